From an optimization exercise on the open Yosys and OpenROAD flow, aimed at a short achievable clock period and few clock cycles; shortcuts taken in it are not production practice. The RTL was checked by simulation tests, not by an equivalence proof against the original design. The runs stand in the order in which they began. Some may have run side by side, so a run need not build on the results above it, and the first need not be the original design. Some runs may be left out. An edit can pass the tests and still lose a function that they never use.

--- design.v ---
module Adder_32bit (sum, overflow, data1, data2);
	output [31:0]sum;
	output overflow;
	input [31:0]data1,data2;
	wire  carry_out;
	wire [31:0] carry;
	genvar i;
   	generate 
		for(i=0; i<32; i=i+1)
			begin: Adder_32bit
				if(i==0) 
					half_adder f(sum[0], carry[0], data1[0], data2[0]);
				else
					full_adder f(sum[i], carry[i], data1[i], data2[i], carry[i-1]);
			end
   	endgenerate
	assign carry_out = carry[31];
	assign overflow=(data1[31]==1'b0 & data2[31]==1'b0 & sum[31]==1'b1)|(data1[31]==1'b1 & data2[31]==1'b1 & sum[31]==1'b0);
endmodule 
module half_adder(out, carry, in1, in2);
   output out, carry;
	input in1, in2;
   assign out = in1^in2;
   assign carry = in1&in2;
endmodule  
module full_adder(out, carry_out, in1, in2, carry_in);
   output out, carry_out;
	input in1, in2, carry_in;
	assign out = (in1^in2) ^ carry_in;
	assign carry_out = (in1&carry_in) | (in1&in2) | (in2&carry_in);
endmodule  
module Two_Complement(out, data);
	output [31:0]out;
	input [31:0]data;
	wire [31:0]one_complement;
	assign one_complement = ~data;
	Adder_32bit adder(out, overflow, one_complement, 32'd1);
endmodule 
module Multiply(
data1,data2,out,overflow
);
input [31:0]	data1,data2;
output [31:0]	out;
output 		overflow;
wire [63:0]	product;
wire [31:0]data1_m,data2_m;
wire [31:0]multiplier,multiplicant;
wire [31:0]product_m;
Two_Complement m1(data1_m,data1);
Two_Complement m2(data2_m,data2);
Two_Complement m3(product_m,product[31:0]);
assign multiplicant	=	(data1[31]==0) ? data1 : data1_m;
assign multiplier	=	(data2[31]==0) ? data2 : data2_m;
assign product = multiplicant * multiplier;
assign out = (data1[31]^data2[31]==0) ? product[31:0] : product_m;
assign overflow = (product[63:32]!=32'b0) ? 1'b1 : 1'b0;
endmodule
module ALU_Cal(ALU_out, Zero, overflow, ALUControl, read_data1, data2,data2_c);
	output [31:0] ALU_out;
	output Zero,overflow;
	input [31:0]read_data1;
	input [31:0]data2;
	input [3:0]ALUControl;
	output [31:0]data2_c;
	wire [31:0]sum,diff,product;
	wire overflow1,overflow2,overflow3;
	Two_Complement m1(data2_c,data2);
	Adder_32bit 	m2(sum,overflow1,read_data1,data2);
	Adder_32bit 	m3(diff,overflow2,read_data1,data2_c);
	Multiply 		m4(read_data1,data2,product,overflow3);
	assign ALU_out = 	(ALUControl == 4'b0010) ? sum :  
				(ALUControl == 4'b0110) ? diff :  
				(ALUControl == 4'b1000) ? product :  
				(ALUControl == 4'b0000) ? (read_data1 & data2) :  
				(ALUControl == 4'b0001) ? (read_data1 | data2) :  
				(read_data1 < data2);  
	assign Zero = (ALU_out == 0) ? 1 : 0;
	assign overflow = 	(ALUControl == 4'b0010) ? overflow1:
				(ALUControl == 4'b0110) ? overflow2:
				(ALUControl == 4'b1000) ? overflow3:
				1'b0;
endmodule	
module ALU_Control (ALUControl , function_code , ALUOp);
	output [3:0]ALUControl;
	input [5:0]function_code;
	input [1:0]ALUOp;
	assign ALUControl = 	(ALUOp == 2'b01) ? (4'b0110) :  
				(ALUOp == 2'b00) ? (4'b0010) :  
				(ALUOp	== 2'b11) ? (4'b0010) :  
			     	(function_code == 6'b100000) ? (4'b0010) :  
				(function_code == 6'b100010) ? (4'b0110) :  
				(function_code == 6'b011010) ? (4'b1111) :  
				(function_code == 6'b010010) ? (4'b1000) :  
				(function_code == 6'b100100) ? (4'b0000) :  
				(function_code == 6'b100101) ? (4'b0001) :  
				(function_code == 6'b101010) ? (4'b0111) :  
				4'b0010;  
endmodule						
module Add_Address_Branch(PC_in,offset,PC_out);
	output [31:0]PC_out;
	input [31:0]PC_in, offset;
	assign PC_out = PC_in + (offset << 2);
endmodule
module Add_PC(PC_in,PC_out);
	input [31:0]PC_in;
	output [31:0]PC_out;
	assign PC_out = PC_in+32'b100;
endmodule
module Exception_Handle(OPCode,ALU_out, ALUOp,rst, ALUControl,  OverFlow,read_data2, Enable);
input [3:0]ALUControl;
input [5:0]OPCode;
input [31:0]read_data2;
input [31:0]ALU_out;
input [1:0]ALUOp;
input OverFlow,rst;
output Enable;
assign Enable = (OPCode==6'b000010)? 0:
		(ALUOp==2'b00 & (ALU_out[0] | ALU_out[1])) ? 1:  
		(&ALUControl & ~|read_data2) ? 1:   
              	(OverFlow)? 1: 0;   
endmodule 
module JumpAddressing(PC_in,instruction,PC_out);
	input [3:0]PC_in;
	input [25:0]instruction;
	output [31:0]PC_out;
	wire [27:0]temp;
	assign PC_out={PC_in,instruction,2'b00};
endmodule
module Main_Control(Opcode,rst,Enable,RegDst,Branch,MemRead,MemtoReg,MemWrite,ALUSrc,RegWrite,Jump,ALUOp);
	input [5:0]Opcode;
	input rst;
	input Enable;	
	output reg RegDst,Branch,MemRead,MemtoReg,MemWrite,ALUSrc,RegWrite,Jump;
	output reg [1:0]ALUOp;
	always@(*)
	begin
		if(rst==1'b0 || Enable==1'b1)
			begin
			RegDst=1'b0;
			Branch=1'b0;
			MemRead=1'b0;
			MemtoReg=1'b0;
			MemWrite=1'b0;
			ALUSrc=1'b0;
			RegWrite=1'b0;
			ALUOp=2'b00;
			Jump=1'b0;
			end
		else begin
		case(Opcode)
		6'b000000:
					begin
					RegDst=1'b1;
					Branch=1'b0;
					MemRead=1'b0;
					MemtoReg=1'b0;
					MemWrite=1'b0;
					ALUSrc=1'b0;
					RegWrite=1'b1;
					ALUOp=2'b10;
					Jump=1'b0;
					end
		6'b100011:
					begin
					RegDst=1'b0;
					Branch=1'b0;
					MemRead=1'b1;
					MemtoReg=1'b1;
					MemWrite=1'b0;
					ALUSrc=1'b1;
					RegWrite=1'b1;
					ALUOp=2'b00;
					Jump=1'b0;
					end
		6'b101011:
					begin
					RegDst=1'bx; 
					Branch=1'b0;
					MemRead=1'b0;
					MemtoReg=1'bx; 
					MemWrite=1'b1;
					ALUSrc=1'b1;
					RegWrite=1'b0;
					ALUOp=2'b00;
					Jump=1'b0;
					end
		6'b000100:
					begin
					RegDst=1'bx; 
					Branch=1'b1;
					MemRead=1'b0;
					MemtoReg=1'bx; 
					MemWrite=1'b0;
					ALUSrc=1'b0;
					RegWrite=1'b0;
					ALUOp=2'b01;
					Jump=1'b0;
					end
		6'b001000:
					begin
					RegDst=1'b0;
					Branch=1'b0;
					MemRead=1'b0;
					MemtoReg=1'b0;
					MemWrite=1'b0;
					ALUSrc=1'b1;
					RegWrite=1'b1;
					ALUOp=2'b11;
					Jump=1'b0;
					end
		6'b000010:
					begin
					RegDst=1'b0;
					Branch=1'b0;
					MemRead=1'b0;
					MemtoReg=1'b0;
					MemWrite=1'b0;
					ALUSrc=1'b0;
					RegWrite=1'b0;
					ALUOp=2'b00;
					Jump=1'b1;
					end
		default:
					begin
					RegDst=1'b0;
					Branch=1'b0;
					MemRead=1'b0;
					MemtoReg=1'b0;
					MemWrite=1'b0;
					ALUSrc=1'b0;
					RegWrite=1'b0;
					ALUOp=2'b00;
					Jump=1'b0;
					end
		endcase
		end
	end
endmodule
module Mux_ALU(data_out, read_data2, sign_extend_data, ALUSrc);
	output [31:0]data_out;
	input [31:0]read_data2;
	input [31:0]sign_extend_data;
	input ALUSrc;
	assign data_out = (ALUSrc == 1'b0) ? read_data2 : sign_extend_data;
endmodule 
module Mux_Jump(PC_out,PC_jump,PC_other,Jump);
	output [31:0]PC_out;
	input [31:0]PC_jump,PC_other;
	input Jump;
	assign PC_out = (Jump==1'b1) ? PC_jump : PC_other;
endmodule 
module Mux_Memory(reg_write_data, read_data, ALU_out, MemtoReg);
	output [31:0]reg_write_data;
	input [31:0]read_data, ALU_out;
	input MemtoReg;
	assign reg_write_data = (MemtoReg==1'b1) ? read_data : ALU_out;
endmodule 
module Mux_PC(PC_out, PC_in_add4, PC_in_addim, Branch, Zero);
	output [31:0]PC_out;
	input [31:0]PC_in_add4,PC_in_addim;
	input Branch, Zero;
	assign PC_out = (Branch && Zero) ? PC_in_addim : PC_in_add4;
endmodule 	
module Mux_Register(RegDst,rt_register, rd_register, write_register);
	input RegDst;
	input [4:0]rt_register,rd_register;
	output [4:0] write_register;
	assign write_register = (RegDst == 1'b1) ? rd_register : rt_register;
endmodule
module PC(PC_in,PC_out,clk,Enable,rst);
	input [31:0]PC_in;
	input clk,rst,Enable;
	output reg [31:0]PC_out;
	always@(posedge clk  or negedge rst)
		begin
		if(!rst)
			PC_out<=32'b0;
		else if (!Enable)
			PC_out<=PC_in;
		end
endmodule
module Register_File(read_register1, read_register2 ,write_register, write_data, RegWrite, clk, rst, read_data1, read_data2);
	input [4:0]read_register1,read_register2,write_register;
	input [31:0]write_data;
	input RegWrite,clk,rst;
	output [31:0]read_data1,read_data2;
	wire [31:0]register[0:31];
	assign read_data1 = (!rst) ? 32'b0: register[read_register1];
	assign read_data2 = (!rst) ? 32'b0: register[read_register2];
	genvar g;
	generate
		for (g = 0; g < 32; g = g + 1) begin: regs
			reg [31:0] q;
			assign register[g] = q;
			if (g >= 16 && g <= 21) begin: with_reset
				always @(posedge clk or negedge rst)
				begin
					if(!rst)
						q <= g - 16;
					else if(RegWrite && write_register == g)
						q <= write_data;
				end
			end else begin: no_reset
				always @(posedge clk)
				begin
					if(rst && RegWrite && write_register == g)
						q <= write_data;
				end
			end
		end
	endgenerate
endmodule 
module Sign_Extend (sign_extend_in , sign_extend_out);
	input [15:0]sign_extend_in;
	output [31:0]sign_extend_out;
	wire [15:0]temp0=16'b0;
	wire [15:0]temp1=~temp0;
	assign sign_extend_out = (sign_extend_in[15]==1'b1) ? {temp1 , sign_extend_in[15:0]} : {temp0  , sign_extend_in[15:0]};
endmodule
module Interface(
clk,rst,imem_addr,imem_rdata,dmem_addr,dmem_wdata,dmem_we,dmem_rdata,halted,epc
);
	input 	clk,
	      	rst;
	input [31:0]	imem_rdata, 
			dmem_rdata; 
	output [31:0]	imem_addr, 
			dmem_wdata,
			epc; 
	output [4:0]	dmem_addr; 
	output		dmem_we,
			halted;
	wire [31:0] 	instruction,
			read_data1,
			read_data2,
			ALU_out,
			read_data_mem,
			sign_extend_out,
			PC_output,
			PC_input,
			reg_write_data,
			Add_PC_output,
			Add_Address_Branch_output,
			ALU_data2,
			PC_output_jump,
			PC_output_MUX_branch;			
	wire [4:0]	write_register;
	wire [3:0] 	ALUControl;
	wire [1:0]	ALUOp;
	wire 	Zero,
		OverFlow,
		RegDst,
		Branch,
		MemRead,
		MemtoReg,
		MemWrite,
		ALUSrc,
		RegWrite,
		Enable,
		Jump;
	reg	halted_q;
	assign instruction	= imem_rdata;
	assign read_data_mem	= MemRead ? dmem_rdata : 32'b0;
	assign imem_addr	= PC_output;
	assign dmem_addr	= ALU_out[6:2];
	assign dmem_wdata	= read_data2;
	assign dmem_we		= MemWrite & ~Enable;
	assign epc		= PC_output;
	assign halted		= halted_q;
	always @(posedge clk or negedge rst)
	begin
		if(!rst)
			halted_q <= 1'b0;
		else if(Enable)
			halted_q <= 1'b1;
	end
	Exception_Handle Exception(
			.OPCode(instruction[31:26]),
			.ALU_out(ALU_out),
			.ALUOp(ALUOp),
			.rst(rst),
			.ALUControl(ALUControl),
			.OverFlow(OverFlow),
			.read_data2(read_data2),
			.Enable(Enable)
			);
	PC module_PC(
			.Enable(Enable),
			.PC_in(PC_input),
			.clk(clk),
			.rst(rst),
			.PC_out(PC_output)
			);
	Add_PC module_Add_PC(
			.PC_in(PC_output),
			.PC_out(Add_PC_output)
			);
	Add_Address_Branch module_Add_Address_Branch(
			.PC_in(Add_PC_output),
			.offset(sign_extend_out),
			.PC_out(Add_Address_Branch_output)
			);
	Mux_PC module_Mux_PC(
			.PC_in_add4(Add_PC_output),
			.PC_in_addim(Add_Address_Branch_output),
			.Branch(Branch),
			.Zero(Zero),
			.PC_out(PC_output_MUX_branch)
			);
	JumpAddressing module_JumpAddressing(
			.PC_in(Add_PC_output[31:28]),
			.instruction(instruction[25:0]),
			.PC_out(PC_output_jump)
			);
	Mux_Jump module_MUX_Jump(
			.PC_jump(PC_output_jump),
			.PC_other(PC_output_MUX_branch),
			.Jump(Jump),
			.PC_out(PC_input)
			);
	Main_Control module_Main_Control(
			.Opcode(instruction[31:26]),
			.rst(rst),
			.Enable(1'b0),
			.RegDst(RegDst),
			.Branch(Branch),
			.MemRead(MemRead),
			.MemtoReg(MemtoReg),
			.MemWrite(MemWrite),
			.ALUSrc(ALUSrc),
			.RegWrite(RegWrite),
			.ALUOp(ALUOp),
			.Jump(Jump)
			);
	Mux_Register module_Mux_Register(
			.RegDst(RegDst),
			.rt_register(instruction[20:16]),
			.rd_register(instruction[15:11]),
			.write_register(write_register)
			);
	Register_File module_Register_File(
			.read_register1(instruction[25:21]),
			.read_register2(instruction[20:16]),
			.write_register(write_register),
			.write_data(reg_write_data),
			.RegWrite(RegWrite & ~Enable),
			.clk(clk),
			.rst(rst),
			.read_data1(read_data1),
			.read_data2(read_data2)
			);
	Sign_Extend module_Sign_Extend(
			.sign_extend_in(instruction[15:0]),
			.sign_extend_out(sign_extend_out)
			);
	Mux_ALU module_Mux_ALU(
			.read_data2(read_data2),
			.sign_extend_data(sign_extend_out),
			.ALUSrc(ALUSrc),
			.data_out(ALU_data2)
			);
	ALU_Control module_ALU_Control(
			.function_code(instruction[5:0]),  
			.ALUOp(ALUOp),
			.ALUControl(ALUControl)
			);
	ALU_Cal module_ALU_Cal(
			.read_data1(read_data1),
			.data2(ALU_data2),
			.ALUControl(ALUControl),
			.ALU_out(ALU_out),
			.Zero(Zero),
			.overflow(OverFlow)
			);
	Mux_Memory module_Mux_Memory(
			.read_data(read_data_mem),
			.ALU_out(ALU_out),
			.MemtoReg(MemtoReg),
			.reg_write_data(reg_write_data)
			);
endmodule
--- run.sh ---
#!/bin/bash
# synth_recipe.tcl (not shown) runs the flow's synth.tcl, then flattens the netlist and writes it again
# the make line also repeats each setting of config.mk as NAME=value (left out here)
make -C /OpenROAD-flow-scripts/flow DESIGN_CONFIG=/design/flow/config.mk WORK_HOME=/design/flow/orfs CLKGATE_MAP_FILE= SYNTH_SCRIPT=/design/flow/synth_recipe.tcl finish
--- constraint.sdc ---
create_clock -name core_clock -period 28.0 [get_ports {clk}]
set_input_delay 5.6000 -clock core_clock [delete_from_list [all_inputs] [get_ports {clk}]]
set_output_delay 5.6000 -clock core_clock [all_outputs]
set_load 0.01 [all_outputs]
--- config.mk ---
export PLATFORM = sky130hd
export DESIGN_NAME = Interface
export DESIGN_NICKNAME = Interface
export VERILOG_FILES = /design/flow/design.v
export SDC_FILE = /design/flow/constraint.sdc
export NUM_CORES = 4
export LEC_CHECK = 0
export CAP_MARGIN = 20
export CORE_MARGIN = 2
export CORE_UTILIZATION = 40
export SETUP_SLACK_MARGIN = 5
export SLEW_MARGIN = 20
==> impl_metrics.yaml, run 1 <==
placement:
  place_area_sq_um: 102000
  place.gp.congestion: 1.06
  place_ws_ns: -1.13
  portBuffers: 164
  dp_hpwl_um: 337000
synthesis:
  synth-edff-count: 832
  ys_types: 105
  synth-seq-area-share_pct: 34.0
  async_flop_share_pct: 21.1
  ys_warn_count: 5
  synthXorXnorAreaFrac_pct: 0.924
  netlist_area_sq_um: 90000
  synth_seq_cells: 1055
  avgSynthCellArea_sq_um: 10.4
  synth_top_area_share_pct: 27.8
  synth-compound-area-share_pct: 13.6
  syn_inst: 8679
  synth.area.top_cells: "edfxtp_1 (28%), fa_1 (21%), ha_1 (6.7%)"
  yosysTopAreaCell: "edfxtp_1"
  muxShareOfSynthArea_pct: 3.66
  synth_fa_ha_area_share_pct: 28.0
  synth_top_family_by_area: "adder cells"
  synth-simple-area-share_pct: 12.5
  synth_ff_type: "edfxtp_1"
sta:
  slew_headroom_pct: 14.5
  skew_ns: 0.0497
  worst_pin_slew_ns: 1.28
  hold_violations: 0
  tns_ns: 0
  period_needed_ns: 26.73
  rsz0062_at_grt: "yes"
  setup_slack_ns: 1.27
  fmax_ghz: 0.0374
  hold_ws_ns: 0.482
  slew_violations: 0
  finalCritPeriodShare_pct: 95.5
  setup_viol: 0
clock_network:
  path_clk_slew_ns: 0.10
  cts_sinks: 1055
  h-tree-depth: 3
  numCtsBuffers: 108
  cts_tree: "built"
  clockBufferDepth: 3
  cts_root_buf: "clkbuf_16"
  clk-insertion-delay-late_ns: 0.79
setup_path:
  crit_slowest_cell: "o21ai_0"
  crit_path_frequent_cell: "fa_2"
  cp.arrival_ns: 21.13
  cp.depth: 53
  worstSetupEndpointType: "output port"
  critPathMaxStageDelay_ns: 0.77
  critical_path.top_delay_family: "adder cells"
  criticalPathCategory: "input pin to output port"
  start_kind: "input pin"
  worst-path-buf-inv: 9
  worstReg2RegEnd: "module_Register_File.regs[30].q[15]$_DFFE_PP_"
  startpoint: "imem_rdata[17]"
  critPathMaxFanout: 15
  reg2reg_from: "module_Register_File.regs[11].q[0]$_DFFE_PP_"
  r2r_slack_ns: 9.94
  crit_path_end: "dmem_we"
  rr_worst_depth: 57
  worstPathRequired_ns: 22.40
global_routing:
  track_usage_pct: 40.3
  overflow: 0
  antenna_found_initial: 29
  grt_pass1_vias: 81149
  grt_pass1_wl_um: 646000
  grt_max_degree: 95
die:
  rows: 174
  pin_count: 169
  initial_core_util_pct: 40.1
  die_y_um: 478
  dieArea_sq_um: 229000
  die_x_um: 478
  core_area_sq_um: 224000
cells_and_area:
  final_area_sq_um: 108000
  synthToLayoutAreaGrowth_pct: 20.0
  drive_gt1_share_pct: 18.5
  finalNetCount: 10941
detailed_routing:
  first_iter_violations: 11634
  drtAntennaViolNets: 0
  drt-vias-per-instance: 6.46
  dr.pass1.iters: 10
  drc_errors: 0
  wl_um: 467000
  vias: 80991
  avgRoutedWirePerCell_um: 37.3
min_path:
  min_path_type: "register to register"
outcome:
  outcome: "timing/DRC/antenna clean"
run:
  maxCapViolCount: 0
-- area by class of cell --
type	count	area (sq um)
Fill cell	20842	116000
Clock buffer	143	3030
Antenna cell	15	37.5
Timing Repair Buffer	1195	10500
Sequential cell	1055	30600
Multi-Input combinational cell	5971	55200
Inverter	1105	4160
Clock inverter	63	779
Tap cell	2992	3740
-- cells in the final DEF, fill, tap and decap left out, types with 63 or more instances in the layout --
master | Yosys | routed
inv_1 | 1102 | 1087
buf_4 | 49 | 910
fa_1 | 957 | 886
edfxtp_1 | 832 | 832
nand2_1 | 805 | 792
nor2_1 | 785 | 721
a22oi_1 | 457 | 436
ha_1 | 482 | 435
a21oi_1 | 266 | 231
a22o_1 | 217 | 216
dfrtp_1 | 216 | 216
a221oi_1 | 213 | 205
nand3_1 | 194 | 189
nand4_1 | 171 | 171
mux2_1 | 160 | 160
clkdlybuf4s50_1 | 0 | 152
o21ai_0 | 160 | 137
clkbuf_16 | 0 | 115
nor3_1 | 121 | 88
fa_2 | 0 | 71
buf_12 | 0 | 70
xnor2_1 | 70 | 69
and3_1 | 70 | 68
nor2_4 | 0 | 66
mux2i_1 | 78 | 63
-- metrics by stage --
step                util [%]  std cells
detailed placement      45.3      12162
CTS                     47.8      12482
finish                  48.2      12539
global route            48.2      12527
global placement        45.3      12162
floorplan                  -       8682
-- flip-flops by register name (all words and copies together), names as in the netlist --
name and flops:
module_PC.PC_out 30, halted_q 1, module_Register_File.regs.q 1024
-- cells by family after synthesis --
family / after synthesis
xor gates and xnor gates: 95
DFF: 1055
other: 1
muxes: 301
and+or+nand+nor: 2439
buffers and inverters: 1656
adders and majority gates: 1439
AOI/OAI and AO/OA: 1693
-- cell usage after synthesis, types with 23 or more instances --
cell type / instances
a22oi_1: 457
and3_1: 70
nand2b_1: 28
mux2_2: 63
mux2i_1: 78
a221oi_1: 213
and4_1: 25
xnor2_1: 70
nand3_1: 194
ha_1: 482
mux2_1: 160
o211ai_1: 23
buf_2: 84
nand4_1: 171
and2_1: 41
a22o_1: 217
clkbuf_1: 378
nor3_1: 121
o21ai_1: 42
nor2_1: 785
nand2_1: 805
dfrtp_1: 216
a21oi_1: 266
a21o_1: 41
buf_4: 49
nor4_1: 42
or3_1: 23
o21ai_0: 160
xor2_1: 25
inv_1: 1102
o22ai_1: 25
edfxtp_1: 832
fa_1: 957
a31oi_1: 38
-- metal layers --
metal  share of wire, %  vias to the layer above  GRT usage (%)
li1                   -                    31901              -
met1                 36                    41038           48.8
met2                 44                     6106           61.7
met3                 12                     1928           12.4
met4                8.7                       18           26.8
met5              0.082                        -          0.609
-- worst reg2reg max path: cells and delay by family (launching register included) --
kind,cells,cell delay (ns)
adders and majority gates,31,11.28
buffers and inverters,11,2.36
AOI/OAI and AO/OA,6,1.58
and+or+nand+nor,6,1.20
muxes,2,0.53
DFF,1,0.49
xor gates and xnor gates,1,0.17
-- worst min-delay path by stage --
stage,cells after the start,start,endpoint,slack (ns)
3_3_place_gp,1,halted_q$_DFFE_PN0N_,halted_q$_DFFE_PN0N_,0.45
5_1_grt,1,halted_q$_DFFE_PN0N_,halted_q$_DFFE_PN0N_,0.53
2_1_floorplan,1,module_Register_File.regs[16].q[7]$_DFFE_PN0P_,module_Register_File.regs[16].q[7]$_DFFE_PN0P_,0.48
4_1_cts,1,halted_q$_DFFE_PN0N_,halted_q$_DFFE_PN0N_,0.48
6_report,1,halted_q$_DFFE_PN0N_,halted_q$_DFFE_PN0N_,0.48
3_5_place_dp,1,halted_q$_DFFE_PN0N_,halted_q$_DFFE_PN0N_,0.45
-- repair_timing --
action / in CTS / in global routing
buffers inserted: 111 / 39
gates resized for setup: 213 / 98
endpoints found under the setup margin: 1051 / 633
pin swaps: 146 / 123
hold buffers: 0 / 0
gates cloned: 3 / 2
Testbench counts, summed over its fixed seeds: cycles 27,468.
Power of run 1 is not shown: the default activity estimate is doubtful for this run.
==> run 2: changes to the inputs <==
==> design.v (replaced) <==
module Interface(
clk,rst,imem_addr,imem_rdata,dmem_addr,dmem_wdata,dmem_we,dmem_rdata,halted,epc
);
	input		clk, rst;
	input  [31:0]	imem_rdata, dmem_rdata;
	output [31:0]	imem_addr, dmem_wdata, epc;
	output [4:0]	dmem_addr;
	output		dmem_we, halted;
	parameter PRED_BEQ = 0;	 
	reg [31:0]	pc_f;		 
	reg [31:0]	ir;		 
	reg [31:0]	pc_d;		 
	reg		v_d;		 
	reg		halt_q;
	reg [31:0]	epc_q;
	reg		m_ld, m_mul;	 
	reg [4:0]	m_rd;
	reg		m_we;		 
	reg [4:0]	m_addr;
	reg [31:0]	m_wdata;
	reg [31:0]	m_a, m_b;	 
	reg [1:0]	x_st;		 
	reg [31:0]	x_a, x_b;	 
	reg [31:0]	x_ll, x_lh, x_hl, x_hh;
	assign imem_addr  = pc_f;
	assign dmem_addr  = m_addr;
	assign dmem_wdata = m_wdata;
	assign dmem_we    = m_we;
	assign halted     = halt_q;
	assign epc        = epc_q;
	wire [31:0]	rf [0:31];
	wire		wr_e;		 
	wire [4:0]	wa_e;
	wire [31:0]	wd_e;
	wire		wr_l = m_ld | m_mul;	 
	wire [31:0]	wd_l;
	genvar g;
	generate
		for (g = 0; g < 32; g = g + 1) begin: regs
			reg [31:0] q;
			assign rf[g] = q;
			if (g >= 16 && g <= 21) begin: with_reset
				always @(posedge clk or negedge rst)
					if (!rst)
						q <= g - 16;
					else if (wr_e && wa_e == g)
						q <= wd_e;
					else if (wr_l && m_rd == g)
						q <= wd_l;
			end else begin: no_reset
				always @(posedge clk)
					if (wr_e && wa_e == g)
						q <= wd_e;
					else if (wr_l && m_rd == g)
						q <= wd_l;
			end
		end
	endgenerate
	wire [5:0]	op = ir[31:26];
	wire [5:0]	fn = ir[5:0];
	wire [4:0]	rs = ir[25:21];
	wire [4:0]	rt = ir[20:16];
	wire [4:0]	rd = ir[15:11];
	wire [31:0]	simm = {{16{ir[15]}}, ir[15:0]};
	wire is_r    = op == 6'b000000;
	wire is_lw   = op == 6'b100011;
	wire is_sw   = op == 6'b101011;
	wire is_addi = op == 6'b001000;
	wire is_beq  = op == 6'b000100;
	wire is_j    = op == 6'b000010;
	wire is_oth  = !(is_r | is_lw | is_sw | is_addi | is_beq | is_j);
	wire f_sub = is_r & (fn == 6'b100010);
	wire f_and = is_r & (fn == 6'b100100);
	wire f_or  = is_r & (fn == 6'b100101);
	wire f_slt = is_r & (fn == 6'b101010);
	wire f_div = is_r & (fn == 6'b011010);
	wire f_mul = is_r & (fn == 6'b010010);
	wire f_add = is_r & !(f_sub | f_and | f_or | f_slt | f_div | f_mul);
	wire use_rs = !is_j;
	wire use_rt = is_r | is_beq | is_sw | is_oth;
	wire [31:0]	a = rf[rs];
	wire [31:0]	b = rf[rt];
	wire [31:0]	y   = (is_lw | is_sw | is_addi) ? simm : b;
	wire [31:0]	sum = a + y;
	wire		ovf_add = (a[31] == y[31]) & (sum[31] != a[31]);
	wire [31:0]	dif = a + ~b + 32'd1;
	wire		bc31 = (b[30:0] == 31'd0) ? b[31] : ~b[31];
	wire		ovf_sub = (a[31] == bc31) & (dif[31] != a[31]);
	wire		ltu = a < b;
	wire		eq  = a == b;
	wire [31:0]	an = a ^ {32{a[31]}};
	wire [31:0]	bn = b ^ {32{b[31]}};
	wire [31:0]	ta, tb;		 
	genvar k;
	generate
		for (k = 0; k < 32; k = k + 1) begin: smear
			assign ta[k] = |an[31:k];
			assign tb[k] = |bn[31:k];
		end
	endgenerate
	wire [30:0]	t32, t33;
	generate
		for (k = 0; k < 31; k = k + 1) begin: pairs
			assign t32[k] = ta[k] & tb[30-k];
			assign t33[k] = ta[k] & tb[31-k];
		end
	endgenerate
	wire		ge32 = |t32;
	wire		ge33 = |t33;
	wire		mul_sure = !ge32 | (!ge33 & !(a[31] & b[31]));
	wire [33:0]	x_mid = {2'b00, x_lh} + {2'b00, x_hl} + {18'd0, x_ll[31:16]};
	wire		x_ovf = (x_hh != 32'd0) | (x_mid[33:16] != 18'd0);
	wire		haz_m = (m_ld | m_mul) & ((use_rs & (m_rd == rs)) | (use_rt & (m_rd == rt)));
	wire		mul_wait = f_mul & !mul_sure & (x_st != 2'd2);
	wire		stall = v_d & (haz_m | mul_wait);
	wire		fault =
		((f_add | is_addi | is_lw | is_sw | is_oth) & ovf_add) |
		((is_lw | is_sw | is_oth) & (sum[1:0] != 2'b00)) |
		((f_sub | is_beq) & ovf_sub) |
		(f_div & (b == 32'd0)) |
		(f_mul & !mul_sure & x_ovf);
	wire		go = v_d & !stall;		 
	wire		commit = go & !fault;
	wire		flt = go & fault;
	wire [31:0]	res =
		f_sub ? dif :
		f_and ? (a & b) :
		f_or  ? (a | b) :
		(f_slt | f_div) ? {31'd0, ltu} :
		sum;
	assign wr_e = commit & ((is_r & !f_mul) | is_addi);
	assign wa_e = is_r ? rd : rt;
	assign wd_e = res;
	wire [31:0]	mul_lo = m_a * m_b;
	assign wd_l = m_ld ? dmem_rdata : mul_lo;
	always @(posedge clk or negedge rst)
		if (!rst) begin
			m_ld  <= 1'b0;
			m_mul <= 1'b0;
			m_we  <= 1'b0;
		end else begin
			m_ld  <= commit & is_lw;
			m_mul <= commit & f_mul;
			m_we  <= commit & is_sw;
		end
	always @(posedge clk) begin
		m_rd    <= is_lw ? rt : rd;
		m_addr  <= sum[6:2];
		m_wdata <= b;
		m_a     <= a;
		m_b     <= b;
	end
	always @(posedge clk or negedge rst)
		if (!rst)
			x_st <= 2'd0;
		else if (go)
			x_st <= 2'd0;
		else if (v_d & f_mul & !haz_m & !mul_sure & x_st != 2'd2)
			x_st <= x_st + 2'd1;
	always @(posedge clk) begin
		if (x_st == 2'd0) begin
			x_a <= a[31] ? -a : a;
			x_b <= b[31] ? -b : b;
		end
		x_ll <= x_a[15:0]  * x_b[15:0];
		x_lh <= x_a[15:0]  * x_b[31:16];
		x_hl <= x_a[31:16] * x_b[15:0];
		x_hh <= x_a[31:16] * x_b[31:16];
	end
	wire [31:0]	pc4_f = pc_f + 32'd4;
	wire		fj = imem_rdata[31:26] == 6'b000010;
	wire		fb = PRED_BEQ && (imem_rdata[31:26] == 6'b000100) &&
			     (imem_rdata[25:21] == imem_rdata[20:16]);
	wire [31:0]	fj_tgt = {pc4_f[31:28], imem_rdata[25:0], 2'b00};
	wire [31:0]	fb_tgt = pc4_f + {{14{imem_rdata[15]}}, imem_rdata[15:0], 2'b00};
	wire [31:0]	br_tgt = pc_d + 32'd4 + {simm[29:0], 2'b00};
	wire		redirect = go & is_beq & eq & !(PRED_BEQ && rs == rt);
	always @(posedge clk or negedge rst)
		if (!rst) begin
			pc_f   <= 32'd0;
			v_d    <= 1'b0;
			halt_q <= 1'b0;
		end else begin
			if (flt)
				halt_q <= 1'b1;
			if (redirect)
				pc_f <= br_tgt;
			else if (!stall)
				pc_f <= fj ? fj_tgt : fb ? fb_tgt : pc4_f;
			if (!stall)
				v_d <= !halt_q & !flt & !redirect;
		end
	always @(posedge clk) begin
		if (!stall) begin
			ir   <= imem_rdata;
			pc_d <= pc_f;
		end
		if (flt)
			epc_q <= pc_d;
	end
endmodule
==> run 2 against run 1 <==
- final cell count is 51% higher
- critical endpoint is now regs[9].q[3]$_DFFE_PP_
- utilization is 4.2 points lower
- die area is 46% higher
- worst setup slack better by 15 ns
- fmax is 130% higher
- critical path depth is 25 lower
- worst hold slack worse by 0.031 ns
- routed wire length is 49% higher
- design area is 34% higher
- area after synthesis is 47% higher
==> impl_metrics.yaml, run 2 <==
detailed_routing:
  drt-vias-per-instance: 6.55
  drtAntennaViolNets: 0
  first_iter_violations: 19559
  drc_errors: 0
  dr.pass1.iters: 10
  wl_um: 698000
  vias: 124023
  avgRoutedWirePerCell_um: 36.9
cells_and_area:
  multi_input_area_sq_um: 83600
  fill_cells: 32120
  synthToLayoutAreaGrowth_pct: 9.74
  finalNetCount: 16364
  drive_gt1_share_pct: 7.38
  final_cell_mix: "inv_1 (1414), nand2_1 (1315), fa_1 (1201)"
  largest_reg_flops: 1024
  layout_commonest_cell: "inv_1"
  stdcell_count: 18927
  largest-register: "regs.q"
  seq_area_sq_um: 39300
clock_network:
  clk-insertion-delay-late_ns: 0.97
  ctsHoldBuffers: 0
  cts_sinks: 1409
  numCtsBuffers: 176
  cts_root_buf: "clkbuf_16"
  clockBufferDepth: 4
  cts_tree: "built"
  cts-resized-gates: 0
  cts_setup_buffers: 0
  path_clk_slew_ns: 0.06
  h-tree-depth: 4
synthesis:
  synth-seq-area-share_pct: 29.7
  syn_inst: 14689
  yosysTopAreaCell: "edfxtp_1"
  avgSynthCellArea_sq_um: 9.00
  yosysMostFrequentCell: "inv_1"
  synthTopCellsByCount: "inv_1 (1416), nand2_1 (1320), fa_1 (1201)"
  synth_ff_type: "edfxtp_1"
  synth_top_area_share_pct: 22.5
  async_flop_share_pct: 16.4
  netlist_area_sq_um: 132000
  synth.area.top_cells: "edfxtp_1 (23%), fa_1 (18%), ha_1 (7.3%)"
  synth_seq_cells: 1409
  ys_types: 110
  synth-edff-count: 992
  ys_warn_count: 1
setup_path:
  reg2reg_from: "ir[19]$_DFFE_PN_"
  worstReg2RegEnd: "regs[9].q[3]$_DFFE_PP_"
  crit_path_frequent_cell: "buf_4"
  critPathMaxFanout: 34
  worstPathRequired_ns: 28.49
  worstSetupEndpointType: "register"
  rr_worst_depth: 28
  cp.arrival_ns: 12.20
  critPathMaxStageDelay_ns: 0.89
  crit_slowest_cell: "or3_1"
  r2r_slack_ns: 16.29
  criticalPathCategory: "register to register"
  critical_path.top_delay_family: "simple AND/OR/NAND/NOR gates"
  worst-path-buf-inv: 8
  start_kind: "register"
global_routing:
  track_usage_pct: 40.9
  grt_pass1_wl_um: 955000
  antenna_found_initial: 109
  grt_pass1_vias: 116912
  overflow: 0
  grt_max_degree: 101
die:
  die_x_um: 579
  die_y_um: 579
  pin_count: 169
  core_area_sq_um: 330000
  dieArea_sq_um: 335000
  rows: 211
  initial_core_util_pct: 40.1
min_path:
  min_path_type: "register to register"
  hold_start: "pc_d[1]$_DFFE_PN_"
  holdPathEnd: "epc_q[1]$_DFFE_PP_"
  whs_path_depth: 0
placement:
  dp_cells: 18507
  place.gp.congestion: 1.07
  portBuffers: 168
  dp_hpwl_um: 479000
outcome:
  outcome: "timing/DRC/antenna clean"
sta:
  setup_viol: 0
  hold_violations: 0
  skew_ns: 0.113
  finalCritPeriodShare_pct: 41.8
  tns_ns: 0
  worst_pin_slew_ns: 1.31
  rsz0062_at_grt: "no"
  slew_violations: 0
  fmax_ghz: 0.0854
  slew_headroom_pct: 12.2
  period_needed_ns: 11.71
run:
  maxCapViolCount: 0
-- run 2: changes by cell type in the layout (fill, tap and decap cells not counted), sizes merged, moves of 454 or more --
cell | previous run | this run
nand2 | 807 | 1320
buf | 1039 | 479
a21oi | 267 | 1083
nand3 | 200 | 902
and2 | 43 | 695
and3 | 70 | 524
-- run 2: worst max-delay path by stage --
stage	startpoint	end	slack, ns	depth (start not counted)
global placement	ir[19]$_DFFE_PN_	regs[9].q[4]$_DFFE_PP_	17.32	30
detailed placement	ir[19]$_DFFE_PN_	regs[9].q[4]$_DFFE_PP_	17.29	28
CTS	ir[19]$_DFFE_PN_	regs[25].q[21]$_DFFE_PP_	17.20	28
floorplan	m_b[4]$_DFF_P_	regs[10].q[31]$_DFFE_PP_	20.02	30
finish	ir[19]$_DFFE_PN_	regs[9].q[3]$_DFFE_PP_	16.29	28
global route	ir[19]$_DFFE_PN_	regs[9].q[3]$_DFFE_PP_	16.50	29
-- run 2: kinds of logic after synthesis --
| logic type | Yosys count | synth area share (%) |
|---|---|---|
| muxes | 117 | 0.925 |
| AOI/OAI and AO/OA | 2610 | 12.4 |
| adders and majority gates | 1974 | 25.5 |
| xor gates and xnor gates | 361 | 2.39 |
| DFF | 1409 | 29.7 |
| buffers and inverters | 2615 | 7.86 |
| and+or+nand+nor | 5603 | 21.2 |
-- run 2: metrics by stage --
stage | setup slack, ns | area [sq um] | hold slack [ns] | util, %
2_1_floorplan | 20.02 | 132000 | 0.426 | -
3_3_place_gp | 17.32 | 139000 | 0.435 | 42.1
3_5_place_dp | 17.29 | 139000 | 0.440 | 42.2
4_1_cts | 17.20 | 145000 | 0.450 | 43.9
5_1_grt | 16.50 | 145000 | 0.458 | 43.9
6_report | 16.29 | 145000 | 0.452 | 44.0
-- run 2: layer usage --
metal  GRT usage (%)  part of all wire [%]  routed length, um  up-vias
met1            50.8                    37             258000    61524
li1                -                     -                  -    49712
met3            15.7                    14              94400     2817
met4            30.7                   9.0              63100       60
met2            57.3                    40             282000     9910
met5           0.383                 0.082                572        -
-- run 2: layout make-up --
class | count | area share, %
diodes | 90 | 0.155
inverters | 1426 | 3.69
clock buffers | 235 | 3.28
flip-flops and latches | 1409 | 27.1
well taps | 4366 | 3.77
multi-input cells | 10665 | 57.6
clock inverters | 90 | 0.624
repair buffers | 646 | 3.74
Testbench counts for the RTL of run 2, summed over its fixed seeds: cycles 28,740.
Power of run 2 is not shown: default switching activity piles up to over one toggle a cycle in this logic, so the estimate is an artifact.
## Run 3: large edit since run 2, in outline
design.v: 201 -> 2897 lines; modules unchanged: 0
  mul32lo_p: new, 1999 lines, shown in part
  mul16x16: new, 683 lines, not shown
  Interface: edited, 201 -> 215 lines
==> module mul32lo_p as of run 3, first 70 of 1999 lines <==
module mul32lo_p(clk, a, b, p);
	input         clk;
	input  [31:0] a, b;
	output [31:0] p;
	wire t1 = a[0] & b[0];
	wire t2 = a[1] & b[0];
	wire t3 = a[2] & b[0];
	wire t4 = a[3] & b[0];
	wire t5 = a[4] & b[0];
	wire t6 = a[5] & b[0];
	wire t7 = a[6] & b[0];
	wire t8 = a[7] & b[0];
	wire t9 = a[8] & b[0];
	wire t10 = a[9] & b[0];
	wire t11 = a[10] & b[0];
	wire t12 = a[11] & b[0];
	wire t13 = a[12] & b[0];
	wire t14 = a[13] & b[0];
	wire t15 = a[14] & b[0];
	wire t16 = a[15] & b[0];
	wire t17 = a[16] & b[0];
	wire t18 = a[17] & b[0];
	wire t19 = a[18] & b[0];
	wire t20 = a[19] & b[0];
	wire t21 = a[20] & b[0];
	wire t22 = a[21] & b[0];
	wire t23 = a[22] & b[0];
	wire t24 = a[23] & b[0];
	wire t25 = a[24] & b[0];
	wire t26 = a[25] & b[0];
	wire t27 = a[26] & b[0];
	wire t28 = a[27] & b[0];
	wire t29 = a[28] & b[0];
	wire t30 = a[29] & b[0];
	wire t31 = a[30] & b[0];
	wire t32 = a[31] & b[0];
	wire t33 = a[0] & b[1];
	wire t34 = a[1] & b[1];
	wire t35 = a[2] & b[1];
	wire t36 = a[3] & b[1];
	wire t37 = a[4] & b[1];
	wire t38 = a[5] & b[1];
	wire t39 = a[6] & b[1];
	wire t40 = a[7] & b[1];
	wire t41 = a[8] & b[1];
	wire t42 = a[9] & b[1];
	wire t43 = a[10] & b[1];
	wire t44 = a[11] & b[1];
	wire t45 = a[12] & b[1];
	wire t46 = a[13] & b[1];
	wire t47 = a[14] & b[1];
	wire t48 = a[15] & b[1];
	wire t49 = a[16] & b[1];
	wire t50 = a[17] & b[1];
	wire t51 = a[18] & b[1];
	wire t52 = a[19] & b[1];
	wire t53 = a[20] & b[1];
	wire t54 = a[21] & b[1];
	wire t55 = a[22] & b[1];
	wire t56 = a[23] & b[1];
	wire t57 = a[24] & b[1];
	wire t58 = a[25] & b[1];
	wire t59 = a[26] & b[1];
	wire t60 = a[27] & b[1];
	wire t61 = a[28] & b[1];
	wire t62 = a[29] & b[1];
	wire t63 = a[30] & b[1];
	wire t64 = a[0] & b[2];
	wire t65 = a[1] & b[2];
	wire t66 = a[2] & b[2];
==> module Interface as of run 3 <==
module Interface(
clk,rst,imem_addr,imem_rdata,dmem_addr,dmem_wdata,dmem_we,dmem_rdata,halted,epc
);
	input		clk, rst;
	input  [31:0]	imem_rdata, dmem_rdata;
	output [31:0]	imem_addr, dmem_wdata, epc;
	output [4:0]	dmem_addr;
	output		dmem_we, halted;
	reg [31:0]	pc_f;		 
	reg [31:0]	ir;		 
	reg [31:0]	rs_oh, rt_oh;	 
	reg [31:0]	pc_d;		 
	reg		v_d;		 
	reg		halt_q;
	reg [31:0]	epc_q;
	reg		w_alu, w_ld, w_mul;	 
	reg [4:0]	w_rd;
	reg [31:0]	w_oh;		 
	reg [31:0]	w_res;
	reg		m_we;		 
	reg [4:0]	m_addr;
	reg [31:0]	m_wdata;
	reg [1:0]	x_st;		 
	reg [31:0]	x_a, x_b;	 
	reg [31:0]	x_ll, x_lh, x_hl, x_hh;
	assign imem_addr  = pc_f;
	assign dmem_addr  = m_addr;
	assign dmem_wdata = m_wdata;
	assign dmem_we    = m_we;
	assign halted     = halt_q;
	assign epc        = epc_q;
	wire [31:0]	rf [0:31];
	wire [31:0]	mul_lo;
	wire [31:0]	wd = w_ld ? dmem_rdata : w_mul ? mul_lo : w_res;
	genvar g;
	generate
		for (g = 0; g < 32; g = g + 1) begin: regs
			reg [31:0] q;
			assign rf[g] = q;
			if (g >= 16 && g <= 21) begin: with_reset
				always @(posedge clk or negedge rst)
					if (!rst)
						q <= g - 16;
					else if (w_oh[g])
						q <= wd;
			end else begin: no_reset
				always @(posedge clk)
					if (w_oh[g])
						q <= wd;
			end
		end
	endgenerate
	reg [31:0]	a_rf, b_rf;
	integer i;
	always @(*) begin
		a_rf = 32'd0;
		b_rf = 32'd0;
		for (i = 0; i < 32; i = i + 1) begin
			a_rf = a_rf | (rf[i] & {32{rs_oh[i]}});
			b_rf = b_rf | (rf[i] & {32{rt_oh[i]}});
		end
	end
	wire [5:0]	op = ir[31:26];
	wire [5:0]	fn = ir[5:0];
	wire [4:0]	rs = ir[25:21];
	wire [4:0]	rt = ir[20:16];
	wire [4:0]	rd = ir[15:11];
	wire [31:0]	simm = {{16{ir[15]}}, ir[15:0]};
	wire is_r    = op == 6'b000000;
	wire is_lw   = op == 6'b100011;
	wire is_sw   = op == 6'b101011;
	wire is_addi = op == 6'b001000;
	wire is_beq  = op == 6'b000100;
	wire is_j    = op == 6'b000010;
	wire is_oth  = !(is_r | is_lw | is_sw | is_addi | is_beq | is_j);
	wire f_sub = is_r & (fn == 6'b100010);
	wire f_and = is_r & (fn == 6'b100100);
	wire f_or  = is_r & (fn == 6'b100101);
	wire f_slt = is_r & (fn == 6'b101010);
	wire f_div = is_r & (fn == 6'b011010);
	wire f_mul = is_r & (fn == 6'b010010);
	wire f_add = is_r & !(f_sub | f_and | f_or | f_slt | f_div | f_mul);
	wire use_rs = !is_j;
	wire use_rt = is_r | is_beq | is_sw | is_oth;
	wire		byp_a = w_alu & (w_rd == rs);
	wire		byp_b = w_alu & (w_rd == rt);
	wire [31:0]	a = byp_a ? w_res : a_rf;
	wire [31:0]	b = byp_b ? w_res : b_rf;
	wire [31:0]	y   = (is_lw | is_sw | is_addi) ? simm : b;
	wire [31:0]	sum = a + y;
	wire		ovf_add = (a[31] == y[31]) & (sum[31] != a[31]);
	wire [31:0]	dif = a + ~b + 32'd1;
	wire		bc31 = (b[30:0] == 31'd0) ? b[31] : ~b[31];
	wire		ovf_sub = (a[31] == bc31) & (dif[31] != a[31]);
	wire		ltu = a < b;
	wire		eq  = a == b;
	wire [31:0]	an = a ^ {32{a[31]}};
	wire [31:0]	bn = b ^ {32{b[31]}};
	wire [31:0]	ta, tb;		 
	genvar k;
	generate
		for (k = 0; k < 32; k = k + 1) begin: smear
			assign ta[k] = |an[31:k];
			assign tb[k] = |bn[31:k];
		end
	endgenerate
	wire [30:0]	t32, t33;
	generate
		for (k = 0; k < 31; k = k + 1) begin: pairs
			assign t32[k] = ta[k] & tb[30-k];
			assign t33[k] = ta[k] & tb[31-k];
		end
	endgenerate
	wire		ge32 = |t32;
	wire		ge33 = |t33;
	wire		mul_sure = !ge32 | (!ge33 & !(a[31] & b[31]));
	wire [33:0]	x_mid = {2'b00, x_lh} + {2'b00, x_hl} + {18'd0, x_ll[31:16]};
	wire		x_ovf = (x_hh != 32'd0) | (x_mid[33:16] != 18'd0);
	wire		haz = (w_ld | w_mul) & ((use_rs & (w_rd == rs)) | (use_rt & (w_rd == rt)));
	wire		stall = v_d & haz;
	wire		replay = v_d & !haz & f_mul & !mul_sure & (x_st != 2'd2);
	wire		fault =
		((f_add | is_addi | is_lw | is_sw | is_oth) & ovf_add) |
		((is_lw | is_sw | is_oth) & (sum[1:0] != 2'b00)) |
		((f_sub | is_beq) & ovf_sub) |
		(f_div & (b == 32'd0)) |
		(f_mul & !mul_sure & x_ovf);
	wire		go = v_d & !stall & !replay;	 
	wire		commit = go & !fault;
	wire		flt = go & fault;
	wire [31:0]	res =
		f_sub ? dif :
		f_and ? (a & b) :
		f_or  ? (a | b) :
		(f_slt | f_div) ? {31'd0, ltu} :
		sum;
	wire		wr_alu = (is_r & !f_mul) | is_addi;
	wire		wr_any = wr_alu | is_lw | f_mul;
	wire [4:0]	dst = is_r ? rd : rt;
	mul32lo_p mul(.clk(clk), .a(a), .b(b), .p(mul_lo));
	always @(posedge clk or negedge rst)
		if (!rst) begin
			w_alu <= 1'b0;
			w_ld  <= 1'b0;
			w_mul <= 1'b0;
			w_oh  <= 32'd0;
			m_we  <= 1'b0;
		end else begin
			w_alu <= commit & wr_alu;
			w_ld  <= commit & is_lw;
			w_mul <= commit & f_mul;
			w_oh  <= (commit & wr_any) ? (32'd1 << dst) : 32'd0;
			m_we  <= commit & is_sw;
		end
	always @(posedge clk) begin
		w_rd    <= dst;
		w_res   <= res;
		m_addr  <= sum[6:2];
		m_wdata <= b;
	end
	always @(posedge clk or negedge rst)
		if (!rst)
			x_st <= 2'd0;
		else if (replay | x_st == 2'd1)
			x_st <= x_st + 2'd1;
		else if (go)
			x_st <= 2'd0;
	always @(posedge clk) begin
		if (x_st == 2'd0) begin
			x_a <= a[31] ? -a : a;
			x_b <= b[31] ? -b : b;
		end
		x_ll <= p_ll;
		x_lh <= p_lh;
		x_hl <= p_hl;
		x_hh <= p_hh;
	end
	wire [31:0]	p_ll, p_lh, p_hl, p_hh;
	mul16x16 m_ll(.a(x_a[15:0]),  .b(x_b[15:0]),  .p(p_ll));
	mul16x16 m_lh(.a(x_a[15:0]),  .b(x_b[31:16]), .p(p_lh));
	mul16x16 m_hl(.a(x_a[31:16]), .b(x_b[15:0]),  .p(p_hl));
	mul16x16 m_hh(.a(x_a[31:16]), .b(x_b[31:16]), .p(p_hh));
	wire [31:0]	pc4_f = pc_f + 32'd4;
	wire		fj = imem_rdata[31:26] == 6'b000010;
	wire [31:0]	fj_tgt = {pc4_f[31:28], imem_rdata[25:0], 2'b00};
	wire [31:0]	br_tgt = pc_d + 32'd4 + {simm[29:0], 2'b00};
	wire		redirect = go & is_beq & eq;
	always @(posedge clk or negedge rst)
		if (!rst) begin
			pc_f   <= 32'd0;
			v_d    <= 1'b0;
			halt_q <= 1'b0;
		end else begin
			if (flt)
				halt_q <= 1'b1;
			if (redirect)
				pc_f <= br_tgt;
			else if (replay)
				pc_f <= pc_d;
			else if (!stall)
				pc_f <= fj ? fj_tgt : pc4_f;
			if (!stall)
				v_d <= !halt_q & !flt & !redirect & !replay;
		end
	always @(posedge clk) begin
		if (!stall) begin
			ir    <= imem_rdata;
			rs_oh <= 32'd1 << imem_rdata[25:21];
			rt_oh <= 32'd1 << imem_rdata[20:16];
			pc_d  <= pc_f;
		end
		if (!halt_q)
			epc_q <= pc_d;
	end
endmodule
removed: run.sh
==> flow/run.sh (new file) <==
#!/bin/bash
# The standard layout, with the timing repairs aimed at a much shorter
# period than the 28 ns constraint (which the design meets many times over):
# a setup margin of MARGIN ns makes repair_timing work until every path has
# that much slack. The constraints themselves are unchanged.
set -euo pipefail
MARGIN=21.5
bash standard.sh SETUP_SLACK_MARGIN=$MARGIN finish > standard_flow.log 2>&1
==> standard.sh (new file) <==
#!/bin/bash
# synth_recipe.tcl (not shown) runs the flow's synth.tcl, then flattens the netlist and writes it again
# the make line also repeats each setting of config.mk as NAME=value (left out here)
make -C /OpenROAD-flow-scripts/flow DESIGN_CONFIG=/design/flow/config.mk WORK_HOME=/design/flow/orfs CLKGATE_MAP_FILE= SYNTH_SCRIPT=/design/flow/synth_recipe.tcl "${@:-finish}"
==> run 3 against run 2 <==
- critical endpoint is now imem_addr[25]
- non-clock buffer count increased by 163
- first-iteration DRC count shrank 22%
- worst setup slack better by 4.6 ns
- largest cell class unchanged
- global-route usage down 8.4 points
- utilization up 2.8 points
- design area shrank 2.6%
- clock-buffer cell count is 17 higher
- clock skew is 0.0062 ns higher
- final cell count fell by 16%
==> impl_metrics.yaml, run 3 <==
sta:
  finalCritPeriodShare_pct: 25.3
  tns_ns: 0
  hold_violations: 0
  rsz0062_at_grt: "yes"
  worst_pin_slew_ns: 1.27
  slew_violations: 0
  fmax_ghz: 0.141
  setup_viol: 0
  period_needed_ns: 7.07
  skew_ns: 0.119
  slew_headroom_pct: 14.9
synthesis:
  yosysMostFrequentCell: "inv_1"
  avgSynthCellArea_sq_um: 10.6
  synth_top_area_share_pct: 26.1
  synth.area.top_cells: "edfxtp_1 (26%), fa_1 (20%), a22oi_1 (6.4%)"
  synth-edff-count: 1056
  ys_types: 109
  synth_ff_type: "edfxtp_1"
  synthTopCellsByCount: "inv_1 (1684), fa_1 (1208), edfxtp_1 (1056)"
  yosysTopAreaCell: "edfxtp_1"
  synth_seq_cells: 1683
  async_flop_share_pct: 15.7
  ys_warn_count: 2
  netlist_area_sq_um: 121000
  synth-seq-area-share_pct: 37.6
  syn_inst: 11438
die:
  pin_count: 169
  core_area_sq_um: 302000
  dieArea_sq_um: 308000
  rows: 202
  die_y_um: 555
  die_x_um: 555
  initial_core_util_pct: 40.1
global_routing:
  grt_pass1_wl_um: 720000
  antenna_found_initial: 38
  grt_max_degree: 89
  overflow: 0
  grt_pass1_vias: 98983
  track_usage_pct: 32.6
cells_and_area:
  largest_reg_flops: 1024
  layout_commonest_cell: "inv_1"
  final_cell_mix: "inv_1 (1630), fa_1 (1191), edfxtp_1 (1056)"
  drive_gt1_share_pct: 15.2
  fill_cells: 27595
  finalNetCount: 13559
  synthToLayoutAreaGrowth_pct: 16.5
  largest-register: "regs.q"
setup_path:
  start_kind: "register"
  critical_path.top_delay_family: "flip-flops"
  criticalPathCategory: "register to output port"
  critPathMaxFanout: 2
  reg2reg_from: "x_a[12]$_DFFE_PN_"
  crit_chain: "buf_6"
  rr_worst_depth: 27
  cp.arrival_ns: 1.47
  worst-path-buf-inv: 1
  worstSetupEndpointType: "output port"
  worstReg2RegEnd: "x_lh[31]$_DFF_P_"
  r2r_slack_ns: 21.33
  crit_slowest_cell: "dfrtp_2"
  worstPathRequired_ns: 22.40
  critPathMaxStageDelay_ns: 0.44
placement:
  portBuffers: 168
  place.gp.congestion: 1.03
  dp_hpwl_um: 334000
min_path:
  whs_path_depth: 0
  hold_start: "pc_d[0]$_DFFE_PN_"
  holdPathEnd: "epc_q[0]$_DFFE_PN_"
  min_path_type: "register to register"
run:
  maxCapViolCount: 0
detailed_routing:
  first_iter_violations: 15311
  vias: 98977
  dr.pass1.iters: 10
  drtAntennaViolNets: 0
  avgRoutedWirePerCell_um: 32.3
  wl_um: 517000
  drt-vias-per-instance: 6.19
  drc_errors: 0
clock_network:
  path_clk_slew_ns: 0.07
  clk-insertion-delay-late_ns: 0.93
  clockBufferDepth: 4
  cts_tree: "built"
  cts_root_buf: "clkbuf_16"
  ctsHoldBuffers: 0
  numCtsBuffers: 188
  cts_sinks: 1683
  h-tree-depth: 4
outcome:
  outcome: "timing/DRC/antenna clean"
[run 3: repair_timing]
action                                  4_1_cts  5_1_grt
gates resized for setup                     960      431
endpoints found under the setup margin      413      360
cloned                                       14       21
pin swaps                                    66      110
setup buffers                               133      165
[run 3: cells by family (layout without fill, tap and decap cells)]
logic type                 after synthesis  count (layout)  share of synthesized area (%)
DFF                                   1683            1683                           37.6
xor gates and xnor gates               357             357                           2.58
AOI/OAI and AO/OA                     1998            1999                           11.5
buffers and inverters                 2339            2867                           7.78
and+or+nand+nor                       3098            3098                           13.2
muxes                                  282             284                           2.59
other                                    0              38                              0
adders and majority gates             1681            1681                           24.8
[run 3: final cells by class]
cell class | instances | area (sq um) | share of cell area (%)
Multi-Input combinational cell | 7419 | 68800 | 48.7
Timing Repair Buffer | 809 | 8730 | 6.18
Clock buffer | 252 | 5330 | 3.77
Inverter | 1711 | 6570 | 4.65
Clock inverter | 95 | 1000 | 0.707
Sequential cell | 1683 | 45800 | 32.4
Tap cell | 3978 | 4980 | 3.52
Antenna cell | 38 | 95.1 | 0.0673
[run 3: metal layers]
metal	track usage, %	up-vias	routed length, um
met3	11.1	1828	71500
met5	0.0938	-	142
met1	42.2	49646	193000
met2	47.5	7825	216000
met4	18.0	24	36200
li1	-	39654	-
[run 3: worst max path at each step]
stage                                 startpoint                   end  slack, ns  cells past startpoint
after CTS                    m_wdata[30]$_DFF_P_        dmem_wdata[30]      20.90                      1
after global routing        pc_f[25]$_DFFE_PN0P_         imem_addr[25]      20.91                      1
after global placement    rs_oh[6]$_SDFFCE_PP0N_    w_oh[18]$_DFF_PN0_      19.26                     22
after floorplan                   imem_rdata[29]  pc_f[24]$_DFFE_PN0P_      21.04                      6
final                       pc_f[25]$_DFFE_PN0P_         imem_addr[25]      20.93                      1
after detailed placement  rs_oh[9]$_SDFFCE_PP0N_     w_oh[1]$_DFF_PN0_      19.27                     21
[run 3: through the flow]
stage                     cells  hold slack [ns]  cell area (sq um)  utilization (%)  setup WS [ns]
after floorplan           11438            0.427             121000                -          21.04
final                     15985            0.466             141000             46.7          20.93
after detailed placement  15267            0.444             128000             42.3          19.27
after global placement    15265            0.451             128000             42.3          19.26
after global routing      15952            0.481             141000             46.7          20.91
after CTS                 15761            0.471             137000             45.4          20.90
[run 3: worst register-to-register path, cell delays in order (launching register included)]
cell and delay [ns]:
edfxtp_1 0.44, buf_12 0.17, buf_12 0.13, and2_4 0.16, fa_1 0.49, fa_1 0.54, inv_1 0.06, fa_2 0.34
fa_1 0.50, inv_2 0.04, fa_1 0.47, inv_1 0.05, fa_1 0.49, inv_2 0.05, ha_4 0.28, nand4_1 0.13
buf_4 0.17, o21ai_1 0.11, o211ai_1 0.18, a21oi_2 0.25, o41ai_4 0.11, o21ai_2 0.24, nor4_4 0.07, nor4_4 0.31
o21a_1 0.20, o21ai_2 0.08, buf_4 0.14, a21oi_4 0.33
Testbench counts for the RTL of run 3, summed over its fixed seeds: cycles 28,740.
Power of run 3 is left out for the same reason.
==> run 4: changes to the inputs <==
--- a/design.v
+++ b/design.v
@@ -2698,6 +2698,7 @@
 	reg		w_alu, w_ld, w_mul;	 
 	reg [4:0]	w_rd;
 	reg [31:0]	w_oh;		 
+	reg		w_kill;		 
 	reg [31:0]	w_res;
 	reg		m_we;		 
 	reg [4:0]	m_addr;
@@ -2723,11 +2724,11 @@
 				always @(posedge clk or negedge rst)
 					if (!rst)
 						q <= g - 16;
-					else if (w_oh[g])
+					else if (w_oh[g] & !w_kill)
 						q <= wd;
 			end else begin: no_reset
 				always @(posedge clk)
-					if (w_oh[g])
+					if (w_oh[g] & !w_kill)
 						q <= wd;
 			end
 		end
@@ -2776,26 +2777,23 @@
 	wire		ovf_sub = (a[31] == bc31) & (dif[31] != a[31]);
 	wire		ltu = a < b;
 	wire		eq  = a == b;
-	wire [31:0]	an = a ^ {32{a[31]}};
-	wire [31:0]	bn = b ^ {32{b[31]}};
+	wire [31:0]	am = a[31] ? -a : a;
+	wire [31:0]	bm = b[31] ? -b : b;
 	wire [31:0]	ta, tb;		 
 	genvar k;
 	generate
 		for (k = 0; k < 32; k = k + 1) begin: smear
-			assign ta[k] = |an[31:k];
-			assign tb[k] = |bn[31:k];
+			assign ta[k] = |am[31:k];
+			assign tb[k] = |bm[31:k];
 		end
 	endgenerate
-	wire [30:0]	t32, t33;
+	wire [31:0]	t33;
 	generate
-		for (k = 0; k < 31; k = k + 1) begin: pairs
-			assign t32[k] = ta[k] & tb[30-k];
+		for (k = 0; k < 32; k = k + 1) begin: pairs
 			assign t33[k] = ta[k] & tb[31-k];
 		end
 	endgenerate
-	wire		ge32 = |t32;
-	wire		ge33 = |t33;
-	wire		mul_sure = !ge32 | (!ge33 & !(a[31] & b[31]));
+	wire		mul_sure = !(|t33);
 	wire [33:0]	x_mid = {2'b00, x_lh} + {2'b00, x_hl} + {18'd0, x_ll[31:16]};
 	wire		x_ovf = (x_hh != 32'd0) | (x_mid[33:16] != 18'd0);
 	wire		haz = (w_ld | w_mul) & ((use_rs & (w_rd == rs)) | (use_rt & (w_rd == rt)));
@@ -2828,13 +2826,14 @@
 			w_oh  <= 32'd0;
 			m_we  <= 1'b0;
 		end else begin
-			w_alu <= commit & wr_alu;
-			w_ld  <= commit & is_lw;
-			w_mul <= commit & f_mul;
-			w_oh  <= (commit & wr_any) ? (32'd1 << dst) : 32'd0;
+			w_alu <= go & wr_alu;
+			w_ld  <= go & is_lw;
+			w_mul <= go & f_mul;
+			w_oh  <= (go & wr_any) ? (32'd1 << dst) : 32'd0;
 			m_we  <= commit & is_sw;
 		end
 	always @(posedge clk) begin
+		w_kill  <= fault;
 		w_rd    <= dst;
 		w_res   <= res;
 		m_addr  <= sum[6:2];
@@ -2849,8 +2848,8 @@
 			x_st <= 2'd0;
 	always @(posedge clk) begin
 		if (x_st == 2'd0) begin
-			x_a <= a[31] ? -a : a;
-			x_b <= b[31] ? -b : b;
+			x_a <= am;
+			x_b <= bm;
 		end
 		x_ll <= p_ll;
 		x_lh <= p_lh;
@@ -2862,11 +2861,14 @@
 	mul16x16 m_lh(.a(x_a[15:0]),  .b(x_b[31:16]), .p(p_lh));
 	mul16x16 m_hl(.a(x_a[31:16]), .b(x_b[15:0]),  .p(p_hl));
 	mul16x16 m_hh(.a(x_a[31:16]), .b(x_b[31:16]), .p(p_hh));
-	wire [31:0]	pc4_f = pc_f + 32'd4;
-	wire		fj = imem_rdata[31:26] == 6'b000010;
-	wire [31:0]	fj_tgt = {pc4_f[31:28], imem_rdata[25:0], 2'b00};
+	wire [31:0]	pc4_f;
+	wire [24:0]	hi, hi_p1, hi_m1;
+	pc_plus pcp(.pc(pc_f), .pc4(pc4_f), .hi(hi), .hi_p1(hi_p1), .hi_m1(hi_m1));
+	wire [31:0]	f_next;
+	fetch_next fnx(.ins(imem_rdata), .pc4(pc4_f), .hi(hi), .hi_p1(hi_p1), .hi_m1(hi_m1), .next(f_next));
 	wire [31:0]	br_tgt = pc_d + 32'd4 + {simm[29:0], 2'b00};
-	wire		redirect = go & is_beq & eq;
+	wire		d_short = (ir[15:4] == 12'd0) | (ir[15:4] == 12'hfff);
+	wire		redirect = go & is_beq & eq & !((rs == rt) & d_short);
 	always @(posedge clk or negedge rst)
 		if (!rst) begin
 			pc_f   <= 32'd0;
@@ -2880,7 +2882,7 @@
 			else if (replay)
 				pc_f <= pc_d;
 			else if (!stall)
-				pc_f <= fj ? fj_tgt : pc4_f;
+				pc_f <= f_next;
 			if (!stall)
 				v_d <= !halt_q & !flt & !redirect & !replay;
 		end
@@ -2895,3 +2897,26 @@
 			epc_q <= pc_d;
 	end
 endmodule
+module pc_plus(pc, pc4, hi, hi_p1, hi_m1);
+	input  [31:0]	pc;
+	output [31:0]	pc4;
+	output [24:0]	hi, hi_p1, hi_m1;
+	assign pc4   = pc + 32'd4;
+	assign hi    = pc4[31:7];
+	assign hi_p1 = hi + 25'd1;
+	assign hi_m1 = hi - 25'd1;
+endmodule
+module fetch_next(ins, pc4, hi, hi_p1, hi_m1, next);
+	input  [31:0]	ins, pc4;
+	input  [24:0]	hi, hi_p1, hi_m1;
+	output [31:0]	next;
+	wire		fj = ins[31:26] == 6'b000010;
+	wire		f_short = (ins[15:4] == 12'd0) | (ins[15:4] == 12'hfff);
+	wire		fb = (ins[31:26] == 6'b000100) & (ins[25:21] == ins[20:16]) & f_short;
+	wire [5:0]	lo = {1'b0, pc4[6:2]} + {1'b0, ins[4:0]};
+	wire [31:0]	fj_tgt = {pc4[31:28], ins[25:0], 2'b00};
+	wire [31:0]	fb_c0 = {ins[4] ? hi_m1 : hi, lo[4:0], 2'b00};
+	wire [31:0]	fb_c1 = {ins[4] ? hi : hi_p1, lo[4:0], 2'b00};
+	wire [31:0]	fb_tgt = lo[5] ? fb_c1 : fb_c0;
+	assign next = fj ? fj_tgt : fb ? fb_tgt : pc4;
+endmodule
==> flow/run.sh (replaced) <==
#!/bin/bash
# The standard layout, with the timing repairs aimed at a much shorter
# period than the 28 ns constraint (which the design meets many times over):
# a setup margin of MARGIN ns makes repair_timing work until every path has
# that much slack. Resizing may change a cell's footprint, and the port
# buffers are buf_6 cells. The constraints themselves are unchanged.
set -euo pipefail
MARGIN=21.5
bash standard.sh SETUP_SLACK_MARGIN=$MARGIN MATCH_CELL_FOOTPRINT=0 \
	"BUFFER_PORTS_ARGS=-buffer_cell sky130_fd_sc_hd__buf_6" \
	finish > standard_flow.log 2>&1
--- a/config.mk
+++ b/config.mk
@@ -10,3 +10,4 @@
 export CORE_UTILIZATION = 40
 export SETUP_SLACK_MARGIN = 5
 export SLEW_MARGIN = 20
+export SYNTH_HIERARCHICAL = 1
==> run 4 against run 3 <==
- first-iteration DRC count is 15% higher
- die area is 3.4% higher
- routed wire length is 0.80% higher
- final cell count is 4.9% higher
- utilization is 0.42 points lower
- synthesized cell count is 6.8% higher
- worst setup slack worse by 0.064 ns
- still clean on timing, DRC and antenna
- register-to-register slack worse by 0.12 ns
- critical path depth stayed put
- clock-buffer cell count is 23 lower
- flip-flop and latch count is 1 higher
==> impl_metrics.yaml, run 4 <==
die:
  core_area_sq_um: 312000
  dieArea_sq_um: 318000
  rows: 205
  die_y_um: 564
  die_x_um: 564
  initial_core_util_pct: 40.2
  pin_count: 169
sta:
  worst_pin_slew_ns: 1.41
  tns_ns: 0
  rsz0062_at_grt: "yes"
  skew_ns: 0.170
  finalCritPeriodShare_pct: 25.5
  period_needed_ns: 7.14
  slew_violations: 0
  fmax_ghz: 0.140
  slew_headroom_pct: 6.13
  hold_violations: 0
  setup_viol: 0
setup_path:
  rr_worst_depth: 21
  criticalPathCategory: "register to output port"
  crit_slowest_cell: "edfxtp_1"
  critPathMaxFanout: 1
  r2r_slack_ns: 21.21
  worstReg2RegEnd: "pc_f[4]$_DFFE_PN0P_"
  worstPathRequired_ns: 22.40
  critPathMaxStageDelay_ns: 0.51
  start_kind: "register"
  worst-path-buf-inv: 1
  crit_chain: "buf_6"
  cp.arrival_ns: 1.54
  worstSetupEndpointType: "output port"
  reg2reg_from: "rt_oh[27]$_SDFFCE_PN0N_"
  critical_path.top_delay_family: "flip-flops"
clock_network:
  cts_root_buf: "clkbuf_16"
  h-tree-depth: 4
  cts_tree: "built"
  clockBufferDepth: 4
  path_clk_slew_ns: 0.06
  ctsHoldBuffers: 0
  cts_sinks: 1684
  clk-insertion-delay-late_ns: 0.95
  numCtsBuffers: 187
min_path:
  hold_start: "pc_d[1]$_DFFE_PN_"
  min_path_type: "register to register"
  whs_path_depth: 0
  holdPathEnd: "epc_q[1]$_DFFE_PN_"
detailed_routing:
  vias: 105194
  drt-vias-per-instance: 6.27
  drtAntennaViolNets: 0
  drc_errors: 0
  wl_um: 521000
  avgRoutedWirePerCell_um: 31.1
  dr.pass1.iters: 14
  first_iter_violations: 17637
synthesis:
  netlist_area_sq_um: 125000
  syn_inst: 12216
  ys_warn_count: 8
  avgSynthCellArea_sq_um: 10.3
placement:
  portBuffers: 168
  place.gp.congestion: 0.956
  place_area_sq_um: 132000
  dp_hpwl_um: 314000
global_routing:
  grt_pass1_wl_um: 733000
  grt_max_degree: 100
  overflow: 0
  grt_pass1_vias: 101974
  antenna_found_initial: 39
  track_usage_pct: 31.9
cells_and_area:
  synthToLayoutAreaGrowth_pct: 15.2
  final_cell_mix: "inv_1 (1588), fa_1 (1205), nand2_1 (1061)"
  final_area_sq_um: 145000
  layout_commonest_cell: "inv_1"
  largest-register: "regs.q"
  multi_input_area_sq_um: 73500
  drive_gt1_share_pct: 12.4
  fill_cells: 29075
  finalNetCount: 14207
  seq_area_sq_um: 45800
  largest_reg_flops: 1024
outcome:
  outcome: "timing/DRC/antenna clean"
run:
  maxCapViolCount: 0
run 4: routing by layer:
layer | track usage [%] | part of all wire (%) | wire [um]
met1 | 42.4 | 38 | 197000
met2 | 44.7 | 40 | 208000
met3 | 11.3 | 15 | 76100
met4 | 18.2 | 7.6 | 39600
met5 | 0.164 | 0.058 | 303
run 4: worst max-delay path by stage:
stage | startpoint | to | slack [ns] | cells past startpoint
floorplan | imem_rdata[3] | pc_f[18]$_DFFE_PN0P_ | 20.57 | 10
global placement | rs_oh[31]$_SDFFCE_PN0N_ | m_we$_DFF_PN0_ | 19.39 | 22
detailed placement | rs_oh[31]$_SDFFCE_PN0N_ | w_oh[9]$_DFF_PN0_ | 19.29 | 22
CTS | epc_q[7]$_DFFE_PN_ | epc[7] | 20.84 | 1
global route | epc_q[7]$_DFFE_PN_ | epc[7] | 20.86 | 1
finish | epc_q[7]$_DFFE_PN_ | epc[7] | 20.86 | 1
run 4: area by class of cell:
class | instances | area share, %
Timing Repair inverter | 19 | 0.0857
Clock buffer | 229 | 3.51
Antenna cell | 25 | 0.0433
Clock inverter | 111 | 0.861
Sequential cell | 1684 | 31.7
Timing Repair Buffer | 684 | 5.03
Tap cell | 4140 | 3.58
Inverter | 1629 | 4.35
Multi-Input combinational cell | 8246 | 50.9
run 4: metrics by stage:
stage	util [%]	std cells	hold WS, ns	setup WS [ns]
floorplan	-	12216	0.420	20.57
finish	46.3	16767	0.452	20.86
CTS	45.5	16642	0.459	20.84
global placement	42.4	16126	0.442	19.39
global route	46.3	16748	0.472	20.86
detailed placement	42.4	16126	0.433	19.29
run 4: timing repair:
action	CTS	global route
pin swaps	70	123
resized for setup	452	313
setup buffers	146	74
gates cloned	30	25
endpoints found under the setup margin	364	567
Testbench counts for the RTL of run 4, summed over its fixed seeds: cycles 27,839.
Power of run 4 is left out for the same reason.
==> run 5: changes to the inputs <==
--- a/design.v
+++ b/design.v
@@ -2893,9 +2893,12 @@
 			rt_oh <= 32'd1 << imem_rdata[20:16];
 			pc_d  <= pc_f;
 		end
-		if (!halt_q)
-			epc_q <= pc_d;
 	end
+	always @(posedge clk or negedge rst)
+		if (!rst)
+			epc_q <= 32'd0;
+		else if (!halt_q)
+			epc_q <= pc_d;
 endmodule
 module pc_plus(pc, pc4, hi, hi_p1, hi_m1);
 	input  [31:0]	pc;
==> run 5 against run 4 <==
- still clean on timing, DRC and antenna
- first-iteration DRC count decreased by 2.6%
- global-route usage is 0.68 points lower
- synthesized cell count about the same
- worst hold slack better by 0.012 ns
- critical path depth rose by 1
==> impl_metrics.yaml, run 5 <==
outcome:
  outcome: "timing/DRC/antenna clean"
synthesis:
  ys_warn_count: 8
  avgSynthCellArea_sq_um: 10.3
  netlist_area_sq_um: 126000
  syn_inst: 12213
detailed_routing:
  avgRoutedWirePerCell_um: 30.9
  drtAntennaViolNets: 0
  vias: 105465
  dr.pass1.iters: 11
  drt-vias-per-instance: 6.26
  drc_errors: 0
  wl_um: 520000
  first_iter_violations: 17177
sta:
  rsz0062_at_grt: "yes"
  worst_pin_slew_ns: 1.18
  period_needed_ns: 7.14
  slew_violations: 0
  skew_ns: 0.117
  finalCritPeriodShare_pct: 25.5
  tns_ns: 0
  hold_violations: 0
  setup_slack_ns: 20.86
  slew_headroom_pct: 20.2
  setup_viol: 0
  fmax_ghz: 0.140
cells_and_area:
  layout_commonest_cell: "inv_1"
  multi_input_area_sq_um: 73400
  drive_gt1_share_pct: 13.2
  seq_area_sq_um: 45600
  largest_reg_flops: 1024
  fill_cells: 29063
  synthToLayoutAreaGrowth_pct: 15.3
  largest-register: "regs.q"
  final_cell_mix: "inv_1 (1581), fa_1 (1205), nand2_1 (1049)"
  finalNetCount: 14278
min_path:
  min_path_type: "register to register"
setup_path:
  start_kind: "register"
  criticalPathCategory: "register to output port"
  worstPathRequired_ns: 22.40
  worstSetupEndpointType: "output port"
  crit_chain: "buf_8 > buf_6"
  worst-path-buf-inv: 2
  cp.arrival_ns: 1.54
  r2r_slack_ns: 21.49
  critPathMaxStageDelay_ns: 0.40
  crit_slowest_cell: "dfrtp_1"
  critical_path.top_delay_family: "flip-flops"
  critPathMaxFanout: 2
die:
  die_x_um: 565
  die_y_um: 565
  dieArea_sq_um: 320000
  rows: 206
  initial_core_util_pct: 40.1
  pin_count: 169
  core_area_sq_um: 314000
placement:
  dp_hpwl_um: 304000
  place.gp.congestion: 0.933
  portBuffers: 168
  place_ws_ns: 19.27
clock_network:
  clk-insertion-delay-late_ns: 0.94
  ctsHoldBuffers: 0
  cts_sinks: 1684
  cts_root_buf: "clkbuf_16"
  cts_tree: "built"
  h-tree-depth: 4
  numCtsBuffers: 185
  clockBufferDepth: 4
  path_clk_slew_ns: 0.06
global_routing:
  grt_pass1_vias: 102282
  track_usage_pct: 31.2
  grt_pass1_wl_um: 722000
  antenna_found_initial: 28
  overflow: 0
  grt_max_degree: 135
run:
  maxCapViolCount: 0
-- run 5: cell type report --
class | count | area share, %
antenna | 25 | 0.0430
inverter | 1623 | 4.30
sequential | 1684 | 31.4
multi-input combinational | 8239 | 50.5
timing repair buffer | 783 | 5.93
clock inverter | 95 | 0.689
clock buffer | 241 | 3.55
timing repair inverter | 6 | 0.0293
tap | 4160 | 3.58
-- run 5: path summary, 6_finish.rpt --
kind                                              from                    endpoint  cells after the start
worst max-delay path              pc_f[14]$_DFFE_PN0P_               imem_addr[14]                      2
worst min-delay path                 pc_d[1]$_DFFE_PN_        epc_q[1]$_DFFE_PN0N_                      1
worst max register to register  rt_oh[4]$_SDFFCE_PP0N_        pc_f[19]$_DFFE_PN0P_                     25
worst min register to register       pc_d[1]$_DFFE_PN_        epc_q[1]$_DFFE_PN0N_                      1
max in group asynchronous                          rst  regs[20].q[22]$_DFFE_PN0P_                      2
min in group asynchronous                          rst       epc_q[29]$_DFFE_PN0N_                      1
-- run 5: stage by stage --
stage | hold WS [ns] | utilization (%) | area [sq um] | cells
6_report | 0.465 | 46.3 | 145000 | 16856
5_1_grt | 0.465 | 46.2 | 145000 | 16833
4_1_cts | 0.460 | 45.0 | 141000 | 16614
3_5_place_dp | 0.487 | 42.2 | 132000 | 16138
3_3_place_gp | 0.482 | 42.2 | 132000 | 16138
2_1_floorplan | 0.467 | - | 126000 | 12213
-- run 5: what timing repair did --
item | in CTS | in global routing
gates resized for setup | 395 | 426
gates cloned | 24 | 38
buffers inserted | 116 | 177
pin swaps | 76 | 142
setup endpoints to repair | 237 | 478
-- run 5: layer usage --
metal | vias to the layer above | wire length (um) | GRT usage, %
met5 | - | 406 | 0.238
met4 | 12 | 40700 | 18.4
li1 | 42593 | - | -
met2 | 8495 | 210000 | 44.8
met3 | 2259 | 75500 | 9.72
met1 | 52106 | 193000 | 41.2
Testbench counts for the RTL of run 5, summed over its fixed seeds: cycles 27,839.
Power of run 5 is left out for the same reason.
==> run 6: changes to the inputs <==
--- a/config.mk
+++ b/config.mk
@@ -7,7 +7,8 @@
 export LEC_CHECK = 0
 export CAP_MARGIN = 20
 export CORE_MARGIN = 2
-export CORE_UTILIZATION = 40
+export CORE_UTILIZATION = 45
+export PLACE_DENSITY = 0.6
 export SETUP_SLACK_MARGIN = 5
 export SLEW_MARGIN = 20
 export SYNTH_HIERARCHICAL = 1
==> run 6 against run 5 <==
- worst setup slack better by 0.048 ns
- still clean
- utilization is 6.4 points higher
- non-clock buffer count is 79 higher
- sequential share of layout area is 0.36 points lower
- critical path type unchanged
==> impl_metrics.yaml, run 6 <==
setup_path:
  rr_worst_depth: 22
  cp.depth: 1
  start_kind: "register"
  critPathMaxStageDelay_ns: 0.48
  worst-path-buf-inv: 1
  reg2reg_from: "rs_oh[27]$_SDFFCE_PN0N_"
  r2r_slack_ns: 21.35
  cp.arrival_ns: 1.50
  critical_path.top_delay_family: "flip-flops"
  crit_slowest_cell: "dfrtp_2"
  worstPathRequired_ns: 22.40
  worstReg2RegEnd: "pc_f[17]$_DFFE_PN0P_"
  crit_chain: "buf_6"
  critPathMaxFanout: 2
  worstSetupEndpointType: "output port"
  criticalPathCategory: "register to output port"
clock_network:
  path_clk_slew_ns: 0.06
  clk-insertion-delay-late_ns: 0.95
  cts_tree: "built"
  h-tree-depth: 4
  numCtsBuffers: 195
  clockBufferDepth: 4
  cts_sinks: 1684
  cts_root_buf: "clkbuf_16"
die:
  die_y_um: 533
  die_x_um: 533
  initial_core_util_pct: 45.2
  core_area_sq_um: 279000
  rows: 194
  dieArea_sq_um: 284000
  pin_count: 169
global_routing:
  overflow: 0
  antenna_found_initial: 40
  grt_pass1_vias: 106065
  track_usage_pct: 38.4
  grt_pass1_wl_um: 783000
  grt_max_degree: 82
sta:
  slew_violations: 0
  rsz0062_at_grt: "yes"
  period_needed_ns: 7.10
  setup_slack_ns: 20.90
  slew_headroom_pct: 7.99
  tns_ns: 0
  hold_violations: 0
  fmax_ghz: 0.141
  finalCritPeriodShare_pct: 25.3
  skew_ns: 0.139
  setup_viol: 0
  worst_pin_slew_ns: 1.38
cells_and_area:
  fin_util_pct: 52.7
  synthToLayoutAreaGrowth_pct: 16.6
  final_cell_mix: "inv_1 (1568), fa_1 (1205), nand2_1 (1048)"
  largest_reg_flops: 1024
  layout_commonest_cell: "inv_1"
  drive_gt1_share_pct: 14.6
  finalNetCount: 14380
  largest-register: "regs.q"
min_path:
  whs_path_depth: 2
  holdPathEnd: "regs[20].q[2]$_DFFE_PN1P_"
  hold_start: "regs[20].q[2]$_DFFE_PN1P_"
  min_path_type: "register to register"
detailed_routing:
  vias: 107564
  dr.pass1.iters: 14
  avgRoutedWirePerCell_um: 34.1
  wl_um: 564000
  drt-vias-per-instance: 6.51
  drc_errors: 0
  first_iter_violations: 18670
  drtAntennaViolNets: 0
placement:
  place_ws_ns: 18.60
  place.gp.congestion: 1.00
  dp_hpwl_um: 352000
  portBuffers: 168
synthesis:
  ys_warn_count: 8
  avgSynthCellArea_sq_um: 10.3
  netlist_area_sq_um: 126000
  syn_inst: 12213
outcome:
  outcome: "timing/DRC/antenna clean"
run:
  maxCapViolCount: 0
[run 6: worst reg2reg max path: cells and delay by family, from the launching register on]
| kind | cells | cell delay [ns] |
|---|---|---|
| buffers and inverters | 8 | 1.68 |
| AO/OA/AOI/OAI | 4 | 0.72 |
| flip-flops | 1 | 0.43 |
| adder cells (fa/ha/maj) | 1 | 0.28 |
| AND/OR/NAND/NOR | 9 | 3.33 |
[run 6: area by class of cell]
cell class	count	area (sq um)
Fill cell	24409	132000
Timing Repair Buffer	862	9700
Sequential cell	1684	45600
Clock buffer	254	5420
Antenna cell	21	52.6
Tap cell	3724	4660
Multi-Input combinational cell	8239	73800
Inverter	1623	6310
Timing Repair inverter	19	124
Clock inverter	101	1290
[run 6: worst max path at each step]
stage	slack, ns	startpoint	to
floorplan	20.58	imem_rdata[3]	pc_f[18]$_DFFE_PN0P_
global placement	18.79	rs_oh[16]$_SDFFCE_PN0N_	m_we$_DFF_PN0_
detailed placement	18.60	ir[21]$_DFFE_PN_	m_we$_DFF_PN0_
CTS	20.87	m_wdata[3]$_DFF_P_	dmem_wdata[3]
global route	20.89	pc_f[28]$_DFFE_PN0P_	imem_addr[28]
finish	20.90	pc_f[24]$_DFFE_PN0P_	imem_addr[24]
[run 6: timing repair]
| action | in CTS | in global routing |
|---|---|---|
| endpoints found under the setup margin | 571 | 621 |
| buffers inserted | 176 | 156 |
| gates resized for setup | 554 | 421 |
| pin swaps | 119 | 118 |
| gates cloned | 31 | 35 |
| hold buffers | 0 | 0 |
[run 6: metal layers]
layer / GRT usage (%) / share of wire (%)
met3: 14.4 / 15
met1: 51.2 / 38
met5: 0.217 / 0.12
met2: 53.6 / 40
met4: 21.1 / 7.1
[run 6: metrics by stage]
stage	cells	hold slack [ns]	cell area, sq um
global route	16509	0.529	147000
floorplan	12213	0.467	126000
finish	16527	0.506	147000
global placement	15752	0.479	132000
CTS	16315	0.501	143000
detailed placement	15753	0.497	132000
Power of run 6 is left out for the same reason.
==> run 7: changes to the inputs <==
--- a/config.mk
+++ b/config.mk
@@ -7,8 +7,8 @@
 export LEC_CHECK = 0
 export CAP_MARGIN = 20
 export CORE_MARGIN = 2
-export CORE_UTILIZATION = 45
-export PLACE_DENSITY = 0.6
+export CORE_UTILIZATION = 50
+export PLACE_DENSITY = 0.64
 export SETUP_SLACK_MARGIN = 5
 export SLEW_MARGIN = 20
 export SYNTH_HIERARCHICAL = 1
==> run 7 against run 6 <==
- fmax shrank 0.52%
- global-route usage grew 2.7 points
- via count shrank 0.70%
- area after synthesis is the same
- clock-buffer cell count shrank 5
- worst setup slack lost 0.037 ns
- routed wire length shrank 4.8%
- still clean
==> impl_metrics.yaml, run 7 <==
clock_network:
  h-tree-depth: 4
  numCtsBuffers: 183
  path_clk_slew_ns: 0.06
  clockBufferDepth: 3
  cts_tree: "built"
  clk-insertion-delay-late_ns: 0.94
  cts_sinks: 1684
  ctsHoldBuffers: 0
  cts_root_buf: "clkbuf_16"
sta:
  hold_violations: 0
  fmax_ghz: 0.140
  worst_pin_slew_ns: 1.22
  tns_ns: 0
  slew_violations: 0
  skew_ns: 0.124
  setup_viol: 0
  slew_headroom_pct: 17.9
  rsz0062_at_grt: "yes"
  period_needed_ns: 7.13
  finalCritPeriodShare_pct: 25.5
setup_path:
  crit_chain: "buf_12 > buf_6"
  critical_path.top_delay_family: "flip-flops"
  criticalPathCategory: "register to output port"
  start_kind: "register"
  worst-path-buf-inv: 2
  startpoint: "halt_q$_DFFE_PN0P_"
  critPathMaxStageDelay_ns: 0.42
  crit_slowest_cell: "dfrtp_2"
  cp.arrival_ns: 1.53
  worstPathRequired_ns: 22.40
  reg2reg_from: "rt_oh[3]$_SDFFCE_PP0N_"
  critPathMaxFanout: 2
  worstSetupEndpointType: "output port"
outcome:
  outcome: "timing/DRC/antenna clean"
detailed_routing:
  dr.pass1.iters: 12
  vias: 106815
  wl_um: 537000
  first_iter_violations: 17294
  drt-vias-per-instance: 6.71
  drtAntennaViolNets: 0
  avgRoutedWirePerCell_um: 33.8
  drc_errors: 0
placement:
  dp_cells: 15333
  portBuffers: 168
  dp_hpwl_um: 338000
  place.gp.congestion: 1.05
cells_and_area:
  fill_cells: 21461
  synthToLayoutAreaGrowth_pct: 13.0
  final_cell_mix: "inv_1 (1583), fa_1 (1205), nand2_1 (1043)"
  multi_input_area_sq_um: 73100
  drive_gt1_share_pct: 12.0
  layout_commonest_cell: "inv_1"
  stdcell_count: 15916
  largest_reg_flops: 1024
  seq_area_sq_um: 45600
  largest-register: "regs.q"
  finalNetCount: 14152
min_path:
  hold_start: "regs[19].q[0]$_DFFE_PN1P_"
  min_path_type: "register to register"
die:
  die_x_um: 506
  die_y_um: 506
  core_area_sq_um: 251000
  rows: 184
  initial_core_util_pct: 50.2
  dieArea_sq_um: 256000
  pin_count: 169
run:
  maxCapViolCount: 0
synthesis:
  syn_inst: 12213
  netlist_area_sq_um: 126000
  avgSynthCellArea_sq_um: 10.3
  ys_warn_count: 8
global_routing:
  grt_max_degree: 127
  antenna_found_initial: 23
  overflow: 0
  grt_pass1_vias: 106717
  track_usage_pct: 41.1
  grt_pass1_wl_um: 759000
-- run 7: cell count changes in the layout (fill, tap and decap cells not counted), moves of 13 or more --
| cell | delta |
|---|---|
| buf_12 | -57 |
| nor2_2 | -13 |
| buf_4 | -114 |
| clkbuf_16 | -36 |
| a22oi_1 | +35 |
| buf_16 | -17 |
| a22oi_2 | -35 |
| a21oi_1 | +18 |
| clkbuf_1 | +14 |
| inv_1 | +15 |
| nor2_1 | +14 |
| a21oi_2 | -20 |
-- run 7: per-stage QoR --
step	utilization [%]	setup WS, ns	instance area [sq um]	hold WS [ns]
2_1_floorplan	-	20.58	126000	0.467
3_3_place_gp	52.4	19.18	132000	0.483
3_5_place_dp	52.4	18.97	132000	0.503
4_1_cts	56.1	20.83	141000	0.516
5_1_grt	56.7	20.83	142000	0.531
6_report	56.7	20.87	142000	0.520
-- run 7: path summary, 6_finish.rpt --
check	end	slack, ns	cells past startpoint
worst max-delay path	halted	20.87	2
worst min-delay path	regs[19].q[0]$_DFFE_PN1P_	0.52	2
worst max register to register	pc_f[2]$_DFFE_PN0P_	21.24	19
worst min register to register	regs[19].q[0]$_DFFE_PN1P_	0.52	2
max in group asynchronous	regs[19].q[25]$_DFFE_PN0P_	21.72	3
min in group asynchronous	epc_q[28]$_DFFE_PN0N_	4.73	1
-- run 7: routing by layer --
| layer | up-vias | part of all wire (%) | wire length [um] | GRT usage (%) |
|---|---|---|---|---|
| met5 | - | 0.047 | 253 | 0.111 |
| met4 | 20 | 7.9 | 42200 | 24.1 |
| met3 | 2534 | 15 | 80500 | 16.0 |
| met2 | 9060 | 41 | 221000 | 59.2 |
| met1 | 52867 | 36 | 193000 | 52.4 |
| li1 | 42334 | - | - | - |
-- run 7: cell type report --
cell class,count,area share (%)
Antenna cell,11,0.0193
Clock buffer,249,3.52
Clock inverter,97,0.951
Inverter,1623,4.37
Multi-Input combinational cell,8238,51.4
Sequential cell,1684,32.0
Tap cell,3348,2.94
Timing Repair Buffer,658,4.78
Timing Repair inverter,8,0.0369
-- run 7: what timing repair did --
item                       4_1_cts  5_1_grt
gates cloned                    24       12
setup endpoints to repair      313      452
setup buffers                  137       53
pin swaps                       70       93
resized for setup              340      252
-- run 7: worst reg2reg max path, delay by kind of cell, from the launching register on --
family          cells  cell delay [ns]
simple gates        9             3.44
buf+inv             5             1.54
compound gates      4             0.82
fa+ha+maj           1             0.39
flops               1             0.34
Power of run 7 is left out for the same reason.

## static timing again, ports no longer ideal
Ports are ideal in the flow. The routed layouts listed here were re-timed in OpenROAD. Step 1 assumes that a clkbuf_16 drives the clock port and a buf_2 every other input. Step 2 adds t to the input delays and takes it off the output delays; t is the mean of the earliest and latest rising clock arrival at the registers after step 1. Input paths then give back, and output paths get back, about the clock's delay inside the block. a / b / c = ideal / step 1 / step 2; a / b = the first two.
run | t, ns | slack for setup (ns) | hold WS [ns] | worst setup path at the end
run 1 | 0.835 | 1.269 / 1.078 / 1.078 | 0.482 / 0.482 / 0.482 | input to output
run 2 | 1.022 | 16.293 / 16.293 / 16.293 | 0.452 / 0.452 / 0.452 | register to register
run 3 | 0.979 | 20.928 / 20.821 / 20.520 | 0.466 / 0.466 / 0.466 | input to register
run 4 | 0.972 | 20.864 / 20.759 / 19.973 | 0.452 / 0.452 / 0.452 | input to register
run 5 | 0.979 | 20.856 / 20.756 / 19.976 | 0.465 / 0.465 / 0.465 | input to register
run 6 | 0.985 | 20.904 / 20.793 / 20.000 | 0.506 / 0.506 / 0.506 | input to register
run 7 | 0.985 | 20.867 / 20.757 / 19.984 | 0.520 / 0.520 / 0.520 | input to register
After both steps every run listed still meets setup and hold. The setup slack of run 6, which loses most, moves by -0.111 ns with the drivers and by -0.904 ns with both steps.
